This is an optimization exercise on Yosys and OpenROAD, whose aim is small area, not a production implementation. Where RTL was checked, it was by simulation tests only, not by an equivalence proof against the original. The runs stand in the order in which they began. Some may have run side by side, so a run need not build on the results above it, and the first need not be the original design. The series may have gaps, and a smaller design here may also do less where the tests do not look. No functional check of the RTL was part of run 1. The flow treats the clock pin as an ideal source, which a real chip does not have. Power is estimated from default activity; no workload was simulated.

===== flow/run.sh =====
#!/bin/bash
# synth_recipe.tcl (not shown) runs the flow's synth.tcl, then flattens the netlist and writes it again
# the make line also repeats each setting of config.mk as NAME=value (left out here)
make -C /OpenROAD-flow-scripts/flow DESIGN_CONFIG=/design/flow/config.mk WORK_HOME=/design/flow/orfs CLKGATE_MAP_FILE= SYNTH_SCRIPT=/design/flow/synth_recipe.tcl finish

===== flow/config.mk =====
export PLATFORM = sky130hd
export DESIGN_NAME = top_module
export DESIGN_NICKNAME = top_module
export VERILOG_FILES = /design/flow/design.v
export SDC_FILE = /design/flow/constraint.sdc
export NUM_CORES = 4
export LEC_CHECK = 0
export CAP_MARGIN = 20
export CORE_MARGIN = 2
export CORE_UTILIZATION = 40
export SLEW_MARGIN = 20

===== flow/constraint.sdc =====
create_clock -name core_clock -period 15.0 [get_ports {clk}]
set_input_delay 3.0000 -clock core_clock [delete_from_list [all_inputs] [get_ports {clk}]]
set_output_delay 3.0000 -clock core_clock [all_outputs]
set_load 0.01 [all_outputs]

===== flow/design.v =====
`timescale 1ns / 1ps
module fnd_controller (
    input clk,
    input reset,
    input [15:0] number,
    output [7:0] seg,
    output [3:0] an
);
    wire [3:0]  w_bcd,
                w_digit_1, w_digit_10, 
                w_digit_100, w_digit_1000; 
    wire [2:0] w_seg_sel;
    wire w_clk_100hz;
    wire w_en_100hz;
    clk_divider U_Clk_Divider (
        .clk  (clk),
        .reset(reset),
        .o_clk(w_clk_100hz),
        .o_en (w_en_100hz)
    );
    counter_8 U_Counter_8 (
        .clk  (clk),
        .en   (w_en_100hz),
        .reset(reset),
        .o_sel(w_seg_sel)
    );
    decoder_3x8 U_decoder_3x8 (
        .seg_sel (w_seg_sel),
        .seg_comm(an)
    );
    digit_splitter U_digit_splitter (
        .bcd(number),
        .digit_1(w_digit_1),
        .digit_10(w_digit_10),
        .digit_100(w_digit_100),
        .digit_1000(w_digit_1000)
    );
    mux_8x1 U_Mux_8x1 (
        .sel(w_seg_sel),
        .x_0(w_digit_1),
        .x_1(w_digit_10),
        .x_2(w_digit_100),
        .x_3(w_digit_1000),
        .x_4(4'ha),
        .x_5(4'ha),
        .x_6(4'ha),
        .x_7(4'ha),
        .y  (w_bcd)
    );
    bcdtoseg U_bcdtoseg (
        .bcd(w_bcd),     
        .seg(seg)
    );
endmodule
module clk_divider (
    input  clk,
    input  reset,
    output o_clk,
    output o_en
);
    parameter FCOUNT = 10_000;   
    reg [$clog2(FCOUNT)-1:0] r_counter;
    reg r_clk;
    assign o_clk = r_clk;
    assign o_en = (r_counter == FCOUNT - 1);
    always @(posedge clk, posedge reset) begin
        if (reset) begin
            r_counter <= 0;
            r_clk <= 1'b0;
        end else begin
            if (r_counter == FCOUNT - 1) begin
                r_counter <= 0;
                r_clk <= 1'b1;   
            end else begin
                r_counter <= r_counter + 1;
                r_clk <= 1'b0;   
            end
        end
    end
endmodule
module counter_8 (
    input        clk,
    input        en,
    input        reset,
    output [3:0] o_sel
);
    reg [3:0] r_counter;
    assign o_sel = r_counter;
    always @(posedge clk, posedge reset) begin
        if (reset) begin
            r_counter <= 0;
        end else if (en) begin
            r_counter <= r_counter + 1;
        end
    end
endmodule
module digit_splitter (
    input  [15:0] bcd,
    output [3:0] digit_1,
    output [3:0] digit_10,
    output [3:0] digit_100,
    output [3:0] digit_1000
);
    assign digit_1  = bcd % 10;  
    assign digit_10 = bcd / 10 % 10; 
    assign digit_100 = bcd / 100 % 10;  
    assign digit_1000 = bcd / 1000 % 10;  
endmodule
module decoder_3x8 (
    input [2:0] seg_sel,
    output reg [3:0] seg_comm
);
    always @(seg_sel) begin
        case (seg_sel)
            3'b000:  seg_comm = 4'b1110;
            3'b001:  seg_comm = 4'b1101;
            3'b010:  seg_comm = 4'b1011;
            3'b011:  seg_comm = 4'b0111;
            3'b100:  seg_comm = 4'b1110;
            3'b101:  seg_comm = 4'b1101;
            3'b110:  seg_comm = 4'b1011;
            3'b111:  seg_comm = 4'b0111;
            default: seg_comm = 4'b1110;
        endcase
    end
endmodule
module mux_8x1 (
    input [2:0] sel,
    input [3:0] x_0,
    input [3:0] x_1,
    input [3:0] x_2,
    input [3:0] x_3,
    input [3:0] x_4,
    input [3:0] x_5,
    input [3:0] x_6,
    input [3:0] x_7,
    output reg [3:0] y
);
    always @(*) begin
        case (sel)
            3'b000:  y = x_0;
            3'b001:  y = x_1;
            3'b010:  y = x_2;
            3'b011:  y = x_3;
            3'b100:  y = x_4;
            3'b101:  y = x_5;
            3'b110:  y = x_6;
            3'b111:  y = x_7;
            default: y = 4'bx;
        endcase
    end
endmodule
module bcdtoseg (
    input [3:0] bcd,   
    output reg [7:0] seg
);
    always @(bcd) begin
        case (bcd)
            4'h0: seg = 8'hc0;
            4'h1: seg = 8'hF9;
            4'h2: seg = 8'hA4;
            4'h3: seg = 8'hB0;
            4'h4: seg = 8'h99;
            4'h5: seg = 8'h92;
            4'h6: seg = 8'h82;
            4'h7: seg = 8'hf8;
            4'h8: seg = 8'h80;
            4'h9: seg = 8'h90;
            4'hf: seg = 8'h7f;  
            default: seg = 8'hff;  
        endcase
    end
endmodule
`timescale 1ns / 1ps
module ultrasonic_sensor (
    input             clk,             
    input             reset,
    input             start_trigger,   
    output reg        trigger,         
    input             echo,            
    output reg [15:0] distance,        
    output reg        echo_done
);
    parameter CLKS_PER_US = 100;   
    parameter
        IDLE = 3'd0,
        TRIG_HIGH = 3'd1,
        WAIT_ECHO_HIGH = 3'd2,
        MEASURE = 3'd3,
        DONE = 3'd4;
    reg [2:0] state, next_state;
    reg [21:0] counter;
    reg [21:0] echo_duration;
    wire tick;
    tick_gen tick_1us (
        .clk  (clk),
        .reset(reset),
        .tick (tick)
    );
    always @(posedge clk or posedge reset) begin
        if (reset) state <= IDLE;
        else state <= next_state;
    end
    always @(*) begin
        case (state)
            IDLE: begin
                if (start_trigger) next_state = TRIG_HIGH;
                else next_state = IDLE;
            end
            TRIG_HIGH: begin
                if (counter >= CLKS_PER_US * 10) next_state = WAIT_ECHO_HIGH;
                else next_state = TRIG_HIGH;
            end
            WAIT_ECHO_HIGH: begin
                if (echo) next_state = MEASURE;
                else next_state = WAIT_ECHO_HIGH;
            end
            MEASURE: begin
                if (!echo) next_state = DONE;
                else next_state = MEASURE;
            end
            DONE: begin
                next_state = IDLE;
            end
            default: begin
                next_state = IDLE;
            end
        endcase
    end
    always @(posedge clk or posedge reset) begin
        if (reset) begin
            counter <= 0;
            echo_duration <= 0;
            trigger <= 0;
            distance <= 0;
            echo_done <= 0;
        end else begin
            case (state)
                IDLE: begin
                    trigger <= 0;
                    counter <= 0;
                    echo_duration <= 0;
                    echo_done <= 0;
                end
                TRIG_HIGH: begin
                    trigger <= 1;
                    counter <= counter + 1;
                end
                WAIT_ECHO_HIGH: begin
                    trigger <= 0;
                end
                MEASURE: begin
                    if (tick) echo_duration <= echo_duration + 1;
                end
                DONE: begin
                    distance  <= echo_duration / 58;
                    echo_done <= 1;
                end
                default: begin
                    trigger <= 0;
                    counter <= 0;
                    echo_duration <= 0;
                    echo_done <= 0;
                end
            endcase
        end
    end
endmodule
module tick_gen #(
    parameter DIV = 100
) (
    input clk,
    input reset,
    output reg tick
);
    reg [$clog2(DIV)-1:0] count;
    always @(posedge clk or posedge reset) begin
        if (reset) begin
            count <= 0;
            tick  <= 0;
        end else if (count == DIV - 1) begin
            count <= 0;
            tick  <= 1;
        end else begin
            count <= count + 1;
            tick  <= 0;
        end
    end
endmodule
`timescale 1ns / 1ps
module fifo (
    input clk,
    input reset,
    input  [7:0] wdata,
    input        wr,
    output       full,
    input        rd,
    output [7:0] rdata,
    output       empty
);
    wire [3:0] waddr, raddr;
    fifo_control_unit U_FIFO_CU (
        .clk(clk),
        .reset(reset),
        .wr(wr),
        .waddr(waddr),
        .full(full),
        .rd(rd),
        .raddr(raddr),
        .empty(empty)
    );
    register_file U_REG_FILE (
        .clk(clk),
        .waddr(waddr),
        .wdata(wdata),
        .wr((~full & wr)),
        .raddr(raddr),
        .rdata(rdata)
    );
endmodule
module uart_rx (
    input        clk,
    input        reset,
    input        tick,
    input        rx,
    output       rx_done,
    output [7:0] rx_data
);
    localparam IDLE = 2'b00;
    localparam START = 2'b01;
    localparam DATA = 2'b10;
    localparam STOP = 2'b11;
    reg [1:0] state, next_state;
    reg rx_done_reg, rx_done_next;
    reg [2:0] bit_count_reg, bit_count_next;
    reg [4:0] tick_count_reg, tick_count_next;
    reg [7:0] rx_data_reg, rx_data_next;
    assign rx_done = rx_done_reg;
    assign rx_data = rx_data_reg;
    always @(posedge clk, posedge reset) begin
        if (reset) begin
            state          <= 0;
            rx_done_reg    <= 0;
            rx_data_reg    <= 0;
            bit_count_reg  <= 0;
            tick_count_reg <= 0;
        end else begin
            state          <= next_state;
            rx_done_reg    <= rx_done_next;
            rx_data_reg    <= rx_data_next;
            bit_count_reg  <= bit_count_next;
            tick_count_reg <= tick_count_next;
        end
    end
    always @(*) begin
        next_state = state;
        tick_count_next = tick_count_reg;
        bit_count_next = bit_count_reg;
        rx_data_next = rx_data_reg;
        rx_done_next = rx_done_reg;
        case (state)
            IDLE: begin
                tick_count_next = 0;
                bit_count_next = 0;
                rx_done_next = 0;
                if (rx == 1'b0) begin
                    next_state = START;
                end
            end
            START: begin
                if (tick == 1'b1) begin
                    if (tick_count_reg == 7) begin
                        next_state = DATA;
                        tick_count_next = 0;
                    end else begin
                        tick_count_next = tick_count_reg + 1;
                    end
                end
            end
            DATA: begin
                if (tick == 1'b1) begin
                    if (tick_count_reg == 15) begin
                        rx_data_next[bit_count_reg] = rx;
                        tick_count_next = 0;
                        if (bit_count_reg == 7) begin
                            next_state = STOP;
                            bit_count_next = 0;
                        end else begin
                            next_state = DATA;
                            bit_count_next = bit_count_reg + 1;
                        end
                    end else begin
                        tick_count_next = tick_count_reg + 1;
                    end
                end
            end
            STOP: begin
                if (tick == 1'b1) begin
                    if (tick_count_reg == 23) begin
                        rx_done_next = 1'b1;
                        next_state = IDLE;
                        tick_count_next = 0;
                    end else begin
                        tick_count_next = tick_count_reg + 1;
                    end
                end
            end
        endcase
    end
endmodule
module baud_tick_gen (
    input  clk,
    input  reset,
    output baud_tick
);
    parameter BAUD_RATE = 9600;
    localparam BAUD_COUNT = (100_000_000 / BAUD_RATE) / 16;
    reg [$clog2(BAUD_COUNT)-1 : 0] count_reg, count_next;
    reg tick_reg, tick_next;
    assign baud_tick = tick_reg;
    always @(posedge clk, posedge reset) begin
        if (reset) begin
            count_reg <= 0;
            tick_reg  <= 0;
        end else begin
            count_reg <= count_next;
            tick_reg  <= tick_next;
        end
    end
    always @(*) begin
        count_next = count_reg;
        tick_next  = tick_reg;
        if (count_reg == BAUD_COUNT - 1) begin
            count_next = 0;
            tick_next  = tick_reg + 1;
        end else begin
            count_next = count_reg + 1;
            tick_next  = 1'b0;
        end
    end
endmodule
module uart_tx (
    input clk,
    input reset,
    input tick,
    input start_trigger,
    input [7:0] data_in,
    output o_tx,
    output o_tx_done
);
    parameter IDLE = 2'b00;
    parameter START = 2'b01;
    parameter DATA = 2'b10;
    parameter STOP = 2'b11;
    reg [7:0] data_in_reg, data_in_next;
    reg [2:0] state, next_state;
    reg tx_reg, tx_next;
    reg tx_done, tx_done_next;
    reg [2:0] data_counter, data_counter_next;
    reg [3:0] tick_count_reg, tick_count_next;
    assign o_tx = tx_reg;
    assign o_tx_done = tx_done;
    always @(posedge clk, posedge reset) begin
        if (reset) begin
            state <= 1'b0;
            tx_reg <= 1'b1;
            tx_done <= 1'b0;
            data_counter <= 3'b000;
            tick_count_reg <= 4'h0;
            data_in_reg <= 0;
        end else begin
            state <= next_state;
            tx_reg <= tx_next;
            tx_done <= tx_done_next;
            data_counter <= data_counter_next;
            tick_count_reg <= tick_count_next;
            data_in_reg <= data_in_next;
        end
    end
    always @(*) begin
        next_state = state;
        tx_next = tx_reg;
        tx_done_next = tx_done;
        data_counter_next = data_counter;
        tick_count_next = tick_count_reg;
        data_in_next = data_in_reg;
        case (state)
            IDLE: begin
                tx_next = 1'b1;
                tx_done_next = 1'b0;
                tick_count_next = 4'h0;
                if (start_trigger) begin
                    next_state   = START;
                    data_in_next = data_in;
                end
            end
            START: begin
                tx_done_next = 1'b1;
                tx_next = 1'b0;
                if (tick == 1'b1) begin
                    if (tick_count_reg == 4'hf) begin
                        next_state = DATA;
                        data_counter_next = 3'b000;
                        tick_count_next = 4'h0;
                    end else begin
                        tick_count_next = tick_count_reg + 1;
                    end
                end
            end
            DATA: begin
                tx_next = data_in_reg[data_counter];
                if (tick == 1'b1) begin
                    if (tick_count_reg == 4'hf) begin
                        tick_count_next = 4'h0;
                        if (data_counter == 3'b111) begin
                            next_state = STOP;
                        end else begin
                            next_state = DATA;
                            data_counter_next = data_counter + 1;
                        end
                    end else begin
                        tick_count_next = tick_count_reg + 1;
                    end
                end
            end
            STOP: begin
                tx_next = 1'b1;
                if (tick == 1'b1) begin
                    if (tick_count_reg == 4'hf) begin
                        next_state = IDLE;
                        tick_count_next = 4'h0;
                    end else begin
                        tick_count_next = tick_count_reg + 1;
                    end
                end
            end
        endcase
    end
endmodule
module register_file (
    input clk,
    input [3:0] waddr,
    input [7:0] wdata,
    input wr,
    input  [3:0] raddr,
    output [7:0] rdata
);
    reg [7:0] mem[0:15];   
    always @(posedge clk) begin
        if (wr) begin
            mem[waddr] <= wdata;
        end
    end
    assign rdata = mem[raddr];
endmodule
module fifo_control_unit (
    input clk,
    input reset,
    input wr,
    output [3:0] waddr,
    output full,
    input rd,
    output [3:0] raddr,
    output empty
);
    reg full_reg, full_next;
    reg empty_reg, empty_next;
    reg [3:0] wptr_reg, wptr_next;
    reg [3:0] rptr_reg, rptr_next;
    assign full  = full_reg;
    assign empty = empty_reg;
    assign waddr = wptr_reg;
    assign raddr = rptr_reg;
    always @(posedge clk, posedge reset) begin
        if (reset) begin
            full_reg  <= 0;
            empty_reg <= 1;
            wptr_reg  <= 0;
            rptr_reg  <= 0;
        end else begin
            full_reg  <= full_next;
            empty_reg <= empty_next;
            wptr_reg  <= wptr_next;
            rptr_reg  <= rptr_next;
        end
    end
    always @(*) begin
        full_next  = full_reg;
        empty_next = empty_reg;
        wptr_next  = wptr_reg;
        rptr_next  = rptr_reg;
        case ({
            wr, rd
        })   
            2'b01: begin   
                if (empty_reg == 1'b0) begin
                    rptr_next = rptr_reg + 1;
                    full_next = 1'b0;
                    if (wptr_reg == rptr_next) begin
                        empty_next = 1'b1;
                    end
                end
            end
            2'b10: begin   
                if (full_reg == 1'b0) begin
                    wptr_next  = wptr_reg + 1;
                    empty_next = 1'b0;
                    if (wptr_next == rptr_reg) begin
                        full_next = 1'b1;
                    end
                end
            end
            2'b11: begin
                if (empty_reg == 1'b1) begin   
                    wptr_next  = wptr_reg + 1;
                    empty_next = 1'b0;
                end else if (full_reg == 1'b1) begin
                    rptr_next = rptr_reg + 1;
                    full_next = 1'b0;
                end else begin
                    wptr_next  = wptr_reg + 1;
                    rptr_next  = rptr_reg + 1;
                    empty_next = empty_reg;
                    full_next  = full_reg;
                end
            end
            default: begin
                wptr_next  = wptr_reg;
                rptr_next  = rptr_reg;
                full_next  = full_reg;
                empty_next = empty_reg;
            end
        endcase
    end
endmodule
module uart_distance_sender (
    input             clk,
    input             reset,
    input      [15:0] distance,
    input             fifo_empty,      
    input             distance_valid,
    output reg        wr,              
    output reg [7:0]  wdata
);
parameter IDLE      = 0,
          LOAD_STR  = 1,
          WR_STR    = 2,
          LOAD_NUM  = 3,
          WR_NUM    = 4,
          SEND_C    = 5,
          SEND_M    = 6,
          SEND_NL   = 7;
    reg [2:0] state;
    reg [15:0] latched_dist;
    reg [3:0] str_index;
    reg [3:0] num_index;
    reg [7:0] num_ascii [0:2];  
    reg [7:0] dist_str_char;
    always @(*) begin
        case (str_index)
            4'd0: dist_str_char = "d";
            4'd1: dist_str_char = "i";
            4'd2: dist_str_char = "s";
            4'd3: dist_str_char = "t";
            4'd4: dist_str_char = "a";
            4'd5: dist_str_char = "n";
            4'd6: dist_str_char = "c";
            4'd7: dist_str_char = "e";
            4'd8: dist_str_char = ":";
            4'd9: dist_str_char = " ";
            default: dist_str_char = 8'd0;
        endcase
    end
    task convert_to_ascii;
        input [15:0] val;
        output [7:0] out0;
        output [7:0] out1;
        output [7:0] out2;
        reg [3:0] h, t, o;
        begin
            h = (val / 100) % 10;
            t = (val / 10) % 10;
            o = val % 10;
            if (val >= 100) begin
                out0 = h + 8'd48;
                out1 = t + 8'd48;
                out2 = o + 8'd48;
            end else if (val >= 10) begin
                out0 = t + 8'd48;
                out1 = o + 8'd48;
                out2 = 8'd0;
            end else begin
                out0 = o + 8'd48;
                out1 = 8'd0;
                out2 = 8'd0;
            end
        end
    endtask
    always @(posedge clk or posedge reset) begin
        if (reset) begin
            state <= IDLE;
            wr <= 0;
            wdata <= 0;
            str_index <= 0;
            latched_dist <= 0;
            num_index <= 0;
        end else begin
            wr <= 0;
            case (state)
                IDLE: begin
                    if (distance_valid && fifo_empty) begin
                        latched_dist <= distance;
                        convert_to_ascii(distance, num_ascii[0], num_ascii[1], num_ascii[2]);
                        state <= LOAD_STR;
                        str_index <= 0;
                    end
                end
                LOAD_STR: begin
                    if (str_index < 10) begin
                        wdata <= dist_str_char;
                        wr <= 1;
                        state <= WR_STR;
                    end else begin
                        num_index <= 0;
                        state <= LOAD_NUM;
                    end
                end
                WR_STR: begin
                    str_index <= str_index + 1;
                    state <= LOAD_STR;
                end
                LOAD_NUM: begin
                    if (num_index < 3) begin
                        if (num_ascii[num_index] != 8'd0) begin
                            wdata <= num_ascii[num_index];
                            wr <= 1;
                            state <= WR_NUM;
                        end else begin
                            num_index <= num_index + 1;
                            state <= LOAD_NUM;
                        end
                    end else begin
                        state <= SEND_C;
                    end
                end
                WR_NUM: begin
                    wr <= 0;
                    num_index <= num_index + 1;
                    state <= LOAD_NUM;
                end
                SEND_C: begin
                    wdata <= "c";
                    wr <= 1;
                    state <= SEND_M;
                end
                SEND_M: begin
                    wdata <= "m";
                    wr <= 1;
                    state <= SEND_NL;
                end
                SEND_NL: begin
                    wdata <= "\n";
                    wr <= 1;
                    state <= IDLE;
                end
                default: state <= IDLE;
            endcase
        end
    end
endmodule
`timescale 1ns / 1ps
module top_module (
    input clk,
    input reset,
    input rx,
    output trigger,
    input echo,
    output tx,
    output [7:0] seg,
    output [3:0] an
);
    wire [15:0] distance;
    wire [7:0] w_rx_data;
    wire tick;
    wire w_rx_done;
    wire rx_trigger;
    wire echo_done;
    baud_tick_gen TICK_GEN (
        .clk(clk),
        .reset(reset),
        .baud_tick(tick)
    );
    uart_rx UART_RX (
        .clk(clk),
        .reset(reset),
        .tick(tick),
        .rx(rx),
        .rx_done(w_rx_done),
        .rx_data(w_rx_data)
    );
    assign rx_trigger = w_rx_done && (w_rx_data == 8'h55 || w_rx_data == 8'h75);  
    ultrasonic_sensor U_ultrasonic_sensor (
        .clk(clk),
        .reset(reset),
        .start_trigger(rx_trigger),
        .trigger(trigger),
        .echo(echo),
        .distance(distance),
        .echo_done(echo_done)
    );
    fnd_controller U_fnd_controller (
        .clk(clk),
        .reset(reset),
        .number(distance),
        .seg(seg),
        .an(an)
    );
    wire tx_fifo_empty;
    wire [7:0] fifo_wdata, o_data;
    wire fifo_wr;
    wire o_tx_done;
    uart_distance_sender U_MSG (
        .clk(clk),
        .reset(reset),
        .distance(distance),
        .fifo_empty(tx_fifo_empty),
        .distance_valid(echo_done),
        .wdata(fifo_wdata),
        .wr(fifo_wr)
    );
    fifo U_TX_FIFO_REG (
        .clk(clk),
        .reset(reset),
        .wdata(fifo_wdata),
        .wr(fifo_wr),
        .full(),
        .rd(~o_tx_done),
        .rdata(o_data),
        .empty(tx_fifo_empty)
    );
    uart_tx UART_TX (
        .clk(clk),
        .reset(reset),
        .tick(tick),
        .start_trigger(!tx_fifo_empty),
        .data_in(o_data),
        .o_tx(tx),
        .o_tx_done(o_tx_done)
    );
endmodule

==> metrics.md, run 1 <==
| Metric | Value |
|---|---|
| Commonest non-fill, non-tap cell in the layout | nor2_1 |
| DR vias/cell | 6.16 |
| Pwr per Cell Area | 133 nW/um^2 |
| Sw Share | 0.405 |
| Detailed Route WL | 74400 um |
| Synthesis Warnings | 15 |
| Post-route antenna net violation count | 0 |
| Hold_buf cts | 0 |
| Crit. Startpoint | U_ultrasonic_sensor.distance[13] |
| Mux contribution to synthesized area | 0.0689 |
| Final core occ | 0.454 |
| Cts bufs inserted | 34 |
| Vias | 24.5k |
| CP Capture Point | seg[6] |
| Fmax | 68.4 MHz |
| Total power | 3.89 mW |
| Dpl cells | 3872 |
| Worst reg2reg path depth | 35 |
| Final Setup Violations | 0 |
| Power share of the combinational group | 0.560 |
| Clock root cell | clkbuf_16 |
| Fin nets | 3174 |
| Crit-path max FO | 9 |
| Final instance area | 29300 sq um |
| Setup CP Type | flop to output pin |
| CTS tree | built |
| Fin Clk Skew | 21.2 ps |
| Pint | 2.31 mW |
| Min-Delay Path Class | flop to flop |
| Largest family of logic cells by synthesized area | compound AO/OA/AOI/OAI gates |
| FF+latch count, synth | 292 |
| Number of synthesized flops with an enable pin | 126 |
| Startpoint types | flop |
| Starting Density | 0.405 |
| # rows | 93 |
| Area delta synth->final | 12.2% |
| CP Data Required Time | 12000 ps |
| Synth Area in Simple Gates | 0.217 |
| Port buffer count | 17 |
| Slew Viols, Final | 0 |
| Core area | 64500 sq um |
| Avg WL per Cell | 18.7 um |
| Final WS setup | 380 ps |
| Initial antenna violation count | 0 |
| Placed inst area | 27100 sq um |
| CP Depth | 43 |
| CP bufs+invs | 6 |
| # H-tree levels | 2 |
| CP max stage cell | clkdlybuf4s50_1 |
| Fin crit period | 14620 ps |
| Share of layout cells above drive strength 1 | 0.142 |
| TritonCTS sink count | 292 |
| DP HPWL | 52300 um |
| Capturing point of the worst reg2reg path | U_ultrasonic_sensor.distance[0] |
| LEAKAGE | 10.6 nW |
| Worst path top cell family by delay | compound AO/OA/AOI/OAI gates |
| Initial DRC count | 2159 |
| Area occupied by multi-input gates | 17700 sq um |
| Clock share of power | 0.218 |
| Syn_area_per_cell | 8.41 sq um |
| Reg2reg start | U_ultrasonic_sensor.echo_duration[17] |
| Clock slew at reported path FFs | 60 ps |
| Period utilization | 0.975 |
| Syn Nets | 3177 |
| Post-Syn Area | 26100 sq um |
| Least-Margin Pin Slew | 1030 ps |
| Pre-CTS WS | 47.0 ps |
| Flop pwr share | 0.222 |
| Global Route Usage Sum | 0.210 |
| Register Area | 7950 sq um |
| Synth Instances | 3101 |
| Top cell by count, worst path | buf_4 |
| RePlAce Congestion | 0.930 |
| DRC | 0 |
| Filler cell count | 6160 |
| Largest register FFs | 112 |
| Max Cap Viol | 0 |
| Post-route insts no fill | 3979 |
| Data arrival at the endpoint of the critical path | 11620 ps |
| Switching power | 1.58 mW |
| DRT Pass-1 Iters | 6 |
| Yosys cell types | 141 |
| Asr flop ratio synth | 0.568 |
| GRT overflow | 0 |
| Diode count | 0 |
| Largest net degree at the start of global routing | 75 |
| Most frequent cells in the layout | nor2_1, nand2_1, o21ai_0 |
| Final hold viol count | 0 |
| Die width | 259 um |
| Seq/Total Area, Yosys | 0.304 |
| IO Pins | 18 |
| Post-Synth XOR/XNOR Area | 0.0631 |
| Top FF cell, synth | dfrtp_1 |
| VDD IR-drop max | 202 uV |
| Vias in the first global route | 23.0k |
| Reg2Reg Setup Slack | 2330 ps |
| Crit-path max cell delay | 550 ps |
| Biggest regs | U_TX_FIFO_REG.U_REG_FILE.mem (112), U_ultrasonic_sensor.counter (22), U_ultrasonic_sensor.echo_duration (22) |
| Worst Setup End Kind | output pin |
| Compound-cell area share of the yosys netlist | 0.263 |
| Max clock buf depth | 3 |
| First-pass GRT wire length | 118000 um |
| Clk latency of the worst-skew pair | 560 ps |
| Largest reg by FF count | U_TX_FIFO_REG.U_REG_FILE.mem |
| Full die area | 67300 sq um |
| Outcome | finished clean |
| Post-Synth Adder-Cell Area | 0.0404 |
| Die height | 259 um |
| Slew HR | 0.307 |
-- worst register-to-register path: cells and delay by family, from the launching register on --
kind	cells	cell delay [ps]
mux	5	1970
compound gates	19	6620
flops	1	610
simple gates	7	1970
xor+xnor	3	910
fa+ha+maj	1	460
-- cells in the mapped netlist, types with 39 or more instances --
master    count  area share
edfxtp_1    126        0.15
nor2_1      332       0.048
o31ai_1      40       0.012
dfrtp_1     164        0.16
nand2_1     301       0.043
a21oi_1     171       0.033
clkbuf_1    105       0.015
xnor2_1     112       0.038
nor3_1       96       0.018
mux2i_1      50       0.019
o21a_1       39       0.011
xor2_1       56       0.019
a211oi_1     40       0.012
nand3_1     104       0.020
ha_1         72       0.035
or3_1        40      0.0096
inv_1       104       0.015
o21ai_0     224       0.043
-- cell type report --
cell class                 count  share of cell area
inverter                     112              0.0145
multi-input combinational   2535               0.606
timing repair buffer         123              0.0331
tap                          855              0.0366
sequential                   292               0.272
clock inverter                11             0.00458
clock buffer                  51              0.0340
-- power groups by stage --
| stage | sequential, mW | combinational, mW | clock (mW) |
|---|---|---|---|
| 2_1_floorplan | 0.877 | 1.38 | 0 |
| 3_3_place_gp | 0.880 | 1.87 | 0 |
| 3_5_place_dp | 0.880 | 1.89 | 0 |
| 4_1_cts | 0.865 | 1.91 | 0.866 |
| 5_1_grt | 0.866 | 2.35 | 0.899 |
| 6_report | 0.865 | 2.18 | 0.847 |
-- worst min path at each step --
| stage | start | endpoint | slack [ps] | depth (start not counted) |
|---|---|---|---|---|
| after floorplan | UART_RX.rx_done_reg | UART_RX.rx_done_reg | 450 | 1 |
| after global placement | U_fnd_controller.U_Clk_Divider.r_counter[0] | U_fnd_controller.U_Clk_Divider.r_counter[0] | 470 | 1 |
| after detailed placement | UART_RX.rx_done_reg | UART_RX.rx_done_reg | 480 | 1 |
| after CTS | U_fnd_controller.U_Clk_Divider.r_counter[0] | U_fnd_controller.U_Clk_Divider.r_counter[0] | 490 | 1 |
| after global routing | U_fnd_controller.U_Clk_Divider.r_counter[0] | U_fnd_controller.U_Clk_Divider.r_counter[0] | 500 | 1 |
| final | U_fnd_controller.U_Clk_Divider.r_counter[0] | U_fnd_controller.U_Clk_Divider.r_counter[0] | 490 | 1 |
-- through the flow --
step / TNS [ps] / hold slack (ps)
CTS: 0 / 490
floorplan: 0 / 452
global route: -680 / 498
detailed placement: 0 / 481
finish: 0 / 488
global placement: 0 / 470
-- metal layers --
metal	up-vias	share of wire	global-route usage
met3	151	0.051	0.0262
met5	-	0	0
met2	756	0.47	0.348
met4	0	0.026	0.0618
met1	11900	0.46	0.287
li1	11700	-	-
-- timing repair --
action / CTS / global route
setup buffers: 1 / 41
pin swaps: 2 / 31
setup endpoints to repair: 8 / 8
gates resized for setup: 16 / 119
hold endpoints to repair: 0 / 0
gates cloned: 1 / 2
-- logic make-up after synthesis --
group / Yosys count
flip-flops: 292
XOR/XNOR: 178
AO/OA/AOI/OAI: 979
AND/OR/NAND/NOR: 1160
buffers and inverters: 277
adder cells (fa/ha/maj): 87
multiplexers: 128
==> run 2, diff against run 1 <==
==> flow/design.v (replaced) <==
`timescale 1ns / 1ps
module fnd_controller (
    input clk,
    input reset,
    input wrap,
    input [10:0] number,
    output reg [7:0] seg,
    output reg [3:0] an
);
    reg [6:0] hi;
    reg [2:0] sel;
    wire hi_wrap = (hi == 7'd99);
    always @(posedge clk or posedge reset) begin
        if (reset) begin
            hi  <= 0;
            sel <= 0;
        end else if (wrap) begin
            hi <= hi_wrap ? 7'd0 : hi + 1'b1;
            if (hi_wrap) sel <= sel + 1'b1;
        end
    end
    reg [3:0] digit;
    always @(*) begin
        case (sel[1:0])
            2'd0: digit = number[3:0];
            2'd1: digit = number[7:4];
            2'd2: digit = {1'b0, number[10:8]};
            default: digit = 4'd0;
        endcase
        case (sel[1:0])
            2'd0: an = 4'b1110;
            2'd1: an = 4'b1101;
            2'd2: an = 4'b1011;
            default: an = 4'b0111;
        endcase
        if (sel[2]) seg = 8'hff;
        else begin
            case (digit)
                4'h0: seg = 8'hc0;
                4'h1: seg = 8'hf9;
                4'h2: seg = 8'ha4;
                4'h3: seg = 8'hb0;
                4'h4: seg = 8'h99;
                4'h5: seg = 8'h92;
                4'h6: seg = 8'h82;
                4'h7: seg = 8'hf8;
                4'h8: seg = 8'h80;
                4'h9: seg = 8'h90;
                default: seg = 8'hff;
            endcase
        end
    end
endmodule
`timescale 1ns / 1ps
module ultrasonic_sensor (
    input             clk,
    input             reset,
    input             tick,
    input             start_trigger,
    output reg        trigger,
    input             echo,
    output reg [10:0] distance,
    output            echo_done
);
    localparam IDLE   = 3'd0,
               IDLE_D = 3'd1,    
               TRIG   = 3'd2,
               WAITE  = 3'd3,
               MEAS   = 3'd4,
               DONE   = 3'd5;
    reg [2:0] state;
    reg [5:0] pre;
    reg [3:0] d1, d10;
    reg [2:0] d100;
    wire idle = (state == IDLE) | (state == IDLE_D);
    assign echo_done = (state == IDLE_D);
    wire trig_end = (pre == 6'd14) & (d1 == 4'd7) & d10[0];   
    wire clr = idle | (state == WAITE);
    wire inc = (state == TRIG) | ((state == MEAS) & tick);
    wire pre_wrap = (pre == 6'd57);
    wire d1_wrap = (d1 == 4'd9);
    wire d10_wrap = (d10 == 4'd9);
    always @(posedge clk or posedge reset) begin
        if (reset) begin
            state <= IDLE;
        end else begin
            case (state)
                IDLE, IDLE_D: state <= start_trigger ? TRIG : IDLE;
                TRIG:         if (trig_end) state <= WAITE;
                WAITE:        if (echo) state <= MEAS;
                MEAS:         if (!echo) state <= DONE;
                DONE:         state <= IDLE_D;
                default:      state <= IDLE;
            endcase
        end
    end
    always @(posedge clk or posedge reset) begin
        if (reset) begin
            pre  <= 0;
            d1   <= 0;
            d10  <= 0;
            d100 <= 0;
        end else if (clr) begin
            pre  <= 0;
            d1   <= 0;
            d10  <= 0;
            d100 <= 0;
        end else if (inc) begin
            if (pre_wrap) begin
                pre <= 0;
                if (d1_wrap) begin
                    d1 <= 0;
                    if (d10_wrap) begin
                        d10  <= 0;
                        d100 <= d100 + 1'b1;
                    end else begin
                        d10 <= d10 + 1'b1;
                    end
                end else begin
                    d1 <= d1 + 1'b1;
                end
            end else begin
                pre <= pre + 1'b1;
            end
        end
    end
    always @(posedge clk or posedge reset) begin
        if (reset) begin
            trigger  <= 0;
            distance <= 0;
        end else begin
            trigger <= (state == TRIG);
            if (state == DONE) distance <= {d100, d10, d1};
        end
    end
endmodule
module tick_gen (
    input  clk,
    input  reset,
    output reg tick,
    output wrap
);
    reg [6:0] count;
    assign wrap = (count == 7'd99);
    always @(posedge clk or posedge reset) begin
        if (reset) begin
            count <= 0;
            tick  <= 0;
        end else begin
            count <= wrap ? 7'd0 : count + 1'b1;
            tick  <= wrap;
        end
    end
endmodule
`timescale 1ns / 1ps
module baud_tick_gen (
    input  clk,
    input  reset,
    output reg baud_tick
);
    reg [9:0] count;
    wire wrap = (count == 10'd650);
    always @(posedge clk or posedge reset) begin
        if (reset) begin
            count     <= 0;
            baud_tick <= 0;
        end else begin
            count     <= wrap ? 10'd0 : count + 1'b1;
            baud_tick <= wrap;
        end
    end
endmodule
module uart_rx (
    input  clk,
    input  reset,
    input  tick,
    input  rx,
    output reg rx_trigger
);
    reg [7:0] t;
    reg match;
    wire idle   = ~t[7] & ~t[5] & t[4] & t[3];
    wire sample = tick & t[7] & (t[3:0] == 4'hf);
    wire done   = tick & ~t[7] & t[4] & ~t[3] & (t[2:0] == 3'b111);
    always @(posedge clk or posedge reset) begin
        if (reset) begin
            t          <= 8'd24;
            match      <= 0;
            rx_trigger <= 0;
        end else begin
            rx_trigger <= done & match;
            if (idle) begin
                if (!rx) t <= 8'd120;
            end else if (tick) begin
                t <= t + 1'b1;
            end
            if (sample)
                match <= ((t[6:4] == 3'd0) | match) & ((t[6:4] == 3'd5) | (rx == ~t[4]));
        end
    end
endmodule
module uart_distance_sender (
    input             clk,
    input             reset,
    input      [10:0] distance,
    input             fifo_empty,
    input             distance_valid,
    output reg [10:0] msg_dist,
    output            n3,
    output            n1,
    output reg        wr
);
    reg [4:0] c;
    assign n3 = (msg_dist[10:8] != 3'd0);
    assign n1 = ~n3 & (msg_dist[7:4] == 4'd0);
    wire skip = ((c == 5'd24) & n1) | ((c == 5'd26) & ~n3);
    wire wr_next = (~c[4] & c[0]) | (c == 5'd17) | (c == 5'd19) | (c == 5'd22)
                 | ((c == 5'd24) & ~n1) | ((c == 5'd26) & n3) | (c >= 5'd29);
    always @(posedge clk or posedge reset) begin
        if (reset) begin
            c        <= 0;
            wr       <= 0;
            msg_dist <= 0;
        end else begin
            wr <= wr_next;
            if (c == 5'd0) begin
                if (distance_valid & fifo_empty) begin
                    c        <= 5'd1;
                    msg_dist <= distance;
                end
            end else begin
                c <= c + (skip ? 5'd2 : 5'd1);
            end
        end
    end
endmodule
module fifo_control_unit (
    input        clk,
    input        reset,
    input        n3,
    input        n1,
    input        wr,
    input        rd,
    output reg [3:0] raddr,
    output reg   empty
);
    reg [3:0] waddr;
    function [3:0] next_slot;
        input [3:0] p;
        input n3, n1;
        begin
            if (p == 4'd9) next_slot = n3 ? 4'd10 : (n1 ? 4'd12 : 4'd11);
            else next_slot = p + 1'b1;
        end
    endfunction
    wire [3:0] wnext = next_slot(waddr, n3, n1);
    wire [3:0] rnext = next_slot(raddr, n3, n1);
    always @(posedge clk or posedge reset) begin
        if (reset) begin
            waddr <= 0;
            raddr <= 0;
            empty <= 1;
        end else begin
            if (wr) begin
                waddr <= wnext;
                if (rd & ~empty) raddr <= rnext;
                empty <= 0;
            end else if (rd & ~empty) begin
                raddr <= rnext;
                empty <= (waddr == rnext);
            end
        end
    end
endmodule
module uart_tx (
    input        clk,
    input        reset,
    input        tick,
    input        start_trigger,
    input  [3:0] slot_in,
    input [10:0] msg_dist,
    output reg   o_tx,
    output reg   o_tx_done
);
    reg [7:0] t;
    reg [3:0] slot;
    wire idle  = ~t[7] & ~t[6] & t[4];
    wire start = ~t[7] & t[6];
    reg [7:0] ch;
    always @(*) begin
        case (slot)
            4'd0:  ch = "d";
            4'd1:  ch = "i";
            4'd2:  ch = "s";
            4'd3:  ch = "t";
            4'd4:  ch = "a";
            4'd5:  ch = "n";
            4'd6:  ch = "c";
            4'd7:  ch = "e";
            4'd8:  ch = ":";
            4'd9:  ch = " ";
            4'd10: ch = {5'b00110, msg_dist[10:8]};
            4'd11: ch = {4'b0011, msg_dist[7:4]};
            4'd12: ch = {4'b0011, msg_dist[3:0]};
            4'd13: ch = "c";
            4'd14: ch = "m";
            default: ch = "\n";
        endcase
    end
    always @(posedge clk or posedge reset) begin
        if (reset) begin
            t         <= 8'd16;
            slot      <= 0;
            o_tx      <= 1'b1;
            o_tx_done <= 1'b0;
        end else begin
            if (idle) begin
                o_tx      <= 1'b1;
                o_tx_done <= 1'b0;
                if (start_trigger) begin
                    t    <= 8'd112;
                    slot <= slot_in;
                end
            end else begin
                if (start) begin
                    o_tx      <= 1'b0;
                    o_tx_done <= 1'b1;
                end else if (t[7]) begin
                    o_tx <= ch[t[6:4]];
                end else begin
                    o_tx <= 1'b1;
                end
                if (tick) t <= t + 1'b1;
            end
        end
    end
endmodule
`timescale 1ns / 1ps
module top_module (
    input clk,
    input reset,
    input rx,
    output trigger,
    input echo,
    output tx,
    output [7:0] seg,
    output [3:0] an
);
    wire baud_tick;
    wire us_tick;
    wire us_wrap;
    wire rx_trigger;
    wire echo_done;
    wire [10:0] distance;    
    wire [10:0] msg_dist;
    wire msg_n3, msg_n1;
    wire fifo_empty;
    wire fifo_wr;
    wire [3:0] rptr;
    wire tx_done;
    baud_tick_gen TICK_GEN (
        .clk(clk), .reset(reset), .baud_tick(baud_tick)
    );
    uart_rx UART_RX (
        .clk(clk), .reset(reset), .tick(baud_tick), .rx(rx),
        .rx_trigger(rx_trigger)
    );
    tick_gen TICK_1US (
        .clk(clk), .reset(reset), .tick(us_tick), .wrap(us_wrap)
    );
    ultrasonic_sensor U_ultrasonic_sensor (
        .clk(clk), .reset(reset), .tick(us_tick),
        .start_trigger(rx_trigger), .trigger(trigger), .echo(echo),
        .distance(distance), .echo_done(echo_done)
    );
    fnd_controller U_fnd_controller (
        .clk(clk), .reset(reset), .wrap(us_wrap), .number(distance),
        .seg(seg), .an(an)
    );
    uart_distance_sender U_MSG (
        .clk(clk), .reset(reset), .distance(distance),
        .fifo_empty(fifo_empty), .distance_valid(echo_done),
        .msg_dist(msg_dist), .n3(msg_n3), .n1(msg_n1), .wr(fifo_wr)
    );
    fifo_control_unit U_TX_FIFO (
        .clk(clk), .reset(reset), .n3(msg_n3), .n1(msg_n1),
        .wr(fifo_wr), .rd(~tx_done), .raddr(rptr), .empty(fifo_empty)
    );
    uart_tx UART_TX (
        .clk(clk), .reset(reset), .tick(baud_tick),
        .start_trigger(~fifo_empty), .slot_in(rptr), .msg_dist(msg_dist),
        .o_tx(tx), .o_tx_done(tx_done)
    );
endmodule
==> metrics.md, run 2 <==
| Metric | Value |
|---|---|
| Max Cap Viol | 0 (unchanged) |
| Die height | 127 um (-51%) |
| Synth Instances | 601 (-81%) |
| Clock root cell | clkbuf_16 |
| Fin Clk Skew | 5.16 ps (-16.0 ps) |
| Starting Density | 0.412 (+0.00731) |
| Final hold viol count | 0 (unchanged) |
| Setup CP Type | flop to output pin |
| M1 GR Usage | 0.192 (-0.0949) |
| Vias | 4339 (-82%) |
| Unrepaired setup endpoints after global routing | no |
| Fin nets | 643 (-80%) |
| DP HPWL | 8130 um (-84%) |
| Startpoint types | flop |
| CP bufs+invs | 3 (-3) |
| IO Pins | 18 (unchanged) |
| Clock slew at reported path FFs | 70 ps (about the same) |
| Share of layout cells above drive strength 1 | 0.109 (-0.0326) |
| Min-Delay Startpoint | U_fnd_controller.hi[6] |
| Synthesis Warnings | 8 (-7) |
| Slew HR | 0.492 (+0.185) |
| Post-Syn Area | 6030 sq um (-77%) |
| DR vias/cell | 5.45 (-12%) |
| WHS Path Cells | 1 (unchanged) |
| Worst reg2reg path depth | 8 (-77%) |
| Global Route Usage Sum | 0.151 (-0.0593) |
| Worst path top cell family by delay | simple AND/OR/NAND/NOR gates |
| Mux contribution to synthesized area | 0.0485 (-0.0204) |
| # H-tree levels | 3 (+1) |
| Fmax | 164 MHz (+140%) |
| Compound-cell area share of the yosys netlist | 0.149 (-0.114) |
| Full die area | 16100 sq um (-76%) |
| TritonCTS sink count | 111 (-62%) |
| First-pass GRT wire length | 19900 um (-83%) |
| Least-Margin Pin Slew | 756 ps (-276 ps) |
| FF+latch count, synth | 111 (-62%) |
| Crit-path max FO | 5 (-4) |
| Clk latency of the worst-skew pair | 360 ps (-200 ps) |
| Worst Setup End Kind | output pin |
| Core area | 14600 sq um (-77%) |
| Fin crit period | 6100 ps (-8520 ps) |
| DRC | 0 (unchanged) |
| Top cell type's share of synthesized area | 0.440 (+0.282) |
| Most frequent cells in the layout | dfrtp_1, o21ai_0, nand2_1 |
| Period utilization | 0.407 (-0.568) |
| CP max stage cell | clkdlybuf4s50_1 |
| Diode count | 0 (unchanged) |
| Syn_area_per_cell | 10.0 sq um (+19%) |
| Biggest regs | U_MSG.msg_dist (11), U_ultrasonic_sensor.distance (11), TICK_GEN.count (10) |
| Largest net degree at the start of global routing | 59 (-21%) |
| Number of synthesized flops with an enable pin | 0 (-100%) |
| Asr flop ratio synth | 1.00 (+0.432) |
| Reg2Reg Setup Slack | 12360 ps (+10030 ps) |
| Grt peak-use layer | met2 |
| Met3 usage | 0.0350 (+0.00884) |
| Area delta synth->final | 9.77% |
| Fin Setup TNS | 0 ps (unchanged) |
| Vias in the first global route | 4285 (-81%) |
| Max clock buf depth | 2 (-1) |
| Avg WL per Cell | 14.3 um (-23%) |
| # rows | 44 (-53%) |
| Min-Delay Path Class | flop to flop |
| Seq/Total Area, Yosys | 0.462 (+0.157) |
| CTS tree | built |
| CTS resizes | 0 (-16) |
| Cts bufs inserted | 9 (-74%) |
| RePlAce Congestion | 0.829 (-11%) |
| GR Layer Usage met2 | 0.249 (-0.0990) |
| Critical path, cell by cell | inv_1 > ha_1 > a222oi_1 > or2_2 > inv_1 > ha_1 > nor3_1 > a21oi_1 > or2_2 > clkdlybuf4s50_1 |
| Post-Synth Adder-Cell Area | 0.0693 (+0.0289) |
| CP Data Required Time | 12000 ps (about the same) |
| Capturing point of the worst reg2reg path | U_MSG.c[1] |
| Initial antenna violation count | 0 (unchanged) |
| Syn Nets | 637 (-80%) |
| Synth Area in Simple Gates | 0.181 (-0.0363) |
| Largest family of logic cells by synthesized area | simple AND/OR/NAND/NOR gates |
| Synth area leader | dfrtp_1 |
| Outcome | finished clean |
| Synth top cells by count | dfrtp_1, o21ai_0, nand2_1 |
| Data arrival at the endpoint of the critical path | 3100 ps (-8520 ps) |
| Hold-critical path endpoint | U_fnd_controller.hi[6] |
| Most frequent cell after synthesis | dfrtp_1 |
| Slew Viols, Final | 0 (unchanged) |
| Die width | 127 um (-51%) |
| Commonest non-fill, non-tap cell in the layout | dfrtp_1 |
| Reg2reg start | U_MSG.msg_dist[4] |
| Final Setup Violations | 0 (unchanged) |
| Detailed Route WL | 11400 um (-85%) |
| Port buffer count | 16 (-1) |
| Top FF cell, synth | dfrtp_1 |
| Post-route antenna net violation count | 0 (unchanged) |
| GRT overflow | 0 (unchanged) |
| Postcts setup bufs | 0 (-1) |
| Filler cell count | 1357 (-78%) |
| Post-Synth XOR/XNOR Area | 0.0523 (-0.0108) |
| Yosys cell types | 69 (-51%) |
| DRT Pass-1 Iters | 4 (-2) |
| Most area-consuming cells after synthesis | dfrtp_1, ha_1, mux2_2, o21ai_0, xnor2_1 |
| Crit-path max cell delay | 480 ps (-70 ps) |
| Initial DRC count | 271 (-87%) |
| Hold_buf cts | 0 (unchanged) |
## run 2: worst reg2reg max path: stages, from the launching register on
cell     delay (ps)
dfrtp_1         430
nor4_1          680
o21ai_0         260
nor3_1          300
inv_1           110
ha_1            220
inv_1            70
fa_1            410
nor2_1          100
## run 2: metal layers
metal / share of wire / up-vias
li1: - / 2152
met1: 0.47 / 2114
met2: 0.48 / 54
met3: 0.026 / 19
met4: 0.021 / 0
met5: 0 / -
## run 2: logic make-up after synthesis
logic type	Yosys count
other cells	1
mux	26
simple gates	202
buf+inv	54
compound gates	138
flops	111
xor+xnor	36
fa+ha+maj	33
## run 2: cell type report
| type | count | area, sq um | share of cell area |
|---|---|---|---|
| timing repair buffer | 17 | 168 | 0.0253 |
| clock inverter | 7 | 75.1 | 0.0113 |
| multi-input combinational | 436 | 3020 | 0.456 |
| tap | 184 | 230 | 0.0348 |
| inverter | 32 | 123 | 0.0185 |
| clock buffer | 9 | 225 | 0.0340 |
| sequential | 111 | 2780 | 0.420 |
## run 2: worst max-delay path by stage
stage	from	end	cells after the start
detailed placement	U_fnd_controller.sel[0]	seg[6]	9
global route	U_fnd_controller.sel[0]	seg[6]	10
global placement	U_fnd_controller.sel[0]	seg[6]	9
CTS	U_fnd_controller.sel[0]	seg[6]	9
floorplan	reset	TICK_1US.count[0]	1
finish	U_fnd_controller.sel[0]	seg[6]	10
## run 2: per-stage QoR
stage | instance area [sq um] | worst slack (ps) | hold WS [ps] | instances | util
finish | 6620 | 8900 | 491 | 796 | 0.452
global route | 6620 | 8710 | 520 | 796 | 0.452
CTS | 6620 | 8940 | 497 | 796 | 0.452
detailed placement | 6320 | 9350 | 489 | 780 | 0.432
global placement | 6320 | 9450 | 471 | 780 | 0.432
floorplan | 6030 | 9080 | 443 | 601 | -
Power of run 2 is not shown: the default activity estimate is doubtful for this run.
==> run 3, diff against run 2 <==
==> flow/design.v (replaced) <==
`timescale 1ns / 1ps
module fnd_controller (
    input clk,
    input reset,
    input wrap,
    input [10:0] number,
    output reg [7:0] seg,
    output reg [3:0] an
);
    reg [6:0] hi;
    reg [2:0] sel;
    wire hi_wrap = (hi == 7'd99);
    always @(posedge clk or posedge reset) begin
        if (reset) begin
            hi  <= 0;
            sel <= 0;
        end else if (wrap) begin
            hi <= hi_wrap ? 7'd0 : hi + 1'b1;
            if (hi_wrap) sel <= sel + 1'b1;
        end
    end
    reg [3:0] digit;
    always @(*) begin
        case (sel[1:0])
            2'd0: digit = number[3:0];
            2'd1: digit = number[7:4];
            2'd2: digit = {1'b0, number[10:8]};
            default: digit = 4'd0;
        endcase
        case (sel[1:0])
            2'd0: an = 4'b1110;
            2'd1: an = 4'b1101;
            2'd2: an = 4'b1011;
            default: an = 4'b0111;
        endcase
        if (sel[2]) seg = 8'hff;
        else begin
            case (digit)
                4'h0: seg = 8'hc0;
                4'h1: seg = 8'hf9;
                4'h2: seg = 8'ha4;
                4'h3: seg = 8'hb0;
                4'h4: seg = 8'h99;
                4'h5: seg = 8'h92;
                4'h6: seg = 8'h82;
                4'h7: seg = 8'hf8;
                4'h8: seg = 8'h80;
                4'h9: seg = 8'h90;
                default: seg = 8'hff;
            endcase
        end
    end
endmodule
`timescale 1ns / 1ps
module ultrasonic_sensor (
    input             clk,
    input             reset,
    input             tick,
    input             start_trigger,
    output            trigger,
    input             echo,
    output reg [10:0] distance,
    output            echo_done
);
    localparam IDLE   = 3'b000,
               IDLE_D = 3'b001,    
               TRIG1  = 3'b100,
               TRIG   = 3'b110,
               WAITE1 = 3'b111,
               WAITE  = 3'b011,
               MEAS   = 3'b010,
               DONE   = 3'b101;
    reg [2:0] state;
    reg [5:0] pre;
    reg [3:0] d1, d10;
    reg [2:0] d100;
    assign trigger   = (state == TRIG) | (state == WAITE1);
    assign echo_done = (state == IDLE_D);
    wire trig_end = (pre == 6'd14) & (d1 == 4'd7) & d10[0];   
    wire clr = (state == IDLE) | (state == IDLE_D) | (state == WAITE) | (state == WAITE1);
    wire inc = (state == TRIG1) | (state == TRIG) | ((state == MEAS) & tick);
    wire pre_wrap = (pre == 6'd57);
    wire d1_wrap = (d1 == 4'd9);
    wire d10_wrap = (d10 == 4'd9);
    reg [2:0] next_state;
    always @(*) begin
        case (state)
            IDLE, IDLE_D: next_state = start_trigger ? TRIG1 : IDLE;
            TRIG1:        next_state = TRIG;
            TRIG:         next_state = trig_end ? WAITE1 : TRIG;
            WAITE1:       next_state = echo ? MEAS : WAITE;
            WAITE:        next_state = echo ? MEAS : WAITE;
            MEAS:         next_state = echo ? MEAS : DONE;
            default:      next_state = IDLE_D;    
        endcase
    end
    always @(posedge clk or posedge reset) begin
        if (reset) state <= IDLE;
        else       state <= next_state;
    end
    always @(posedge clk) begin
        if (clr) begin
            pre  <= 0;
            d1   <= 0;
            d10  <= 0;
            d100 <= 0;
        end else if (inc) begin
            if (pre_wrap) begin
                pre <= 0;
                if (d1_wrap) begin
                    d1 <= 0;
                    if (d10_wrap) begin
                        d10  <= 0;
                        d100 <= d100 + 1'b1;
                    end else begin
                        d10 <= d10 + 1'b1;
                    end
                end else begin
                    d1 <= d1 + 1'b1;
                end
            end else begin
                pre <= pre + 1'b1;
            end
        end
    end
    always @(posedge clk or posedge reset) begin
        if (reset) distance <= 0;
        else if (state == DONE) distance <= {d100, d10, d1};
    end
endmodule
module tick_gen (
    input  clk,
    input  reset,
    output tick,
    output wrap
);
    reg [6:0] s;
    assign wrap = (s == 7'b1100011);
    assign tick = (s == 7'b1000111);
    always @(posedge clk or posedge reset) begin
        if (reset) s <= 7'b1000111;
        else       s <= {s[5:0], s[6] ^ s[0] ^ wrap};
    end
endmodule
`timescale 1ns / 1ps
module baud_tick_gen (
    input  clk,
    input  reset,
    output baud_tick
);
    reg [9:0] s;
    assign baud_tick = (s == 10'b0110011111);
    always @(posedge clk or posedge reset) begin
        if (reset) s <= 10'b0110011111;
        else       s <= {s[8:0], s[9] ^ s[2] ^ baud_tick};
    end
endmodule
module uart_rx (
    input  clk,
    input  reset,
    input  tick,
    input  rx,
    output rx_trigger
);
    reg [7:0] t;
    reg match;
    wire idle   = ~t[7] & ~t[5] & t[4] & t[3];
    wire sample = tick & t[7] & (t[3:0] == 4'hf);
    assign rx_trigger = idle & ~t[0] & match;
    always @(posedge clk or posedge reset) begin
        if (reset) begin
            t <= 8'd25;
        end else if (idle) begin
            t <= {1'b0, ~rx, ~rx, 2'b11, 2'b00, rx};    
        end else if (tick) begin
            t <= t + 1'b1;
        end
    end
    always @(posedge clk) begin
        if (sample)
            match <= ((t[6:4] == 3'd0) | match) & ((t[6:4] == 3'd5) | (rx == ~t[4]));
    end
endmodule
module uart_distance_sender (
    input             clk,
    input             reset,
    input      [10:0] distance,
    input             distance_valid,
    input             rd,            
    output reg [10:0] msg_dist,
    output reg [4:0]  q,
    output            empty
);
    wire n3 = (msg_dist[10:8] != 3'd0);
    wire n1 = ~n3 & (msg_dist[7:4] == 4'd0);
    wire none = (q == 5'd15);
    assign empty = none | (q[4] & ~(q[1] & q[0]));
    wire start = distance_valid & none;
    wire adv = (q[4] & ~(q[1] & q[0])) | (rd & ~empty);
    always @(posedge clk or posedge reset) begin
        if (reset) begin
            q <= 5'd15;
        end else if (start) begin
            q <= 5'd29;
        end else if (adv) begin
            if (q == 5'd9) q <= n3 ? 5'd10 : (n1 ? 5'd12 : 5'd11);
            else q <= q + 1'b1;
        end
    end
    always @(posedge clk) begin
        if (start) msg_dist <= distance;
    end
endmodule
module uart_tx (
    input        clk,
    input        reset,
    input        tick,
    input        start_trigger,
    input  [4:0] slot,           
    input [10:0] msg_dist,
    output reg   o_tx,
    output       o_take
);
    reg [7:0] t;
    wire idle  = ~t[7] & ~t[6] & t[4];
    assign o_take = idle & start_trigger;
    wire start = ~t[7] & t[6];
    reg [7:0] ch;
    always @(*) begin
        case (slot[4] ? 4'd15 : slot[3:0])
            4'd0:  ch = "d";
            4'd1:  ch = "i";
            4'd2:  ch = "s";
            4'd3:  ch = "t";
            4'd4:  ch = "a";
            4'd5:  ch = "n";
            4'd6:  ch = "c";
            4'd7:  ch = "e";
            4'd8:  ch = ":";
            4'd9:  ch = " ";
            4'd10: ch = {5'b00110, msg_dist[10:8]};
            4'd11: ch = {4'b0011, msg_dist[7:4]};
            4'd12: ch = {4'b0011, msg_dist[3:0]};
            4'd13: ch = "c";
            4'd14: ch = "m";
            default: ch = "\n";
        endcase
    end
    always @(posedge clk or posedge reset) begin
        if (reset) begin
            t         <= 8'd16;
            o_tx <= 1'b1;
        end else begin
            if (idle) begin
                o_tx <= 1'b1;
                if (start_trigger) t <= 8'd112;
            end else begin
                if (start) begin
                    o_tx <= 1'b0;
                end else if (t[7]) begin
                    o_tx <= ch[t[6:4]];
                end else begin
                    o_tx <= 1'b1;
                end
                if (tick) t <= t + 1'b1;
            end
        end
    end
endmodule
`timescale 1ns / 1ps
module top_module (
    input clk,
    input reset,
    input rx,
    output trigger,
    input echo,
    output tx,
    output [7:0] seg,
    output [3:0] an
);
    wire baud_tick;
    wire us_tick;
    wire us_wrap;
    wire rx_trigger;
    wire echo_done;
    wire [10:0] distance;    
    wire [10:0] msg_dist;
    wire fifo_empty;
    wire [4:0] rptr;
    wire tx_take;
    baud_tick_gen TICK_GEN (
        .clk(clk), .reset(reset), .baud_tick(baud_tick)
    );
    uart_rx UART_RX (
        .clk(clk), .reset(reset), .tick(baud_tick), .rx(rx),
        .rx_trigger(rx_trigger)
    );
    tick_gen TICK_1US (
        .clk(clk), .reset(reset), .tick(us_tick), .wrap(us_wrap)
    );
    ultrasonic_sensor U_ultrasonic_sensor (
        .clk(clk), .reset(reset), .tick(us_tick),
        .start_trigger(rx_trigger), .trigger(trigger), .echo(echo),
        .distance(distance), .echo_done(echo_done)
    );
    fnd_controller U_fnd_controller (
        .clk(clk), .reset(reset), .wrap(us_wrap), .number(distance),
        .seg(seg), .an(an)
    );
    uart_distance_sender U_MSG (
        .clk(clk), .reset(reset), .distance(distance),
        .distance_valid(echo_done), .rd(tx_take),
        .msg_dist(msg_dist), .q(rptr), .empty(fifo_empty)
    );
    uart_tx UART_TX (
        .clk(clk), .reset(reset), .tick(baud_tick),
        .start_trigger(~fifo_empty), .slot(rptr), .msg_dist(msg_dist),
        .o_tx(tx), .o_take(tx_take)
    );
endmodule
==> flow/flow/run.sh (new file) <==
#!/bin/bash
# Layout flow: the standard ORFS flow (standard.sh) with three changes
# that only affect how the layout is built:
#  - synthesis maps the combinational logic with an area-oriented ABC
#    script (flow/abc_area.script); registers are mapped exactly as in the
#    standard synthesis, before ABC runs
#  - ports are buffered with the smallest buffer cell
#  - the clock tree is built by flow/clock_tree.tcl: the clock port drives
#    four clkbuf_16, each feeding the registers of one placement cluster
# Each tool's full output is in the ORFS logs under orfs/logs and in
# flow_make.log.
set -euo pipefail
cp -r "$FLOW_HOME/scripts" "$PWD/scripts"
cp flow/abc_area.script scripts/abc_speed.script
bash standard.sh SCRIPTS_DIR="$PWD/scripts" \
  "BUFFER_PORTS_ARGS=-buffer_cell sky130_fd_sc_hd__buf_1" \
  "CTS_ARGS=-repair_clock_nets -dont_use_dummy_load" \
  PRE_CTS_TCL="$PWD/flow/clock_tree.tcl" \
  finish > flow_make.log 2>&1
==> flow/flow/abc_area.script (new file) <==
&get -n
&st
&deepsyn -T 30
&dch -f
&nf -R 1000
&put
==> flow/flow/clock_tree.tcl (new file) <==
# Clock tree: the clock port drives four clkbuf_16 directly, each feeding
# the clock sinks of one cluster (k-means on the placed sink positions).
set nb 4
set cell sky130_fd_sc_hd__clkbuf_16
set block [ord::get_db_block]
set clk_net [$block findNet clk]
set master [[ord::get_db] findMaster $cell]
set pts {}
foreach it [$clk_net getITerms] {
  set b [[$it getInst] getBBox]
  lappend pts [list $it [expr {([$b xMin] + [$b xMax]) / 2}] [expr {([$b yMin] + [$b yMax]) / 2}]]
}
# k-means on sink positions
set n [llength $pts]
set cent {}
set sorted [lsort -real -index 1 $pts]
for {set k 0} {$k < $nb} {incr k} {
  set p [lindex $sorted [expr {int(($k + 0.5) * $n / $nb)}]]
  lappend cent [list [lindex $p 1] [lindex $p 2]]
}
for {set iter 0} {$iter < 50} {incr iter} {
  set asg {}
  foreach p $pts {
    set best 0; set bd 1e30
    for {set k 0} {$k < $nb} {incr k} {
      set c [lindex $cent $k]
      set d [expr {abs([lindex $p 1] - [lindex $c 0]) + abs([lindex $p 2] - [lindex $c 1])}]
      if {$d < $bd} {set bd $d; set best $k}
    }
    lappend asg $best
  }
  set newc {}
  for {set k 0} {$k < $nb} {incr k} {
    set sx 0; set sy 0; set m 0
    foreach p $pts a $asg { if {$a == $k} { set sx [expr {$sx + [lindex $p 1]}]; set sy [expr {$sy + [lindex $p 2]}]; incr m } }
    if {$m > 0} { lappend newc [list [expr {$sx / $m}] [expr {$sy / $m}]] } else { lappend newc [lindex $cent $k] }
  }
  set cent $newc
}
for {set k 0} {$k < $nb} {incr k} {
  set buf [odb::dbInst_create $block $master clkbuf_leaf_$k]
  set leaf [odb::dbNet_create $block clknet_leaf_$k]
  $leaf setSigType CLOCK
  set m 0
  foreach p $pts a $asg {
    if {$a == $k} { set it [lindex $p 0]; $it disconnect; $it connect $leaf; incr m }
  }
  [$buf findITerm A] connect $clk_net
  [$buf findITerm X] connect $leaf
  set c [lindex $cent $k]
  $buf setLocation [expr {int([lindex $c 0])}] [expr {int([lindex $c 1])}]
  $buf setPlacementStatus PLACED
  puts "clkbuf_leaf_$k drives $m sinks"
  lappend skip clknet_leaf_$k
}
detailed_placement
set_cts_config -skip_nets [concat clk $skip]
==> flow/standard.sh (new file) <==
#!/bin/bash
# synth_recipe.tcl (not shown) runs the flow's synth.tcl, then flattens the netlist and writes it again
# the make line also repeats each setting of config.mk as NAME=value (left out here)
make -C /OpenROAD-flow-scripts/flow DESIGN_CONFIG=/design/flow/config.mk WORK_HOME=/design/flow/orfs CLKGATE_MAP_FILE= SYNTH_SCRIPT=/design/flow/synth_recipe.tcl "${@:-finish}"
--- a/flow/config.mk
+++ b/flow/config.mk
@@ -9,3 +9,4 @@
 export CORE_MARGIN = 2
-export CORE_UTILIZATION = 40
+export CORE_UTILIZATION = 75
+export GPL_TIMING_DRIVEN = 0
 export SLEW_MARGIN = 20
removed: flow/run.sh
==> metrics.md, run 3 <==
| Metric | Value |
|---|---|
| VDD IR-drop max | 106 uV |
| DRT Pass-1 Iters | 5 (+1) |
| Die height | 79.2 um (-38%) |
| Global Route Usage Sum | 0.264 (+0.114) |
| DP HPWL | 5790 um (-29%) |
| CP max stage cell | dfrtp_1 |
| Fin Clk Skew | 17.1 ps (+12.0 ps) |
| Most area-consuming cells after synthesis | dfrtp_1, dfstp_2, edfxtp_1, dfxtp_1, ha_1 |
| Critical path, cell by cell | clkinv_1 > ha_1 > a222oi_1 > nor2_1 > clkinv_1 > ha_1 > nand2_1 > a21oi_1 > o221ai_1 > buf_1 |
| Hold_buf cts | 0 (unchanged) |
| Least-Margin Pin Slew | 682 ps (-73.2 ps) |
| Number of synthesized flops with an enable pin | 12 (+12) |
| Synth area leader | dfrtp_1 |
| Die width | 79.2 um (-38%) |
| Initial DRC count | 202 (-25%) |
| Post-Syn Area | 4240 sq um (-30%) |
| Fin nets | 461 (-28%) |
| DR vias/cell | 6.22 (+14%) |
| Syn Nets | 437 (-31%) |
| Data arrival at the endpoint of the critical path | 2370 ps (-730 ps) |
| Min-Delay Path Class | flop to flop |
| Fin Setup TNS | 0 ps (unchanged) |
| Worst path top cell family by delay | compound AO/OA/AOI/OAI gates |
| Starting Density | 0.775 (+0.363) |
| Syn_area_per_cell | 10.3 sq um (+2.3%) |
| IO Pins | 18 (unchanged) |
| Share of layout cells above drive strength 1 | 0.0644 (-0.0451) |
| Filler cell count | 358 (-74%) |
| Synth top cells by count | dfrtp_1, nand2_1, a21oi_1 |
| Clk latency of the worst-skew pair | 160 ps (-200 ps) |
| Unrepaired setup endpoints after global routing | no |
| First-pass GRT wire length | 13700 um (-31%) |
| Most frequent cells in the layout | dfrtp_1, nand2_1, a21oi_1 |
| Port buffer count | 16 (unchanged) |
| Core area | 5470 sq um (-63%) |
| Slew HR | 0.541 (+0.0492) |
| CP bufs+invs | 3 (unchanged) |
| Largest net degree at the start of global routing | 37 (-37%) |
| Startpoint types | flop |
| Top cell type's share of synthesized area | 0.254 (-0.186) |
| Asr flop ratio synth | 0.685 (-0.315) |
| Full die area | 6270 sq um (-61%) |
| Max Cap Viol | 0 (unchanged) |
| Vias in the first global route | 3046 (-29%) |
| CP Data Required Time | 12000 ps (about the same) |
| Period utilization | 0.358 (-0.0484) |
| Avg WL per Cell | 15.9 um (+11%) |
| Commonest non-fill, non-tap cell in the layout | dfrtp_1 |
| Crit-path max cell delay | 420 ps (-60 ps) |
| Fin crit period | 5370 ps (-725 ps) |
| Postcts setup bufs | 0 (unchanged) |
| Final Setup Violations | 0 (unchanged) |
| Final hold viol count | 0 (unchanged) |
| FF+latch count, synth | 92 (-17%) |
| Clock slew at reported path FFs | 80 ps (about the same) |
| Outcome | finished clean |
| Slew Viols, Final | 0 (unchanged) |
| # rows | 27 (-39%) |
| GRT overflow | 0 (unchanged) |
| Detailed Route WL | 8040 um (-29%) |
| DRC | 0 (unchanged) |
| Area delta synth->final | 6.52% |
| Diode count | 0 (unchanged) |
| CTS resizes | 0 (unchanged) |
| Biggest regs | U_MSG.msg_dist (11), U_ultrasonic_sensor.distance (11), TICK_GEN.s (10) |
| Post-route antenna net violation count | 0 (unchanged) |
| Synth Instances | 413 (-31%) |
| Synthesis Warnings | 7 (-1) |
| Top FF cell, synth | dfrtp_1 |
| Setup CP Type | flop to output pin |
| Pwr per Cell Area | 96.2 nW/um^2 |
| Worst Setup End Kind | output pin |
| LEAKAGE | 1.89 nW |
| Final core occ | 0.826 (+0.373) |
| Vias | 3152 (-27%) |
| Crit-path max FO | 4 (-1) |
| Most frequent cell after synthesis | dfrtp_1 |
| Seq/Total Area, Yosys | 0.543 (+0.0813) |
| Initial antenna violation count | 0 (unchanged) |
| RePlAce Congestion | 0.916 (+10%) |
| Yosys cell types | 45 (-35%) |
| Fmax | 186 MHz (+13%) |
-- run 3: cell types whose count changed after synthesis, moves of 12 or more --
cell,before,now
dfxtp_1,0,17
a21oi_1,24,36
mux2_1,0,12
mux2_2,26,0
o21ai_0,53,33
xnor2_1,25,8
inv_1,30,0
dfrtp_1,106,43
dfstp_2,5,20
edfxtp_1,0,12
clkinv_1,0,25
clkbuf_1,13,0
-- run 3: logic make-up after synthesis --
| group | after synthesis | share of synthesized area |
|---|---|---|
| AO/OA/AOI/OAI | 104 | 0.147 |
| XOR/XNOR | 11 | 0.0227 |
| adder cells (fa/ha/maj) | 20 | 0.0590 |
| buffers and inverters | 26 | 0.0239 |
| flip-flops | 92 | 0.543 |
| multiplexers | 13 | 0.0342 |
| other | 1 | 0.000884 |
| AND/OR/NAND/NOR | 146 | 0.170 |
-- run 3: stage by stage --
step	setup WS, ps	power [mW]	area (sq um)	instances	hold slack (ps)
after floorplan	10140	0.314	4240	413	347
after global placement	9910	0.329	4390	501	352
after detailed placement	9850	0.331	4420	503	357
after CTS	9830	0.417	4520	507	356
after global routing	9430	0.453	4520	507	373
final	9630	0.434	4520	507	368
-- run 3: final timing paths --
path	start	end	slack, ps	cells after the start
min in group asynchronous	reset	UART_TX.t[3]	2820	2
max in group asynchronous	reset	TICK_1US.s[0]	11560	3
hold / removal	TICK_1US.s[1]	TICK_1US.s[2]	370	0
hold reg to reg	TICK_1US.s[1]	TICK_1US.s[2]	370	0
setup / recovery	U_fnd_controller.sel[0]	seg[4]	9630	10
setup reg to reg	TICK_1US.s[0]	U_ultrasonic_sensor.d10[3]	11850	10
-- run 3: area by class of cell --
type                       count  area [sq um]  area share
tap                           72          90.1      0.0199
multi-input combinational    295          1840       0.407
sequential                    92          2300       0.510
timing repair buffer          18          85.1      0.0188
buffer                         5           108      0.0238
inverter                      25          95.1      0.0210
-- run 3: worst reg2reg max path, stage by stage (launching register included) --
cell and delay, ps:
dfstp_2 560, nand2_1 50, nor4b_1 370, a31oi_1 240, nor4_1 410, and2_0 330
a21oi_1 140, and2_0 270, and3_1 290, and3_1 200, nor3_1 190
-- run 3: power by group --
group / internal [mW] / switching (mW)
registers: 0.259 / 0.0104
logic: 0.0179 / 0.0397
clock network: 0.0487 / 0.0592
total: 0.325 / 0.109
-- run 3: metal layers --
layer	routed length (um)	global-route usage	vias up
li1	-	-	1540
met1	3480	0.338	1519
met2	4150	0.499	82
met3	314	0.0239	11
met4	95	0.0379	0
met5	0	0	-
==> run 4, diff against run 3 <==
==> flow/run.sh (new file) <==
#!/bin/bash
# synth_recipe.tcl (not shown) runs the flow's synth.tcl, then flattens the netlist and writes it again
# the make line also repeats each setting of config.mk as NAME=value (left out here)
make -C /OpenROAD-flow-scripts/flow DESIGN_CONFIG=/design/flow/config.mk WORK_HOME=/design/flow/orfs CLKGATE_MAP_FILE= SYNTH_SCRIPT=/design/flow/synth_recipe.tcl finish
removed: flow/flow/run.sh
removed: flow/flow/abc_area.script
removed: flow/flow/clock_tree.tcl
removed: flow/standard.sh
==> metrics.md, run 4 <==
| Metric | Value |
|---|---|
| Post-Syn Area | 4890 sq um (+15%) |
| Clock slew at reported path FFs | 100 ps (+20 ps) |
| Die height | 84.8 um (+7.0%) |
| First-pass GRT wire length | 17300 um (+26%) |
| Reg2reg start | U_MSG.q[4] |
| Fmax | 157 MHz (-15%) |
| Top FF cell, synth | dfrtp_1 |
| Fin crit period | 6350 ps (+977 ps) |
| Crit-path max FO | 5 (+1) |
| FF+latch count, synth | 92 (unchanged) |
| Yosys cell types | 69 (+53%) |
| Global Route Usage Sum | 0.299 (+0.0345) |
| Final Setup Violations | 0 (unchanged) |
| IO Pins | 18 (unchanged) |
| Final WS setup | 8650 ps (-977 ps) |
| Synth Instances | 491 (+19%) |
| Slew HR | 0.422 (-0.118) |
| Initial antenna violation count | 0 (unchanged) |
| DR vias/cell | 6.44 (+3.7%) |
| DRT Pass-1 Iters | 5 (unchanged) |
| Diode count | 0 (unchanged) |
| Syn Nets | 515 (+18%) |
| DRC | 0 (unchanged) |
| Data arrival at the endpoint of the critical path | 3350 ps (+980 ps) |
| Min-Delay Startpoint | TICK_GEN.s[7] |
| GRT overflow | 0 (unchanged) |
| Syn_area_per_cell | 9.97 sq um (-3.0%) |
| Top cell type's share of synthesized area | 0.220 (-0.0338) |
| Unrepaired setup endpoints after global routing | no |
| Filler cell count | 339 (-5.3%) |
| Biggest regs | U_MSG.msg_dist (11), U_ultrasonic_sensor.distance (11), TICK_GEN.s (10) |
| TritonCTS sink count | 92 |
| Setup CP Type | flop to output pin |
| CTS resizes | 0 (unchanged) |
| Core area | 6310 sq um (+15%) |
| Most frequent cell after synthesis | nand2_1 |
| # H-tree levels | 3 |
| Number of synthesized flops with an enable pin | 12 (unchanged) |
| Cts bufs inserted | 9 |
| Clock root cell | clkbuf_8 |
| Asr flop ratio synth | 0.685 (unchanged) |
| RePlAce Congestion | 0.936 (+2.2%) |
| Fin Setup TNS | 0 ps (unchanged) |
| Final instance area | 5370 sq um (+19%) |
| # rows | 29 (+7.4%) |
| Synth area leader | dfrtp_1 |
| Max Cap Viol | 0 (unchanged) |
| Slew Viols, Final | 0 (unchanged) |
| Final hold viol count | 0 (unchanged) |
| Capturing point of the worst reg2reg path | U_MSG.q[3] |
| Detailed Route WL | 10200 um (+27%) |
| Die width | 84.8 um (+7.0%) |
| Worst Setup End Kind | output pin |
| Starting Density | 0.775 (about the same) |
| Max clock buf depth | 2 |
| Postcts setup bufs | 0 (unchanged) |
| Synthesis Warnings | 7 (unchanged) |
| Startpoint types | flop |
| Outcome | finished clean |
| Largest net degree at the start of global routing | 60 (+62%) |
| DP HPWL | 7090 um (+22%) |
| Area delta synth->final | 9.64% |
| Min-Delay Path Class | flop to flop |
| Reg2Reg Setup Slack | 12470 ps (+620 ps) |
| Fin nets | 543 (+18%) |
| Synth top cells by count | nand2_1, dfrtp_1, nor2_1 |
| Commonest non-fill, non-tap cell in the layout | nand2_1 |
| Register Area | 2300 sq um (unchanged) |
| Area occupied by multi-input gates | 2400 sq um (+31%) |
| Initial DRC count | 411 (+100%) |
| Seq/Total Area, Yosys | 0.470 (-0.0723) |
| Hold-critical path endpoint | TICK_GEN.s[8] |
| Most area-consuming cells after synthesis | dfrtp_1, dfstp_2, edfxtp_1, dfxtp_1, ha_1 |
| CP Data Required Time | 12000 ps (about the same) |
| Vias | 3873 (+23%) |
| Period utilization | 0.423 (+0.0651) |
| Vias in the first global route | 3709 (+22%) |
| Pre-CTS WS | 9090 ps (-758 ps) |
| Share of layout cells above drive strength 1 | 0.139 (+0.0749) |
| Full die area | 7190 sq um (+15%) |
| Least-Margin Pin Slew | 867 ps (+184 ps) |
| Avg WL per Cell | 17.0 um (+6.9%) |
| Most frequent cells in the layout | nand2_1, dfrtp_1, nor2_1 |
| Min Hold Slack | 361 ps (-7.44 ps) |
| Clk latency of the worst-skew pair | 360 ps (+200 ps) |
| Post-route antenna net violation count | 0 (unchanged) |
| Worst reg2reg path depth | 8 (-2) |
| Placed inst area | 5180 sq um (+17%) |
| Port buffer count | 16 (unchanged) |
| Fin Clk Skew | 18.1 ps (+0.937 ps) |
| CTS tree | built |
| WHS Path Cells | 0 (unchanged) |
| Hold_buf cts | 0 (unchanged) |
## run 4: changes by cell type in the layout (fill, tap and decap cells not counted), sizes merged, moves of 6 or more
cell | before | now
xor2 | 3 | 10
xnor2 | 8 | 14
a21oi | 36 | 22
clkdlybuf4s50 | 0 | 16
clkbuf | 4 | 23
nor2b | 2 | 9
nand2 | 37 | 44
and3 | 12 | 6
nand4 | 6 | 14
clkinv | 25 | 4
inv | 0 | 25
buf | 19 | 10
## run 4: per-layer routing
metal | wire, um | GRT usage | vias up
li1 | - | - | 1810
met1 | 4300 | 0.396 | 1871
met2 | 5180 | 0.499 | 150
met3 | 469 | 0.0433 | 42
met4 | 245 | 0.121 | 0
met5 | 0 | 0 | -
## run 4: kinds of logic (layout without fill, tap and decap cells)
| group | Yosys count | in the layout | share of synthesized area |
|---|---|---|---|
| and+or+nand+nor | 192 | 192 | 0.226 |
| AOI/OAI and AO/OA | 100 | 100 | 0.132 |
| DFF | 92 | 92 | 0.470 |
| buffers and inverters | 45 | 78 | 0.0386 |
| xor gates and xnor gates | 24 | 24 | 0.0430 |
| adders and majority gates | 20 | 20 | 0.0511 |
| muxes | 17 | 17 | 0.0376 |
| other | 1 | 1 | 0.000766 |
## run 4: layout make-up
class	count	share of cell area
clock buffer	11	0.0285
inverter	24	0.0173
multi-input combinational	354	0.448
buffer	21	0.0184
timing repair buffer	17	0.0350
tap	77	0.0180
clock inverter	5	0.00606
sequential	92	0.429
## run 4: critical path: stages, from the launching register on
cell and delay, ps:
dfrtp_1 420, inv_1 100, ha_1 250, a222oi_1 600, nor2_1 170, ha_1 260, or4_1 540, a21o_1 190
clkdlybuf4s50_1 470
## run 4: per-stage QoR
| step | std cells | utilization |
|---|---|---|
| detailed placement | 585 | 0.820 |
| CTS | 601 | 0.850 |
| floorplan | 491 | - |
| global route | 601 | 0.850 |
| global placement | 584 | 0.816 |
| finish | 601 | 0.850 |
## run 4: worst max path at each step
stage	cells past startpoint	endpoint	start
finish	8	seg[6]	U_fnd_controller.sel[1]
CTS	8	seg[6]	U_fnd_controller.sel[1]
floorplan	7	seg[6]	U_fnd_controller.sel[1]
global route	8	seg[6]	U_fnd_controller.sel[1]
global placement	8	seg[6]	U_fnd_controller.sel[1]
detailed placement	8	seg[6]	U_fnd_controller.sel[1]
Power of run 4 is not shown: the default activity estimate is doubtful for this run.
==> run 5, diff against run 4 <==
==> flow/flow/run.sh (new file) <==
#!/bin/bash
# Layout flow: the standard ORFS flow (standard.sh) with three changes
# that only affect how the layout is built:
#  - synthesis maps the combinational logic with an area-oriented ABC
#    script (flow/abc_area.script); registers are mapped exactly as in the
#    standard synthesis, before ABC runs
#  - ports are buffered with the smallest buffer cell
#  - the clock tree is built by flow/clock_tree.tcl: the clock port drives
#    four clkbuf_16, each feeding the registers of one placement cluster
# Each tool's full output is in the ORFS logs under orfs/logs and in
# flow_make.log.
set -euo pipefail
cp -r "$FLOW_HOME/scripts" "$PWD/scripts"
cp flow/abc_area.script scripts/abc_speed.script
bash standard.sh SCRIPTS_DIR="$PWD/scripts" \
  "BUFFER_PORTS_ARGS=-buffer_cell sky130_fd_sc_hd__buf_1" \
  "CTS_ARGS=-repair_clock_nets -dont_use_dummy_load" \
  PRE_CTS_TCL="$PWD/flow/clock_tree.tcl" \
  finish > flow_make.log 2>&1
==> flow/flow/abc_area.script (new file) <==
&get -n
&st
&deepsyn -T 30
&dch -f
&nf -R 1000
&put
==> flow/flow/clock_tree.tcl (new file) <==
# Clock tree: the clock port drives four clkbuf_16 directly, each feeding
# the clock sinks of one cluster (k-means on the placed sink positions).
set nb 4
set cell sky130_fd_sc_hd__buf_12
set block [ord::get_db_block]
set clk_net [$block findNet clk]
set master [[ord::get_db] findMaster $cell]
set pts {}
foreach it [$clk_net getITerms] {
  set b [[$it getInst] getBBox]
  lappend pts [list $it [expr {([$b xMin] + [$b xMax]) / 2}] [expr {([$b yMin] + [$b yMax]) / 2}]]
}
# k-means on sink positions
set n [llength $pts]
set cent {}
set sorted [lsort -real -index 1 $pts]
for {set k 0} {$k < $nb} {incr k} {
  set p [lindex $sorted [expr {int(($k + 0.5) * $n / $nb)}]]
  lappend cent [list [lindex $p 1] [lindex $p 2]]
}
for {set iter 0} {$iter < 50} {incr iter} {
  set asg {}
  foreach p $pts {
    set best 0; set bd 1e30
    for {set k 0} {$k < $nb} {incr k} {
      set c [lindex $cent $k]
      set d [expr {abs([lindex $p 1] - [lindex $c 0]) + abs([lindex $p 2] - [lindex $c 1])}]
      if {$d < $bd} {set bd $d; set best $k}
    }
    lappend asg $best
  }
  set newc {}
  for {set k 0} {$k < $nb} {incr k} {
    set sx 0; set sy 0; set m 0
    foreach p $pts a $asg { if {$a == $k} { set sx [expr {$sx + [lindex $p 1]}]; set sy [expr {$sy + [lindex $p 2]}]; incr m } }
    if {$m > 0} { lappend newc [list [expr {$sx / $m}] [expr {$sy / $m}]] } else { lappend newc [lindex $cent $k] }
  }
  set cent $newc
}
for {set k 0} {$k < $nb} {incr k} {
  set buf [odb::dbInst_create $block $master clkbuf_leaf_$k]
  set leaf [odb::dbNet_create $block clknet_leaf_$k]
  $leaf setSigType CLOCK
  set m 0
  foreach p $pts a $asg {
    if {$a == $k} { set it [lindex $p 0]; $it disconnect; $it connect $leaf; incr m }
  }
  [$buf findITerm A] connect $clk_net
  [$buf findITerm X] connect $leaf
  set c [lindex $cent $k]
  $buf setLocation [expr {int([lindex $c 0])}] [expr {int([lindex $c 1])}]
  $buf setPlacementStatus PLACED
  puts "clkbuf_leaf_$k drives $m sinks"
  lappend skip clknet_leaf_$k
}
detailed_placement
set_cts_config -skip_nets [concat clk $skip]
==> flow/standard.sh (new file) <==
#!/bin/bash
# synth_recipe.tcl (not shown) runs the flow's synth.tcl, then flattens the netlist and writes it again
# the make line also repeats each setting of config.mk as NAME=value (left out here)
make -C /OpenROAD-flow-scripts/flow DESIGN_CONFIG=/design/flow/config.mk WORK_HOME=/design/flow/orfs CLKGATE_MAP_FILE= SYNTH_SCRIPT=/design/flow/synth_recipe.tcl "${@:-finish}"
--- a/flow/config.mk
+++ b/flow/config.mk
@@ -7,3 +7,3 @@
 export LEC_CHECK = 0
-export CAP_MARGIN = 20
+export CAP_MARGIN = 0
 export CORE_MARGIN = 2
@@ -11,2 +11,2 @@
 export GPL_TIMING_DRIVEN = 0
-export SLEW_MARGIN = 20
+export SLEW_MARGIN = 0
removed: flow/run.sh
==> metrics.md, run 5 <==
| Metric | Value |
|---|---|
| Crit-path max FO | 5 (unchanged) |
| Period utilization | 0.358 (-0.0654) |
| Avg WL per Cell | 15.7 um (-7.6%) |
| Top FF cell, synth | dfrtp_1 |
| VDD IR-drop max | 100 uV |
| Pint | 0.320 mW |
| Synth area leader | dfrtp_1 |
| Sw Share | 0.253 |
| Vias in the first global route | 2959 (-20%) |
| Starting Density | 0.775 (about the same) |
| Most frequent cell after synthesis | dfrtp_1 |
| Max Cap Viol | 0 (unchanged) |
| Die height | 79.2 um (-6.6%) |
| Fin crit period | 5370 ps (-981 ps) |
| Synthesis Warnings | 7 (unchanged) |
| Crit-path max cell delay | 430 ps (-170 ps) |
| Full die area | 6270 sq um (-13%) |
| Slew HR | 0.452 (+0.0299) |
| Core area | 5470 sq um (-13%) |
| Hold_buf cts | 0 (unchanged) |
| Fin Setup TNS | 0 ps (unchanged) |
| Asr flop ratio synth | 0.685 (unchanged) |
| Post-route antenna net violation count | 0 (unchanged) |
| Unrepaired setup endpoints after global routing | no |
| Worst Setup End Kind | output pin |
| Syn_area_per_cell | 10.3 sq um (+3.0%) |
| Initial DRC count | 152 (-63%) |
| Critical path, cell by cell | clkinv_1 > ha_1 > a222oi_1 > nor2_1 > clkinv_1 > ha_1 > nand2_1 > a21oi_1 > o221ai_1 > buf_1 |
| Seq/Total Area, Yosys | 0.543 (+0.0723) |
| Vias | 3150 (-19%) |
| LEAKAGE | 1.88 nW |
| Die width | 79.2 um (-6.6%) |
| Min-Delay Path Class | flop to flop |
| CP max stage cell | a222oi_1 |
| CTS resizes | 0 (unchanged) |
| Fin Clk Skew | 9.75 ps (-8.33 ps) |
| Post-Syn Area | 4240 sq um (-13%) |
| Fin nets | 460 (-15%) |
| Largest family of logic cells by synthesized area | simple AND/OR/NAND/NOR gates |
| Final hold viol count | 0 (unchanged) |
| Clock slew at reported path FFs | 80 ps (-20 ps) |
| GRT overflow | 0 (unchanged) |
| Clock share of power | 0.237 |
| Outcome | finished clean |
| Reg2reg start | TICK_1US.s[0] |
| Share of layout cells above drive strength 1 | 0.0645 (-0.0748) |
| DP HPWL | 5760 um (-19%) |
| Yosys cell types | 45 (-35%) |
| Least-Margin Pin Slew | 815 ps (-51.7 ps) |
| Largest net degree at the start of global routing | 37 (-38%) |
| Synth Area in Simple Gates | 0.170 (-0.0564) |
| Port buffer count | 16 (unchanged) |
| Data arrival at the endpoint of the critical path | 2370 ps (-980 ps) |
| Min Hold Slack | 369 ps (+8.33 ps) |
| Most frequent cells in the layout | dfrtp_1, nand2_1, a21oi_1 |
| DRT Pass-1 Iters | 4 (-1) |
| Startpoint types | flop |
| FF+latch count, synth | 92 (unchanged) |
| Biggest regs | U_MSG.msg_dist (11), U_ultrasonic_sensor.distance (11), TICK_GEN.s (10) |
| Top cell type's share of synthesized area | 0.254 (+0.0338) |
| Postcts setup bufs | 0 (unchanged) |
| Synth Instances | 413 (-16%) |
| Synth top cells by count | dfrtp_1, nand2_1, a21oi_1 |
| Min-Delay Startpoint | TICK_1US.s[1] |
| CP Data Required Time | 12000 ps (about the same) |
| Most area-consuming cells after synthesis | dfrtp_1, dfstp_2, edfxtp_1, dfxtp_1, ha_1 |
| Post-Synth XOR/XNOR Area | 0.0227 (-0.0202) |
| First-pass GRT wire length | 13600 um (-21%) |
| Post-Synth Adder-Cell Area | 0.0590 (+0.00786) |
| Commonest non-fill, non-tap cell in the layout | dfrtp_1 |
| Filler cell count | 347 (+2.4%) |
| Mux contribution to synthesized area | 0.0342 (-0.00337) |
| RePlAce Congestion | 0.916 (-2.1%) |
| DR vias/cell | 6.23 (-3.4%) |
| Flop pwr share | 0.628 |
| Pwr per Cell Area | 95.2 nW/um^2 |
| Syn Nets | 437 (-15%) |
| Fmax | 186 MHz (+18%) |
| Switching power | 0.108 mW |
| DRC | 0 (unchanged) |
| Crit. Startpoint | U_fnd_controller.sel[1] |
| Compound-cell area share of the yosys netlist | 0.147 (+0.0144) |
| Initial antenna violation count | 0 (unchanged) |
| Final Setup Violations | 0 (unchanged) |
| Power share of the combinational group | 0.135 |
| Global Route Usage Sum | 0.263 (-0.0360) |
| Number of synthesized flops with an enable pin | 12 (unchanged) |
| Detailed Route WL | 7930 um (-22%) |
| # rows | 27 (-6.9%) |
| Slew Viols, Final | 0 (unchanged) |
| IO Pins | 18 (unchanged) |
| Setup CP Type | flop to output pin |
| Clk latency of the worst-skew pair | 130 ps (-230 ps) |
| Area delta synth->final | 6.08% |
| Diode count | 0 (unchanged) |
## run 5: path summary, 6_finish.rpt
kind	to	slack [ps]	cells past startpoint
min in group asynchronous	U_MSG.q[4]	2850	2
max in group asynchronous	TICK_1US.s[6]	11540	3
max	seg[4]	9630	10
max reg2reg	U_ultrasonic_sensor.d10[3]	11910	10
min	TICK_1US.s[2]	370	0
min reg2reg	TICK_1US.s[2]	370	0
## run 5: cell families (layout without fill, tap and decap cells)
kind of cell	after synthesis	count (layout)
XOR/XNOR	11	11
flip-flops	92	92
adder cells (fa/ha/maj)	20	20
buffers and inverters	26	47
other	1	1
AO/OA/AOI/OAI	104	104
multiplexers	13	13
AND/OR/NAND/NOR	146	146
## run 5: per-stage QoR
stage | worst slack [ps] | total power [mW] | cells | area [sq um] | utilization
after global placement | 9910 | 0.329 | 501 | 4390 | 0.802
after CTS | 9830 | 0.411 | 506 | 4490 | 0.821
final | 9630 | 0.429 | 506 | 4500 | 0.822
after global routing | 9450 | 0.447 | 506 | 4500 | 0.822
after floorplan | 10140 | 0.314 | 413 | 4240 | -
after detailed placement | 9850 | 0.331 | 502 | 4410 | 0.806
## run 5: routing by layer
metal / share of wire / GRT usage / vias up
met5: 0 / 0 / -
li1: - / - / 1543
met2: 0.51 / 0.480 / 59
met3: 0.029 / 0.0136 / 9
met1: 0.45 / 0.362 / 1539
met4: 0.011 / 0.0310 / 0
## run 5: worst max-delay path, delay by kind of cell (launching register included)
kind                     cells  cell delay (ps)
buffers and inverters        3              410
AND/OR/NAND/NOR              2              230
adder cells (fa/ha/maj)      2              440
flip-flops                   1              420
AO/OA/AOI/OAI                3              750
## run 5: power by group through the flow
stage / clock network (mW) / registers (mW) / logic (mW)
final: 0.102 / 0.269 / 0.0578
after global routing: 0.112 / 0.271 / 0.0649
after CTS: 0.0799 / 0.274 / 0.0574
after detailed placement: 0 / 0.274 / 0.0575
after global placement: 0 / 0.273 / 0.0555
after floorplan: 0 / 0.271 / 0.0438
## run 5: cell type report
type	count	area (sq um)	share of cell area
sequential	92	2300	0.512
multi-input combinational	295	1840	0.410
inverter	25	95.1	0.0211
tap	72	90.1	0.0200
buffer	5	87.6	0.0195
timing repair buffer	17	80.1	0.0178
==> run 6, diff against run 5 <==
--- a/flow/config.mk
+++ b/flow/config.mk
@@ -7,3 +7,3 @@
 export LEC_CHECK = 0
-export CAP_MARGIN = 0
+export CAP_MARGIN = 20
 export CORE_MARGIN = 2
@@ -11,2 +11,2 @@
 export GPL_TIMING_DRIVEN = 0
-export SLEW_MARGIN = 0
+export SLEW_MARGIN = 20
==> metrics.md, run 6 <==
| Metric | Value |
|---|---|
| Outcome | finished clean |
| Seq/Total Area, Yosys | 0.543 (unchanged) |
| # rows | 27 (unchanged) |
| Clock slew at reported path FFs | 80 ps (about the same) |
| WHS Path Cells | 0 (unchanged) |
| Detailed Route WL | 8040 um (+1.3%) |
| Synth Area in Simple Gates | 0.170 (unchanged) |
| Fmax | 187 MHz (+0.17%) |
| VDD IR-drop max | 99.9 uV (about the same) |
| Fin nets | 461 (+0.22%) |
| Data arrival at the endpoint of the critical path | 2360 ps (about the same) |
| Flop pwr share | 0.628 (about the same) |
| Crit-path max FO | 5 (unchanged) |
| Post-route antenna net violation count | 0 (unchanged) |
| Power share of the combinational group | 0.134 (about the same) |
| GRT overflow | 0 (unchanged) |
| Pwr per Cell Area | 95.2 nW/um^2 (about the same) |
| CP Data Required Time | 12000 ps (about the same) |
| Worst Setup End Kind | output pin |
| Reg2reg start | TICK_1US.s[0] |
| DR WL met3 | 246 um (+7.4%) |
| Pre-CTS WS | 9850 ps (-6.06 ps) |
| Hold-critical path endpoint | TICK_GEN.s[4] |
| Fin Clk Skew | 17.4 ps (+7.66 ps) |
| First-pass GRT wire length | 13800 um (+1.3%) |
| Least-Margin Pin Slew | 645 ps (-170 ps) |
| Die height | 79.2 um (unchanged) |
| CTS resizes | 0 (unchanged) |
| Max Cap Viol | 0 (unchanged) |
| Vias | 3184 (+1.1%) |
| Full die area | 6270 sq um (unchanged) |
| Period utilization | 0.357 (-0.000609) |
| Syn Nets | 437 (unchanged) |
| Synth area leader | dfrtp_1 |
| IO Pins | 18 (unchanged) |
| Diode count | 0 (unchanged) |
| Biggest regs | U_MSG.msg_dist (11), U_ultrasonic_sensor.distance (11), TICK_GEN.s (10) |
| Top FF cell, synth | dfrtp_1 |
| DR vias/cell | 6.28 (+0.88%) |
| DP HPWL | 5790 um (+0.53%) |
| Commonest non-fill, non-tap cell in the layout | dfrtp_1 |
| Port buffer count | 16 (unchanged) |
| Number of synthesized flops with an enable pin | 12 (unchanged) |
| Largest family of logic cells by synthesized area | simple AND/OR/NAND/NOR gates |
| FF+latch count, synth | 92 (unchanged) |
| Most area-consuming cells after synthesis | dfrtp_1, dfstp_2, edfxtp_1, dfxtp_1, ha_1 |
| Initial DRC count | 193 (+27%) |
| Mux contribution to synthesized area | 0.0342 (unchanged) |
| LEAKAGE | 1.88 nW (+0.29%) |
| Die width | 79.2 um (unchanged) |
| Fin Setup TNS | 0 ps (unchanged) |
| Final Setup Violations | 0 (unchanged) |
| Largest net degree at the start of global routing | 37 (unchanged) |
| Slew Viols, Final | 0 (unchanged) |
| Sw Share | 0.253 (-0.000322) |
| Startpoint types | flop |
| Asr flop ratio synth | 0.685 (unchanged) |
| Syn_area_per_cell | 10.3 sq um (unchanged) |
| Filler cell count | 364 (+4.9%) |
| Worst reg2reg path depth | 10 (unchanged) |
| Switching power | 0.108 mW (-0.19%) |
| Synth top cells by count | dfrtp_1, nand2_1, a21oi_1 |
| Reg2Reg Setup Slack | 11760 ps (-150 ps) |
| Synth Instances | 413 (unchanged) |
| Area delta synth->final | 6.05% (about the same) |
| Post-Synth XOR/XNOR Area | 0.0227 (unchanged) |
| Unrepaired setup endpoints after global routing | no |
| Compound-cell area share of the yosys netlist | 0.147 (unchanged) |
| Global Route Usage Sum | 0.266 (+0.00321) |
| Most frequent cell after synthesis | dfrtp_1 |
| Final hold viol count | 0 (unchanged) |
| Vias in the first global route | 3047 (+3.0%) |
| Min-Delay Path Class | flop to flop |
| Met2 wire len | 4170 um (+2.8%) |
| Top cell type's share of synthesized area | 0.254 (unchanged) |
| DRC | 0 (unchanged) |
| Setup CP Type | flop to output pin |
| Most frequent cells in the layout | dfrtp_1, nand2_1, a21oi_1 |
| Capturing point of the worst reg2reg path | U_ultrasonic_sensor.d10[3] |
| Final WS setup | 9640 ps (+9.14 ps) |
| Avg WL per Cell | 15.8 um (+1.1%) |
| Share of layout cells above drive strength 1 | 0.0644 (-0.000148) |
| Starting Density | 0.775 (unchanged) |
| Pint | 0.320 mW (about the same) |
| Min-Delay Startpoint | TICK_GEN.s[3] |
| Fin crit period | 5360 ps (-9.14 ps) |
| DRT Pass-1 Iters | 5 (+1) |
| Metal-1 WL | 3490 um (-1.8%) |
| Core area | 5470 sq um (unchanged) |
| Postcts setup bufs | 0 (unchanged) |
| Post-Syn Area | 4240 sq um (unchanged) |
| Initial antenna violation count | 0 (unchanged) |
| Yosys cell types | 45 (unchanged) |
| Clock share of power | 0.238 (about the same) |
| Highest Signal Layer | met4 |
| Synthesis Warnings | 7 (unchanged) |
| RePlAce Congestion | 0.916 (unchanged) |
| Clk latency of the worst-skew pair | 130 ps (about the same) |
| Post-Synth Adder-Cell Area | 0.0590 (unchanged) |
| Slew HR | 0.565 (+0.113) |
| Hold_buf cts | 0 (unchanged) |
==> run 6: worst max-delay path by stage <==
stage,startpoint,to,slack [ps],depth (start not counted)
after global placement,U_fnd_controller.sel[0],seg[6],9910,8
after floorplan,U_fnd_controller.sel[0],seg[5],10140,7
after global routing,U_fnd_controller.sel[0],seg[6],9470,8
after detailed placement,U_fnd_controller.sel[1],seg[4],9850,10
final,U_fnd_controller.sel[0],seg[5],9640,8
after CTS,U_fnd_controller.sel[1],seg[4],9830,10
==> run 6: layout make-up <==
| class | instances | area (sq um) | area share |
|---|---|---|---|
| plain buffers | 5 | 87.6 | 0.0195 |
| well taps | 72 | 90.1 | 0.0200 |
| multi-input cells | 295 | 1840 | 0.409 |
| repair buffers | 18 | 85.1 | 0.0189 |
| flip-flops and latches | 92 | 2300 | 0.512 |
| inverters | 25 | 95.1 | 0.0211 |
==> run 6: cells by family after synthesis <==
group                    after synthesis
AND/OR/NAND/NOR                      146
AO/OA/AOI/OAI                        104
flip-flops                            92
buffers and inverters                 26
adder cells (fa/ha/maj)               20
multiplexers                          13
XOR/XNOR                              11
other                                  1
==> run 6: metrics by stage <==
stage	std cells	total power, mW	util	hold WS, ps	area, sq um
after CTS	507	0.412	0.822	356	4500
final	507	0.428	0.822	367	4500
after global placement	501	0.329	0.802	352	4390
after detailed placement	503	0.331	0.807	357	4420
after floorplan	413	0.314	-	347	4240
after global routing	507	0.448	0.822	374	4500
==> run 6: routing by layer <==
layer,vias up,global-route usage
met5,-,0
met3,14,0.0125
met1,1560,0.356
met4,0,0.0552
li1,1533,-
met2,77,0.486
==> run 6: power by group through the flow <==
stage,registers [mW],clock network (mW),logic [mW]
after floorplan,0.271,0,0.0438
after global placement,0.273,0,0.0555
after global routing,0.271,0.112,0.0653
final,0.269,0.102,0.0573
after detailed placement,0.274,0,0.0578
after CTS,0.274,0.0799,0.0581
==> run 6: worst max-delay path, cell delays in order, from the launching register on <==
cell and delay (ps):
dfrtp_1 410, clkinv_1 170, ha_1 290, a222oi_1 600, nand2_1 160, a21o_1 220
a21oi_1 140, o21ai_0 110, buf_1 140
==> run 7, diff against run 6 <==
--- a/flow/flow/run.sh
+++ b/flow/flow/run.sh
@@ -8,3 +8,3 @@
 #  - the clock tree is built by flow/clock_tree.tcl: the clock port drives
-#    four clkbuf_16, each feeding the registers of one placement cluster
+#    four buf_12, each feeding the registers of one placement cluster
 # Each tool's full output is in the ORFS logs under orfs/logs and in
--- a/flow/flow/clock_tree.tcl
+++ b/flow/flow/clock_tree.tcl
@@ -1,2 +1,2 @@
-# Clock tree: the clock port drives four clkbuf_16 directly, each feeding
+# Clock tree: the clock port drives four buf_12 directly, each feeding
 # the clock sinks of one cluster (k-means on the placed sink positions).
==> metrics.md, run 7 <==
| Metric | Value |
|---|---|
| Starting Density | 0.775 (unchanged) |
| Seq/Total Area, Yosys | 0.543 (unchanged) |
| Syn_area_per_cell | 10.3 sq um (unchanged) |
| Port buffer count | 16 (unchanged) |
| Commonest non-fill, non-tap cell in the layout | dfrtp_1 |
| Diode count | 0 (unchanged) |
| Min-Delay Path Class | flop to flop |
| CTS resizes | 0 (unchanged) |
| VDD IR-drop max | 99.9 uV (unchanged) |
| DRC | 0 (unchanged) |
| Fin crit period | 5360 ps (unchanged) |
| Fin Setup TNS | 0 ps (unchanged) |
| Full die area | 6270 sq um (unchanged) |
| Startpoint types | flop |
| Critical path, cell by cell | clkinv_1 > ha_1 > a222oi_1 > nand2_1 > a21o_1 > a21oi_1 > o21ai_0 > buf_1 |
| GRT overflow | 0 (unchanged) |
| Setup CP Type | flop to output pin |
| Synth top cells by count | dfrtp_1, nand2_1, a21oi_1 |
| RePlAce Congestion | 0.916 (unchanged) |
| LEAKAGE | 1.88 nW (unchanged) |
| CP Data Required Time | 12000 ps (about the same) |
| Crit-path max FO | 5 (unchanged) |
| Data arrival at the endpoint of the critical path | 2360 ps (about the same) |
| Total power | 0.428 mW (unchanged) |
| Post-route antenna net violation count | 0 (unchanged) |
| Biggest regs | U_MSG.msg_dist (11), U_ultrasonic_sensor.distance (11), TICK_GEN.s (10) |
| Most frequent cells in the layout | dfrtp_1, nand2_1, a21oi_1 |
| Core area | 5470 sq um (unchanged) |
| Initial antenna violation count | 0 (unchanged) |
| Unrepaired setup endpoints after global routing | no |
| CP Depth | 8 (unchanged) |
| Capturing point of the worst reg2reg path | U_ultrasonic_sensor.d10[3] |
| Yosys cell types | 45 (unchanged) |
| Clock slew at reported path FFs | 80 ps (about the same) |
| Most area-consuming cells after synthesis | dfrtp_1, dfstp_2, edfxtp_1, dfxtp_1, ha_1 |
| Share of layout cells above drive strength 1 | 0.0644 (unchanged) |
| Asr flop ratio synth | 0.685 (unchanged) |
| CP max stage cell | a222oi_1 |
| Top cell type's share of synthesized area | 0.254 (unchanged) |
| Final instance area | 4500 sq um (unchanged) |
| Least-Margin Pin Slew | 645 ps (unchanged) |
| Outcome | finished clean |
| Worst Setup End Kind | output pin |
| Postcts setup bufs | 0 (unchanged) |
| FF+latch count, synth | 92 (unchanged) |
| Post-route insts no fill | 507 (unchanged) |
| Detailed Route WL | 8040 um (unchanged) |
| Pwr per Cell Area | 95.2 nW/um^2 (unchanged) |
| First-pass GRT wire length | 13800 um (unchanged) |
| Fin Clk Skew | 17.4 ps (unchanged) |
| Vias | 3184 (unchanged) |
| Period utilization | 0.357 (unchanged) |
| Placed inst area | 4420 sq um (unchanged) |
| Final Setup Violations | 0 (unchanged) |
| Final hold viol count | 0 (unchanged) |
| Initial DRC count | 193 (unchanged) |
| Reg2Reg Setup Slack | 11760 ps (about the same) |
| Post-Syn Area | 4240 sq um (unchanged) |
| Most frequent cell after synthesis | dfrtp_1 |
| Worst path top cell family by delay | compound AO/OA/AOI/OAI gates |
| Number of synthesized flops with an enable pin | 12 (unchanged) |
| Min-Delay Startpoint | TICK_GEN.s[3] |
| Synthesis Warnings | 7 (unchanged) |
| Dpl cells | 503 (unchanged) |
| Min Hold Slack | 367 ps (unchanged) |
| Die width | 79.2 um (unchanged) |
| Max Cap Viol | 0 (unchanged) |
| DRT Pass-1 Iters | 5 (unchanged) |
| Hold_buf cts | 0 (unchanged) |
| Syn Nets | 437 (unchanged) |
| Crit-path max cell delay | 600 ps (about the same) |
| Top FF cell, synth | dfrtp_1 |
| CP bufs+invs | 2 (unchanged) |
| Slew Viols, Final | 0 (unchanged) |
| Area delta synth->final | 6.05% (unchanged) |
| # rows | 27 (unchanged) |
| Largest net degree at the start of global routing | 37 (unchanged) |
| Global Route Usage Sum | 0.266 (unchanged) |
| Slew HR | 0.565 (unchanged) |
| IO Pins | 18 (unchanged) |
| Clk latency of the worst-skew pair | 130 ps (about the same) |
| CP Capture Point | seg[5] |
| Vias in the first global route | 3047 (unchanged) |
| Die height | 79.2 um (unchanged) |
| DR vias/cell | 6.28 (unchanged) |
| Fmax | 187 MHz (unchanged) |
| Worst reg2reg path depth | 10 (unchanged) |
| Avg WL per Cell | 15.8 um (unchanged) |
| Fin nets | 461 (unchanged) |
| Synth area leader | dfrtp_1 |
| Reg2reg start | TICK_1US.s[0] |
| DP HPWL | 5790 um (unchanged) |
| Crit. Startpoint | U_fnd_controller.sel[0] |
| Synth Instances | 413 (unchanged) |
==> run 7: logic make-up after synthesis <==
family | count (synthesis) | synth area share
AND/OR/NAND/NOR | 146 | 0.170
AO/OA/AOI/OAI | 104 | 0.147
flip-flops | 92 | 0.543
buffers and inverters | 26 | 0.0239
adder cells (fa/ha/maj) | 20 | 0.0590
multiplexers | 13 | 0.0342
XOR/XNOR | 11 | 0.0227
other | 1 | 0.000884
==> run 7: final cells by class <==
class                   instances  area, sq um
flip-flops and latches         92         2300
multi-input cells             295         1840
fillers                       364          975
inverters                      25         95.1
well taps                      72         90.1
plain buffers                   5         87.6
repair buffers                 18         85.1
==> run 7: worst min-delay path by stage <==
stage	to	slack (ps)	depth (start not counted)
after floorplan	TICK_GEN.s[6]	350	0
after global placement	TICK_GEN.s[4]	350	0
after detailed placement	TICK_GEN.s[4]	360	0
after CTS	TICK_GEN.s[4]	360	0
after global routing	TICK_GEN.s[4]	370	0
final	TICK_GEN.s[4]	370	0
==> run 7: per-stage QoR <==
step	util	worst slack, ps
after global routing	0.822	9470
after detailed placement	0.807	9850
after CTS	0.822	9830
after global placement	0.802	9910
after floorplan	-	10140
final	0.822	9640
==> run 7: power by group <==
part | switching, mW | total (mW) | internal (mW)
Clock | 0.0585 | 0.102 | 0.0434
Sequential | 0.0104 | 0.269 | 0.259
Combinational | 0.0394 | 0.0573 | 0.0179
Total | 0.108 | 0.428 | 0.320
==> run 7: per-layer routing <==
layer  GRT usage  up-vias  routed length [um]
met5           0        -                   0
met4      0.0552        0                 129
met3      0.0125       14                 246
met2       0.486       77                4170
met1       0.356     1560                3490
li1            -     1533                   -
==> run 8, diff against run 7 <==
--- a/flow/flow/run.sh
+++ b/flow/flow/run.sh
@@ -18,2 +18,3 @@
   PRE_CTS_TCL="$PWD/flow/clock_tree.tcl" \
+  SYNTH_INSBUF=0 \
   finish > flow_make.log 2>&1
==> metrics.md, run 8 <==
| Metric | Value |
|---|---|
| Commonest non-fill, non-tap cell in the layout | dfrtp_1 |
| GRT overflow | 0 (unchanged) |
| Final core occ | 0.821 (-0.00137) |
| Die width | 79.1 um (about the same) |
| Final instance area | 4490 sq um (-0.17%) |
| Postcts setup bufs | 0 (unchanged) |
| DR vias/cell | 6.24 (-0.59%) |
| Port buffer count | 16 (unchanged) |
| Number of synthesized flops with an enable pin | 12 (unchanged) |
| Post-route antenna net violation count | 0 (unchanged) |
| Synth area leader | dfrtp_1 |
| Filler cell count | 350 (-3.8%) |
| Worst path top cell family by delay | compound AO/OA/AOI/OAI gates |
| VDD IR-drop max | 118 uV (+18%) |
| Asr flop ratio synth | 0.685 (unchanged) |
| Full die area | 6260 sq um (-0.16%) |
| Final hold viol count | 0 (unchanged) |
| Reg2reg start | TICK_1US.s[0] |
| Pre-CTS WS | 9820 ps (-21.3 ps) |
| Post-route insts no fill | 506 (-0.20%) |
| Min-Delay Startpoint | TICK_GEN.s[3] |
| Most frequent cells in the layout | dfrtp_1, nand2_1, a21oi_1 |
| Most frequent cell after synthesis | dfrtp_1 |
| Initial DRC count | 174 (-9.8%) |
| Slew HR | 0.514 (-0.0511) |
| Max Cap Viol | 0 (unchanged) |
| Seq/Total Area, Yosys | 0.544 (+0.000962) |
| Pwr per Cell Area | 95.3 nW/um^2 (about the same) |
| Detailed Route WL | 7950 um (-1.0%) |
| Clock slew at reported path FFs | 100 ps (+20 ps) |
| Min Hold Slack | 370 ps (+2.48 ps) |
| Crit-path max FO | 5 (unchanged) |
| Biggest regs | U_MSG.msg_dist (11), U_ultrasonic_sensor.distance (11), TICK_GEN.s (10) |
| CP bufs+invs | 2 (unchanged) |
| Top cell type's share of synthesized area | 0.254 (+0.000450) |
| Starting Density | 0.774 (-0.00137) |
| Total power | 0.428 mW (about the same) |
| Min-Delay Path Class | flop to flop |
| DRT Pass-1 Iters | 4 (-1) |
| Crit. Startpoint | U_fnd_controller.sel[0] |
| Final WS setup | 9620 ps (-21.9 ps) |
| Fin Setup TNS | 0 ps (unchanged) |
| Fin Clk Skew | 20.1 ps (+2.66 ps) |
| Fin nets | 460 (-0.22%) |
| Global Route Usage Sum | 0.264 (-0.00247) |
| CTS resizes | 0 (unchanged) |
| Synthesis Warnings | 7 (unchanged) |
| DP HPWL | 5990 um (+3.4%) |
| Critical path, cell by cell | clkinv_1 > ha_1 > a222oi_1 > nand2_1 > a21o_1 > a21oi_1 > o21ai_0 > buf_1 |
| Data arrival at the endpoint of the critical path | 2380 ps (+20 ps) |
| Startpoint types | flop |
| Largest net degree at the start of global routing | 41 (+11%) |
| Period utilization | 0.359 (+0.00146) |
| Synth top cells by count | dfrtp_1, nand2_1, a21oi_1 |
| CP Data Required Time | 12000 ps (about the same) |
| Reg2Reg Setup Slack | 11970 ps (+210 ps) |
| Area occupied by multi-input gates | 1840 sq um (unchanged) |
| Fin crit period | 5380 ps (+21.9 ps) |
| Clk latency of the worst-skew pair | 130 ps (about the same) |
| Setup CP Type | flop to output pin |
| Synth Instances | 412 (-0.24%) |
| Register Area | 2300 sq um (unchanged) |
| Die height | 79.1 um (about the same) |
| Slew Viols, Final | 0 (unchanged) |
| Outcome | finished clean |
| Most area-consuming cells after synthesis | dfrtp_1, dfstp_2, edfxtp_1, dfxtp_1, ha_1 |
| Hold-critical path endpoint | TICK_GEN.s[4] |
| Crit-path max cell delay | 610 ps (about the same) |
| Final Setup Violations | 0 (unchanged) |
| Top FF cell, synth | dfrtp_1 |
| Vias | 3159 (-0.79%) |
| Avg WL per Cell | 15.7 um (-0.82%) |
| IO Pins | 18 (unchanged) |
| Syn Nets | 436 (-0.23%) |
| RePlAce Congestion | 0.870 (-5.0%) |
| Area delta synth->final | 6.06% (about the same) |
| Initial antenna violation count | 0 (unchanged) |
| Share of layout cells above drive strength 1 | 0.0622 (-0.00216) |
| Placed inst area | 4410 sq um (-0.17%) |
| Capturing point of the worst reg2reg path | U_ultrasonic_sensor.d10[3] |
| Post-Syn Area | 4230 sq um (-0.18%) |
| CP max stage cell | a222oi_1 |
| # rows | 27 (unchanged) |
| Syn_area_per_cell | 10.3 sq um (about the same) |
| Unrepaired setup endpoints after global routing | no |
| LEAKAGE | 1.88 nW (-0.22%) |
| First-pass GRT wire length | 13600 um (-0.90%) |
| Fmax | 186 MHz (-0.41%) |
| Diode count | 0 (unchanged) |
| Least-Margin Pin Slew | 721 ps (+75.8 ps) |
| Yosys cell types | 44 (-2.2%) |
| Vias in the first global route | 3159 (+3.7%) |
| Hold_buf cts | 0 (unchanged) |
| WHS Path Cells | 0 (unchanged) |
| DRC | 0 (unchanged) |
| FF+latch count, synth | 92 (unchanged) |
| Worst Setup End Kind | output pin |
| Core area | 5470 sq um (unchanged) |
| Dpl cells | 502 (-0.20%) |
| Worst reg2reg path depth | 10 (unchanged) |
run 8: per-layer routing:
layer	routed length, um	vias up	GRT usage	share of wire
met3	206	17	0.0136	0.026
met1	3340	1539	0.322	0.42
met5	0	-	0	0
met4	170	0	0.0603	0.021
li1	-	1542	-	-
met2	4240	61	0.511	0.53
run 8: final cells by class:
type	count	share of cell area
inverter	25	0.0212
sequential	92	0.513
multi-input combinational	295	0.409
buffer	4	0.0178
tap	72	0.0201
timing repair buffer	18	0.0189
run 8: worst max path at each step:
stage               endpoint  slack, ps  depth (start not counted)
global route          seg[6]       9370                          8
floorplan             seg[5]      10140                          7
finish                seg[5]       9620                          8
CTS                   seg[5]       9820                          8
detailed placement    seg[5]       9820                          8
global placement      seg[6]       9870                          8
run 8: power breakdown:
part | switching [mW] | internal (mW) | leakage (nW)
Sequential | 0.0105 | 0.259 | 1.02
Combinational | 0.0403 | 0.0178 | 0.819
Clock | 0.0572 | 0.0434 | 0.0376
run 8: cell families after synthesis:
logic type	Yosys count	share of synthesized area
adder cells (fa/ha/maj)	20	0.0591
other	1	0.000886
buffers and inverters	25	0.0222
AND/OR/NAND/NOR	146	0.170
multiplexers	13	0.0343
XOR/XNOR	11	0.0228
AO/OA/AOI/OAI	104	0.147
flip-flops	92	0.544
==> run 9, diff against run 8 <==
--- a/flow/flow/run.sh
+++ b/flow/flow/run.sh
@@ -6,3 +6,4 @@
 #    standard synthesis, before ABC runs
-#  - ports are buffered with the smallest buffer cell
+#  - ports are buffered with the smallest buffer cell, the constant output
+#    too (SYNTH_INSBUF=0: synthesis adds no buffer of its own there)
 #  - the clock tree is built by flow/clock_tree.tcl: the clock port drives
==> metrics.md, run 9 <==
| Metric | Value |
|---|---|
| Fin nets | 460 (unchanged) |
| Initial antenna violation count | 0 (unchanged) |
| RePlAce Congestion | 0.870 (unchanged) |
| Synth Instances | 412 (unchanged) |
| Seq/Total Area, Yosys | 0.544 (unchanged) |
| CTS resizes | 0 (unchanged) |
| Synth area leader | dfrtp_1 |
| Biggest regs | U_MSG.msg_dist (11), U_ultrasonic_sensor.distance (11), TICK_GEN.s (10) |
| CP Data Required Time | 12000 ps (about the same) |
| Area delta synth->final | 6.06% (unchanged) |
| Least-Margin Pin Slew | 721 ps (unchanged) |
| Vias in the first global route | 3159 (unchanged) |
| DRC | 0 (unchanged) |
| Pwr per Cell Area | 95.3 nW/um^2 (unchanged) |
| Clk latency of the worst-skew pair | 130 ps (about the same) |
| Most frequent cells in the layout | dfrtp_1, nand2_1, a21oi_1 |
| Global Route Usage Sum | 0.264 (unchanged) |
| Top FF cell, synth | dfrtp_1 |
| Worst Setup End Kind | output pin |
| Fin Setup TNS | 0 ps (unchanged) |
| Most frequent cell after synthesis | dfrtp_1 |
| Full die area | 6260 sq um (unchanged) |
| Hold_buf cts | 0 (unchanged) |
| Post-route antenna net violation count | 0 (unchanged) |
| Final instance area | 4490 sq um (unchanged) |
| Outcome | finished clean |
| IO Pins | 18 (unchanged) |
| First-pass GRT wire length | 13600 um (unchanged) |
| Initial DRC count | 174 (unchanged) |
| Placed inst area | 4410 sq um (unchanged) |
| Startpoint types | flop |
| Min-Delay Path Class | flop to flop |
| Top cell type's share of synthesized area | 0.254 (unchanged) |
| Clock slew at reported path FFs | 100 ps (about the same) |
| Share of layout cells above drive strength 1 | 0.0622 (unchanged) |
| # rows | 27 (unchanged) |
| Detailed Route WL | 7950 um (unchanged) |
| DRT Pass-1 Iters | 4 (unchanged) |
| VDD IR-drop max | 118 uV (unchanged) |
| Slew Viols, Final | 0 (unchanged) |
| GRT overflow | 0 (unchanged) |
| Post-route insts no fill | 506 (unchanged) |
| Core area | 5470 sq um (unchanged) |
| Max Cap Viol | 0 (unchanged) |
| Total power | 0.428 mW (unchanged) |
| Post-Syn Area | 4230 sq um (unchanged) |
| Most area-consuming cells after synthesis | dfrtp_1, dfstp_2, edfxtp_1, dfxtp_1, ha_1 |
| Synth top cells by count | dfrtp_1, nand2_1, a21oi_1 |
| Fmax | 186 MHz (unchanged) |
| Asr flop ratio synth | 0.685 (unchanged) |
| Avg WL per Cell | 15.7 um (unchanged) |
| Die height | 79.1 um (unchanged) |
| Number of synthesized flops with an enable pin | 12 (unchanged) |
| Final hold viol count | 0 (unchanged) |
| Syn_area_per_cell | 10.3 sq um (unchanged) |
| Yosys cell types | 44 (unchanged) |
| Fin Clk Skew | 20.1 ps (unchanged) |
| Postcts setup bufs | 0 (unchanged) |
| LEAKAGE | 1.88 nW (unchanged) |
| Slew HR | 0.514 (unchanged) |
| Fin crit period | 5380 ps (unchanged) |
| Setup CP Type | flop to output pin |
| Data arrival at the endpoint of the critical path | 2380 ps (about the same) |
| Period utilization | 0.359 (unchanged) |
| Largest net degree at the start of global routing | 41 (unchanged) |
| Starting Density | 0.774 (unchanged) |
| DP HPWL | 5990 um (unchanged) |
| DR vias/cell | 6.24 (unchanged) |
| Diode count | 0 (unchanged) |
| Unrepaired setup endpoints after global routing | no |
| Vias | 3159 (unchanged) |
| Crit-path max FO | 5 (unchanged) |
| WHS Path Cells | 0 (unchanged) |
| Port buffer count | 16 (unchanged) |
| Syn Nets | 436 (unchanged) |
| Final Setup Violations | 0 (unchanged) |
| Worst reg2reg path depth | 10 (unchanged) |
| Dpl cells | 502 (unchanged) |
| Synthesis Warnings | 7 (unchanged) |
| FF+latch count, synth | 92 (unchanged) |
| Commonest non-fill, non-tap cell in the layout | dfrtp_1 |
| Die width | 79.1 um (unchanged) |
## run 9: cell counts in the layout (fill, tap and decap cells not counted)
Identical to the previous run, type by type.
## run 9: cell type report
class,count,area [sq um]
buffer,4,80.1
fill,350,982
inverter,25,95.1
multi-input combinational,295,1840
sequential,92,2300
tap,72,90.1
timing repair buffer,18,85.1
## run 9: worst paths after layout
| check | from | to | slack (ps) |
|---|---|---|---|
| max | U_fnd_controller.sel[0] | seg[5] | 9620 |
| min | TICK_GEN.s[3] | TICK_GEN.s[4] | 370 |
| max reg2reg | TICK_1US.s[0] | U_ultrasonic_sensor.d10[3] | 11970 |
| min reg2reg | TICK_GEN.s[3] | TICK_GEN.s[4] | 370 |
| max in group asynchronous | reset | TICK_1US.s[2] | 11560 |
| min in group asynchronous | reset | UART_RX.t[2] | 2830 |
## run 9: critical path, cell delays in order (launching register included)
cell and delay, ps:
dfrtp_1 410, clkinv_1 150, ha_1 270, a222oi_1 610
nand2_1 180, a21o_1 220, a21oi_1 140, o21ai_0 120
buf_1 140
## run 9: per-layer routing
metal | GRT usage | share of wire | vias to the layer above
met5 | 0 | 0 | -
met4 | 0.0603 | 0.021 | 0
met3 | 0.0136 | 0.026 | 17
met2 | 0.511 | 0.53 | 61
met1 | 0.322 | 0.42 | 1539
li1 | - | - | 1542
## run 9: where the power goes
| group | total, mW | leakage [nW] | internal, mW | switching [mW] |
|---|---|---|---|---|
| Combinational | 0.0581 | 0.819 | 0.0178 | 0.0403 |
| Clock | 0.101 | 0.0376 | 0.0434 | 0.0572 |
| Sequential | 0.269 | 1.02 | 0.259 | 0.0105 |
## run 9: stage by stage
step,setup slack (ps),hold slack [ps],util
finish,9620,370,0.821
CTS,9820,357,0.821
global route,9370,372,0.821
global placement,9870,354,0.801
floorplan,10140,347,-
detailed placement,9820,356,0.806
## run 9: kinds of logic (layout without fill, tap and decap cells)
logic type                 count (synthesis)  count (layout)  synth area share
AOI/OAI and AO/OA                        104             104             0.147
DFF                                       92              92             0.544
adders and majority gates                 20              20            0.0591
muxes                                     13              13            0.0343
buffers and inverters                     25              47            0.0222
xor gates and xnor gates                  11              11            0.0228
and+or+nand+nor                          146             146             0.170
other                                      1               1          0.000886

[re-timing with driven ports]
How much do the figures lean on ideal ports? The routed layouts below were timed once more, with nothing changed but the port constraints. Step 1 assumes that a clkbuf_16 drives the clock port and a buf_2 every other input. Step 2, shift: input delay + t, output delay - t, t = (earliest + latest rising clock arrival at the registers) / 2. This alone moves slack from input paths to output paths. Three values: no drivers, after step 1, after step 2; two values: the first two.
run | t (ns) | setup slack, ns | hold slack, ns
run 1 | 0.601 | 0.380 / 0.323 / 0.924 | 0.488 / 0.488 / 0.488
run 2 | 0.400 | 8.901 / 8.860 / 9.260 | 0.491 / 0.491 / 0.491
run 3 | 0.224 | 9.626 / 9.553 / 9.777 | 0.368 / 0.368 / 0.368
run 4 | 0.381 | 8.650 / 8.618 / 8.999 | 0.361 / 0.361 / 0.361
run 5 | 0.206 | 9.631 / 9.547 / 9.753 | 0.369 / 0.369 / 0.369
run 6 | 0.207 | 9.640 / 9.557 / 9.764 | 0.367 / 0.367 / 0.367
run 7 | 0.207 | 9.640 / 9.557 / 9.764 | 0.367 / 0.367 / 0.367
run 8 | 0.204 | 9.618 / 9.536 / 9.739 | 0.370 / 0.370 / 0.370
run 9 | 0.204 | 9.618 / 9.536 / 9.739 | 0.370 / 0.370 / 0.370
After both steps setup and hold are still met in every run listed.
